This is an optimization exercise on Yosys and OpenROAD, whose aim is small area and a short achievable clock period, not a production implementation. RTL that was checked went through simulation tests only; none was proved equivalent to the original. Runs are listed by start time; runs that overlapped did not see each other's results, and the first one shown may already differ from the original design. Not every run is shown, and edits may drop behaviour that the tests do not exercise. The RTL of run 2 was laid out without a check of its function. Power figures rest on the tool's default switching activity, not on a simulated workload.

### flow/constraint.sdc
create_clock -name core_clock -period 9.0 [get_ports {clk}]
set_input_delay 1.8000 -clock core_clock [delete_from_list [all_inputs] [get_ports {clk}]]
set_output_delay 1.8000 -clock core_clock [all_outputs]
set_load 0.01 [all_outputs]
### flow/run.sh
#!/bin/bash
# synth_recipe.tcl (not shown) runs the flow's synth.tcl, then flattens the netlist and writes it again
# the make line also repeats each setting of config.mk as NAME=value (left out here)
make -C /OpenROAD-flow-scripts/flow DESIGN_CONFIG=/design/flow/config.mk WORK_HOME=/design/flow/orfs CLKGATE_MAP_FILE= SYNTH_SCRIPT=/design/flow/synth_recipe.tcl finish
### flow/design.v
`timescale 1ns / 1ps
module alu(
  input wire [31:0] a,
  input wire [31:0] b,
  input wire [2:0] funct3,
  input wire [6:0] funct7,
  input wire [6:0] opcode,
  output reg [31:0] result
);
  always @(*) begin
    case (funct3)
      3'b000: result = (opcode == 7'b0110011 && funct7 == 7'b0100000) ? a - b : a + b;   
      3'b111: result = a & b;                                                           
      3'b110: result = a | b;                                                           
      3'b100: result = a ^ b;                                                           
      3'b001: result = a << b[4:0];                                                     
      3'b101: result = (funct7 == 7'b0100000) ? $signed(a) >>> b[4:0] : a >> b[4:0];     
      3'b010: result = ($signed(a) < $signed(b)) ? 32'b1 : 32'b0;                        
      3'b011: result = (a < b) ? 32'b1 : 32'b0;                                           
      default: result = 32'hDEAD_BEEF;
    endcase
  end
endmodule
`timescale 1ns/1ps
module reg_file (input wire clk, input wire [4:0] rs1, rs2, rd, input wire we, input wire [31:0] wd, output wire [31:0] rd1, rd2);
  reg [31:0] regs [0:31];
  assign rd1=(rs1==0)?0:regs[rs1];
  assign rd2=(rs2==0)?0:regs[rs2];
  always @(posedge clk) begin
    if (we && rd!=0)
      regs[rd]<=wd;
  end
endmodule
`timescale 1ns / 1ps
module rv32i_core #(parameter XLEN=32, REG_COUNT=32)(
  input wire clk,
  input wire rst,
  input wire [31:0] instr,
  input wire [31:0] mem_rdata,
  output reg signed [31:0] pc,
  output wire [31:0] mem_addr,
  output wire [31:0] mem_wdata,
  output wire mem_we
);
  reg [31:0] instr_reg;
  reg [31:0] pc_reg;
  wire [6:0] opcode = instr_reg[6:0];
  wire [4:0] rd     = instr_reg[11:7];
  wire [2:0] funct3 = instr_reg[14:12];
  wire [4:0] rs1    = instr_reg[19:15];
  wire [4:0] rs2    = instr_reg[24:20];
  wire [6:0] funct7 = instr_reg[31:25];
  wire signed [31:0] imm_i = $signed({{20{instr_reg[31]}}, instr_reg[31:20]});
  wire signed [31:0] imm_s = $signed({{20{instr_reg[31]}}, instr_reg[31:25], instr_reg[11:7]});
  wire signed [31:0] imm_b = $signed({{19{instr_reg[31]}}, instr_reg[31], instr_reg[7], instr_reg[30:25], instr_reg[11:8], 1'b0});
  wire [31:0]         imm_u = {instr_reg[31:12], 12'b0};
  wire signed [31:0] imm_j = $signed({{11{instr_reg[31]}}, instr_reg[31], instr_reg[19:12], instr_reg[20], instr_reg[30:21], 1'b0});
  wire [31:0] reg_rdata1, reg_rdata2;
  wire [31:0] writeback_data;
  wire writeback_en;
  reg_file regfile (
    .clk(clk),
    .rs1(rs1),
    .rs2(rs2),
    .rd(rd),
    .we(writeback_en),
    .wd(writeback_data),
    .rd1(reg_rdata1),
    .rd2(reg_rdata2)
  );
  wire [31:0] alu_operand_b = (opcode == 7'b0010011 || opcode == 7'b0000011 || opcode == 7'b1100111) ? imm_i :
                              (opcode == 7'b0100011) ? imm_s :
                              reg_rdata2;
  wire [31:0] alu_result;
  alu alu_inst (
    .a(reg_rdata1),
    .b(alu_operand_b),
    .funct3(funct3),
    .funct7(funct7),
    .opcode(opcode),
    .result(alu_result)
  );
  assign writeback_en = (opcode == 7'b0010011 ||   
                         opcode == 7'b0110011 ||   
                         opcode == 7'b0000011 ||   
                         opcode == 7'b1101111 ||   
                         opcode == 7'b1100111 ||   
                         opcode == 7'b0010111 ||   
                         opcode == 7'b0110111);    
  assign writeback_data = (opcode == 7'b0000011) ? mem_rdata :
                          (opcode == 7'b1101111 || opcode == 7'b1100111) ? pc_reg + 4 :
                          (opcode == 7'b0010111 || opcode == 7'b0110111) ? imm_u :
                          alu_result;
  reg [31:0] mem_addr_reg, mem_wdata_reg;
  reg mem_we_reg;
  assign mem_addr  = mem_addr_reg;
  assign mem_wdata = mem_wdata_reg;
  assign mem_we    = mem_we_reg;
  reg branch_taken;
  reg signed [31:0] branch_target;
  always @(*) begin
    branch_taken  = 0;
    branch_target = pc_reg + 4;
    if (opcode == 7'b1100011) begin
      case (funct3)
        3'b000: branch_taken = (reg_rdata1 == reg_rdata2);
        3'b001: branch_taken = (reg_rdata1 != reg_rdata2);
        3'b100: branch_taken = ($signed(reg_rdata1) < $signed(reg_rdata2));
        3'b101: branch_taken = ($signed(reg_rdata1) >= $signed(reg_rdata2));
        3'b110: branch_taken = (reg_rdata1 < reg_rdata2);
        3'b111: branch_taken = (reg_rdata1 >= reg_rdata2);
      endcase
      branch_target = pc_reg + imm_b;
    end
  end
  always @(posedge clk or posedge rst) begin
    if (rst) begin
      pc <= 0;
      pc_reg <= 0;
      instr_reg <= 0;
      mem_addr_reg <= 0;
      mem_wdata_reg <= 0;
      mem_we_reg <= 0;
    end else begin
      pc_reg <= pc;
      instr_reg <= instr;
      case (opcode)
        7'b1100011: pc <= branch_taken ? branch_target : pc_reg + 4;
        7'b1101111: pc <= pc_reg + imm_j;
        7'b1100111: pc <= (reg_rdata1 + imm_i) & ~32'b1;
        default:    pc <= pc_reg + 4;
      endcase
      mem_we_reg <= 0;
      case (opcode)
        7'b0100011: begin
          mem_addr_reg  <= reg_rdata1 + imm_s;
          mem_wdata_reg <= reg_rdata2;
          mem_we_reg    <= 1;
        end
        7'b0000011: begin
          mem_addr_reg <= reg_rdata1 + imm_i;
        end
      endcase
    end
  end
endmodule
### flow/config.mk
export PLATFORM = sky130hd
export DESIGN_NAME = rv32i_core
export DESIGN_NICKNAME = rv32i_core
export VERILOG_FILES = /design/flow/design.v
export SDC_FILE = /design/flow/constraint.sdc
export NUM_CORES = 4
export LEC_CHECK = 0
export CAP_MARGIN = 20
export CORE_MARGIN = 2
export CORE_UTILIZATION = 45
export SLEW_MARGIN = 20
==> impl_metrics.ini, run 1 <==
[outcome]
outcome = finished clean

[final_layout]
final_util_pct = 51.4
final_common_cell = edfxtp_1
drive_gt1_share_pct = 16.8
layout_common_cells = edfxtp_1 (1024), a21oi_1 (434), mux2i_1 (404)
nets = 6164
syn_to_final_growth_pct = 13.8
fill_cells = 13288
largest_reg_flops = 1024

[min_path]
hp-class = reg2reg

[grt]
grt_pass1_vias = 53566
grt_usage_pct = 37.0
grt_pass1_wl_mm = 411
overflow = 0
grt_max_degree = 132
antenna_found_initial = 13

[timing]
worst_pin_slew_ns = 1.23
slew_viol_final = 0
rsz0062_at_grt = no
max_slew_margin_pct = 17.9
fin_crit_sh_pct = 95.5
fin_skew_ns = 0.0554
setup_violations = 0
period_needed_ns = 8.59
fin_setup_tns_ns = 0
hold_viol_final = 0
fmax_mhz = 116

[synthesis]
synth_top_area_share_pct = 44.3
yosys.area.top_type = edfxtp_1
synthDistinctLibCells = 99
synth.avg_cell_area_um2 = 12.1
synth.cell_area_um2 = 69400
netlist_instances = 5720
synthTopCellsByArea = edfxtp_1 (44%), mux4_2 (9.8%), mux2i_1 (5.8%)
async_reset_ff_share_pct = 13.6
ys_ff_latch = 1185
synthFlopType = edfxtp_1
ys_warn_count = 3
ys_seq_area_share_pct = 50.1
synth-edff-count = 1024

[routing]
first_pass_iters = 6
ant_nets = 0
route.detailed.drc = 0
avgRoutedWirePerCell_um = 36.9
wl_mm = 297
via_per_inst = 6.90
vias = 55492
initialDrtViolationCount = 8004

[placed_design]
numPortBuffers = 162
gp_congestion = 1.06
dp_hpwl_mm = 197

[clock_tree]
cts_tree = done
post_cts_resize_count = 0
htreeDepth = 4
cts_root_buf = clkbuf_16
cts_setup_buffers = 0
cts_buffers = 134
ctsHoldBuffers = 0
insertion_delay_ns = 0.80
cts.path.max_buffers = 3
cts_sinks = 1185
clk_pin_slew_ns = 0.06

[floorplan]
die_y_um = 397
num_io_pins = 163
initial_core_util_pct = 45.2
chipWidth_um = 397
rows = 144
dieArea_um2 = 157000
core_um2 = 154000

[critical_path]
cp-start-kind = flip-flop
arrival_ns = 9.09
crit_required_ns = 9.49
worstSetupPathType = reg2reg
endpoint_kind = flip-flop
path_max_fanout = 65

[power]
cellPowerDensity_nw_per_um2 = 212
ir_worst_vdd_mv = 0.186
p_leak_uw = 0.0284

[job]
cap_violations = 0
Yosys cell counts (38+ instances only):
library cell / n
nor2_1: 298
a211oi_1: 62
edfxtp_1: 1024
clkbuf_1: 240
nand2_1: 357
o21a_1: 39
xor2_1: 65
mux2i_1: 404
a31oi_1: 41
mux4_2: 301
buf_1: 48
o22ai_1: 135
xnor2_1: 101
dfrtp_1: 161
nand3_1: 84
o221ai_1: 92
a21o_1: 68
a22oi_1: 54
nand4_1: 42
ha_1: 208
a21oi_1: 438
o211ai_1: 47
o21bai_1: 38
buf_2: 83
nor3_1: 103
inv_1: 147
o21ai_0: 370
mux2_2: 126
cells by family after synthesis:
| family | synth area share (%) |
|---|---|
| compound gates | 15.1 |
| xor+xnor | 2.09 |
| fa+ha+maj | 3.92 |
| buf+inv | 3.37 |
| flops | 50.1 |
| mux | 17.7 |
| other cells | 0.00540 |
| simple gates | 7.74 |
critical path: stages (launching register included):
cell and delay [ns]:
dfrtp_4 0.86, buf_12 0.43, mux2_2 0.40, a221oi_1 0.46, a22oi_1 0.16, o2111ai_1 0.72, inv_1 0.54, ha_1 0.62
inv_1 0.20, nor3_1 0.29, nand3_1 0.25, a211oi_1 0.63, o21ai_0 0.27, a211oi_1 0.42, a211oi_1 0.10, a21oi_1 0.21
xnor2_1 0.14, a211oi_1 0.59, o221ai_2 0.43, buf_4 0.36
stage by stage:
step                      std cells  setup WS (ns)  instance area [um^2]  hold slack (ns)  power [uW]
after global routing           8036          0.281                 79000            0.381       17300
after CTS                      8033          0.656                 78900            0.376       16700
after floorplan                5751           1.35                 69500            0.416        9250
after detailed placement       7789          0.712                 74400            0.358       11100
after global placement         7787          0.611                 74400            0.359       11100
final                          8040          0.407                 79000            0.374       16800
cell type report:
cell class,instances,area (um^2),area share (%)
sequential,1185,34800,44.0
inverter,151,572,0.724
tap,2044,2560,3.24
clock buffer,160,3550,4.50
clock inverter,84,956,1.21
antenna,4,10.0,0.0127
timing repair buffer,402,3680,4.66
multi-input combinational,4010,32900,41.6
report_power, final:
part | total [uW] | internal [uW] | switching, uW
Sequential | 6610 | 6400 | 211
Clock | 5590 | 3210 | 2390
Combinational | 4560 | 1550 | 3010
Total | 16800 | 11200 | 5610
metal layers:
layer	GRT usage, %	wire length (um)
met3	8.20	31400
met4	20.6	19100
met1	48.8	113000
met2	56.8	133000
met5	0	72
worst paths after layout:
check	endpoint	depth (start not counted)	start	slack, ns
setup / recovery	regfile.regs[21][26]$_DFFE_PP_	19	instr_reg[15]$_DFF_PP0_	0.41
hold / removal	pc_reg[20]$_DFF_PP0_	0	pc[20]$_DFF_PP0_	0.37
setup reg to reg	regfile.regs[21][26]$_DFFE_PP_	19	instr_reg[15]$_DFF_PP0_	0.41
hold reg to reg	pc_reg[20]$_DFF_PP0_	0	pc[20]$_DFF_PP0_	0.37
max in group asynchronous	instr_reg[22]$_DFF_PP0_	3	rst	6.42
min in group asynchronous	mem_wdata_reg[27]$_DFFE_PP0P_	2	rst	1.36
==> inputs of run 2 (changes only) <==
==> flow/design.v (replaced) <==
`timescale 1ns / 1ps
module alu(
  input  wire [31:0] a,
  input  wire [31:0] b,
  input  wire [2:0]  funct3,
  input  wire        sub,
  output reg  [31:0] result,
  output wire        eq,
  output wire        lt,
  output wire        ltu
);
  wire [32:0] sum = {1'b0, a} + {1'b0, b ^ {32{sub}}} + {32'b0, sub};
  assign ltu = ~sum[32];
  assign lt  = ltu ^ a[31] ^ b[31];
  assign eq  = (a == b);
  wire [31:0] sll = a << b[4:0];
  wire [31:0] sr  = a >> b[4:0];
  always @(*) begin
    case (funct3)
      3'b000: result = sum[31:0];
      3'b001: result = sll;
      3'b010: result = {31'b0, lt};
      3'b011: result = {31'b0, ltu};
      3'b100: result = a ^ b;
      3'b101: result = sr;
      3'b110: result = a | b;
      default: result = a & b;
    endcase
  end
endmodule
`timescale 1ns/1ps
module reg_file (
  input  wire        clk,
  input  wire [4:0]  rs1,
  input  wire [4:0]  rs2,
  input  wire [4:0]  rd,
  input  wire        we,
  input  wire [31:0] wd,
  output reg  [31:0] rd1,
  output reg  [31:0] rd2
);
  wire [32*32-1:0] q;
  assign q[31:0] = 32'b0;
  genvar g;
  generate
    for (g = 1; g < 32; g = g + 1) begin : r
      reg [31:0] x;
      always @(posedge clk)
        if (we && rd == g)
          x <= wd;
      assign q[32*g +: 32] = x;
    end
  endgenerate
  integer k;
  always @(*) begin
    rd1 = 32'b0;
    rd2 = 32'b0;
    for (k = 1; k < 32; k = k + 1) begin
      rd1 = rd1 | (q[32*k +: 32] & {32{rs1 == k}});
      rd2 = rd2 | (q[32*k +: 32] & {32{rs2 == k}});
    end
  end
endmodule
`timescale 1ns / 1ps
module rv32i_core #(parameter XLEN=32, REG_COUNT=32)(
  input  wire        clk,
  input  wire        rst,
  input  wire [31:0] instr,
  input  wire [31:0] mem_rdata,
  output wire [31:0] pc,
  output wire [31:0] mem_addr,
  output wire [31:0] mem_wdata,
  output wire        mem_we
);
  localparam OP_IMM = 7'b0010011, OP   = 7'b0110011, LOAD  = 7'b0000011,
             STORE  = 7'b0100011, BRANCH = 7'b1100011, JAL = 7'b1101111,
             JALR   = 7'b1100111, AUIPC = 7'b0010111, LUI   = 7'b0110111;
  reg  [31:0] instr_reg;
  reg  [31:1] pc_q;        
  reg  [31:1] pc_reg;
  reg  [31:0] op_a, op_b;  
  reg         sub_q;
  reg  [31:0] mem_addr_reg, mem_wdata_reg;
  reg         mem_we_reg;
  assign pc        = {pc_q, 1'b0};
  assign mem_addr  = mem_addr_reg;
  assign mem_wdata = mem_wdata_reg;
  assign mem_we    = mem_we_reg;
  wire [6:0] opcode = instr_reg[6:0];
  wire [4:0] rd     = instr_reg[11:7];
  wire [2:0] funct3 = instr_reg[14:12];
  wire is_opimm  = opcode == OP_IMM;
  wire is_op     = opcode == OP;
  wire is_load   = opcode == LOAD;
  wire is_store  = opcode == STORE;
  wire is_branch = opcode == BRANCH;
  wire is_jal    = opcode == JAL;
  wire is_jalr   = opcode == JALR;
  wire is_auipc  = opcode == AUIPC;
  wire is_lui    = opcode == LUI;
  wire [31:0] imm_i = {{20{instr_reg[31]}}, instr_reg[31:20]};
  wire [31:0] imm_s = {{20{instr_reg[31]}}, instr_reg[31:25], instr_reg[11:7]};
  wire [31:0] imm_b = {{19{instr_reg[31]}}, instr_reg[31], instr_reg[7], instr_reg[30:25], instr_reg[11:8], 1'b0};
  wire [31:0] imm_u = {instr_reg[31:12], 12'b0};
  wire [31:0] imm_j = {{11{instr_reg[31]}}, instr_reg[31], instr_reg[19:12], instr_reg[20], instr_reg[30:21], 1'b0};
  wire [31:0] alu_result;
  wire        eq, lt, ltu;
  alu alu_inst (
    .a(op_a), .b(op_b), .funct3(funct3), .sub(sub_q),
    .result(alu_result), .eq(eq), .lt(lt), .ltu(ltu)
  );
  wire [31:1] pc_plus4 = {pc_reg[31:2] + 30'd1, pc_reg[1]};
  wire wb_en = is_opimm | is_op | is_load | is_jal | is_jalr | is_auipc | is_lui;
  wire we    = wb_en & (rd != 5'd0);
  wire [31:0] wd = is_load            ? mem_rdata :
                   (is_jal | is_jalr) ? {pc_plus4, 1'b0} :
                   (is_auipc | is_lui) ? imm_u :
                   alu_result;
  wire [4:0] rs1_n = instr[19:15];
  wire [4:0] rs2_n = instr[24:20];
  wire [31:0] rf_rd1, rf_rd2;
  reg_file regfile (
    .clk(clk), .rs1(rs1_n), .rs2(rs2_n), .rd(rd), .we(we), .wd(wd),
    .rd1(rf_rd1), .rd2(rf_rd2)
  );
  wire fwd1 = we & (rd == rs1_n);
  wire fwd2 = we & (rd == rs2_n);
  wire opimm_n = instr[6:0] == OP_IMM;
  always @(posedge clk) begin
    op_a <= fwd1 ? wd : rf_rd1;
    op_b <= opimm_n ? {{20{instr[31]}}, instr[31:20]} : fwd2 ? wd : rf_rd2;
  end
  wire sub_n   = instr[6:0] == BRANCH || instr[14:13] == 2'b01 ||
                 (instr[14:12] == 3'b000 && instr[6:0] == OP && instr[31:25] == 7'b0100000);
  reg cond;
  always @(*) begin
    case (funct3)
      3'b000:  cond = eq;
      3'b001:  cond = ~eq;
      3'b100:  cond = lt;
      3'b101:  cond = ~lt;
      3'b110:  cond = ltu;
      3'b111:  cond = ~ltu;
      default: cond = 1'b0;
    endcase
  end
  wire [31:0] base = (is_jalr | is_load | is_store) ? op_a : {pc_reg, 1'b0};
  wire [31:0] timm = is_jal ? imm_j : is_branch ? imm_b : is_store ? imm_s : imm_i;
  wire [31:0] tgt  = base + timm;
  wire redirect = is_jal | is_jalr | (is_branch & cond);
  wire [31:1] pc_next = redirect ? tgt[31:1] : pc_plus4;
  always @(posedge clk or posedge rst) begin
    if (rst) begin
      pc_q          <= 31'b0;
      pc_reg        <= 31'b0;
      instr_reg     <= 32'b0;
      sub_q         <= 1'b0;
      mem_addr_reg  <= 32'b0;
      mem_wdata_reg <= 32'b0;
      mem_we_reg    <= 1'b0;
    end else begin
      pc_reg    <= pc_q;
      instr_reg <= instr;
      sub_q     <= sub_n;
      pc_q      <= pc_next;
      mem_we_reg <= is_store;
      if (is_load | is_store)
        mem_addr_reg <= tgt;
      if (is_store)
        mem_wdata_reg <= op_b;
    end
  end
endmodule
==> run 2 against run 1 <==
Effect of this change:
- register-to-register slack better by 2.8 ns
- count of clock-buffer cells in the layout is 8 lower
- highest routed layer unchanged
- sequential power is 5.3% higher
- maximum frequency is 49% higher
- critical path depth is 4 lower
- cell count is 17% lower
- non-clock buffer count is 22 lower
- still clean
- clock power is 1% lower
- first-iteration DRC count is 61% higher
- largest cell class unchanged
- core utilization is 1.3 points higher
- worst setup slack better by 2.8 ns
==> impl_metrics.ini, run 2 <==
[power]
ir_worst_vdd_mv = 0.175
p_int_uw = 10900
cellPowerDensity_nw_per_um2 = 234
clock_power_share_pct = 34.5
p_switching_uw = 5130
p_seq_share_pct = 43.5
p_leak_uw = 0.0236
combPwrFrac_pct = 22.0
swShare_pct = 32.1

[critical_path]
crit_required_ns = 9.63
timing.rr.end = pc_q[30]$_DFF_PP0_
crit_chain = nand2b_1 -> or3_1 -> o21a_2 -> nor2_1 -> ha_1 -> fa_1 -> a211oi_1 -> o211ai_1 -> a21oi_1 -> nor3_1 -> o31ai_1 -> a21oi_1 -> mux2i_1 -> o2111ai_1 -> mux2_1
critPathMaxStageDelay_ns = 0.96
crit_slowest_cell = o21a_2
cp-start-kind = flip-flop
worstSetupPathType = reg2reg
crit_top_cell = a21oi_1
r2r_setup_slack_ns = 3.23
arrival_ns = 6.40
rr_startpoint = instr_reg[5]$_DFF_PP0_
reg2reg_depth = 15
path_buf_inv = 0
endpoint_kind = flip-flop
path_max_fanout = 62
path_delay_family = compound AO/OA/AOI/OAI gates

[clock_tree]
cts_sinks = 1216
cts_tree = done
cts_root_buf = clkbuf_16
cts_setup_buffers = 0
insertion_delay_ns = 0.83
cts.path.max_buffers = 3
htreeDepth = 4
ctsHoldBuffers = 0
post_cts_resize_count = 0
cts_buffers = 131
clk_pin_slew_ns = 0.06

[grt]
antenna_found_initial = 17
grt_pass1_wl_mm = 408
grt_pass1_vias = 48912
grt_usage_pct = 44.0
overflow = 0
grt_max_degree = 63

[timing]
hold_viol_final = 0
fin_crit_sh_pct = 64.1
period_needed_ns = 5.77
worst_pin_slew_ns = 1.33
slew_viol_final = 0
rsz0062_at_grt = no
setup_violations = 0
max_slew_margin_pct = 11.1
hold-worst-slack_ns = 0.372
fmax_mhz = 173
fin_skew_ns = 0.0765
fin_setup_tns_ns = 0

[final_layout]
largest_reg_flops = 992
final_common_cell = edfxtp_1
drive_gt1_share_pct = 14.5
nets = 4973
regMostFlops = regfile.r.x
seqCellArea_um2 = 35100
multi_input_area_um2 = 23200
fill_cells = 11018
syn_to_final_growth_pct = 15.9
final_util_pct = 52.7
layout_common_cells = edfxtp_1 (992), a22oi_1 (316), a22o_1 (315)

[outcome]
outcome = finished clean

[synthesis]
yosys.area.top_type = edfxtp_1
ys_seq_area_share_pct = 59.3
synth-edff-count = 992
ys_warn_count = 3
synthTopCellsByArea = edfxtp_1 (50%), dfrtp_1 (6.8%), a22o_1 (4.7%)
async_reset_ff_share_pct = 13.2
synthDistinctLibCells = 100
synthFlopType = edfxtp_1
synth.most_common_cell = edfxtp_1
synth.avg_cell_area_um2 = 12.9
ys_ff_latch = 1216
netlist_instances = 4596
synth_top_area_share_pct = 50.4
synth_commonest_cells = edfxtp_1 (992), a22oi_1 (316), a22o_1 (315), a221oi_1 (312), nor2_1 (267)
synth.cell_area_um2 = 59100

[routing]
wl_mm = 306
vias = 52757
route.detailed.drc = 0
initialDrtViolationCount = 12847
ant_nets = 0
avgRoutedWirePerCell_um = 46.1
first_pass_iters = 20
via_per_inst = 7.95

[floorplan]
dieArea_um2 = 134000
num_io_pins = 163
rows = 132
core_um2 = 130000
die_y_um = 366
initial_core_util_pct = 45.5
chipWidth_um = 366

[placed_design]
gp_congestion = 1.07
dp_hpwl_mm = 180
numPortBuffers = 161

[job]
cap_violations = 0

[min_path]
hp-class = reg2reg
holdPathEnd = pc_reg[19]$_DFF_PP0_
hold_depth = 0
worstHoldStart = pc_q[19]$_DFF_PP0_
## run 2: cell count changes after synthesis, moves of 72 or more
cell / previous run / this run
mux2_2: 126 / 54
nand2_1: 357 / 193
a22oi_1: 54 / 316
a21oi_1: 438 / 161
nand4_1: 42 / 137
mux2i_1: 404 / 52
o22ai_1: 135 / 6
o221ai_1: 92 / 6
mux4_2: 301 / 59
a22o_1: 24 / 315
ha_1: 208 / 128
o21ai_0: 370 / 153
a221oi_1: 35 / 312
## run 2: power by group through the flow
stage | clock (uW) | sequential [uW] | combinational, uW
after floorplan | 0 | 6940 | 1920
after global placement | 0 | 7060 | 3350
after detailed placement | 0 | 7060 | 3360
after CTS | 5520 | 6940 | 3370
after global routing | 5750 | 6970 | 3670
final | 5520 | 6960 | 3520
## run 2: cells by family after synthesis
logic type | after synthesis | synth area share (%)
XOR/XNOR | 113 | 1.69
AO/OA/AOI/OAI | 1576 | 20.5
multiplexers | 187 | 4.93
flip-flops | 1216 | 59.3
other | 1 | 0.00634
AND/OR/NAND/NOR | 943 | 7.84
adder cells (fa/ha/maj) | 130 | 2.78
buffers and inverters | 430 | 2.91
## run 2: worst max-delay path by stage
stage / from / endpoint / slack, ns / cells after the start
6_report: instr_reg[5]$_DFF_PP0_ / pc_q[30]$_DFF_PP0_ / 3.23 / 15
5_1_grt: instr_reg[5]$_DFF_PP0_ / pc_q[30]$_DFF_PP0_ / 2.87 / 15
4_1_cts: instr_reg[5]$_DFF_PP0_ / pc_q[30]$_DFF_PP0_ / 3.34 / 15
3_5_place_dp: instr_reg[5]$_DFF_PP0_ / pc_q[30]$_DFF_PP0_ / 3.42 / 15
3_3_place_gp: instr_reg[5]$_DFF_PP0_ / pc_q[30]$_DFF_PP0_ / 3.46 / 15
2_1_floorplan: rst / instr_reg[0]$_DFF_PP0_ / 2.88 / 1
## run 2: layout make-up
cell class,count,area share [%]
flip-flops and latches,1216,51.2
multi-input cells,2950,33.8
clock buffers,152,4.99
repair buffers,380,4.88
well taps,1742,3.18
clock inverters,86,1.36
inverters,98,0.544
diodes,12,0.0438
## run 2: through the flow
step,cells,instance area (um^2),worst slack [ns],total power [uW]
2_1_floorplan,4596,59100,2.88,8860
3_3_place_gp,6383,64100,3.46,10400
3_5_place_dp,6384,64100,3.42,10400
4_1_cts,6622,68500,3.34,15800
5_1_grt,6624,68500,2.87,16400
6_report,6636,68500,3.23,16000
## run 2: layer usage
layer | part of all wire [%] | GRT usage (%) | wire length [um] | vias up
li1 | - | - | - | 19310
met1 | 33 | 52.2 | 99900 | 25240
met2 | 40 | 61.2 | 122000 | 6153
met3 | 17 | 21.9 | 52500 | 2026
met4 | 10 | 32.5 | 31000 | 28
met5 | 0.12 | 1.10 | 374 | -
==> inputs of run 3 (changes only) <==
==> flow/design.v (replaced) <==
`timescale 1ns / 1ps
module add32 #(parameter KS = 1) (
  input  wire [31:0] a,
  input  wire [31:0] b,
  input  wire        ci,
  output wire [31:0] s,
  output wire        co
);
  wire [32*6-1:0] G, P;
  assign G[31:0] = (a & b) | {31'b0, (a[0] ^ b[0]) & ci};
  assign P[31:0] = a ^ b;
  genvar l, i;
  generate
    for (l = 0; l < 5; l = l + 1) begin : lv
      for (i = 0; i < 32; i = i + 1) begin : bt
        if (KS ? (i >= (1 << l)) : ((i >> l) & 1)) begin : node
          localparam integer J = KS ? i - (1 << l) : ((i >> l) << l) - 1;
          assign G[32*(l+1)+i] = G[32*l+i] | (P[32*l+i] & G[32*l+J]);
          assign P[32*(l+1)+i] = P[32*l+i] & P[32*l+J];
        end else begin : pass
          assign G[32*(l+1)+i] = G[32*l+i];
          assign P[32*(l+1)+i] = P[32*l+i];
        end
      end
    end
  endgenerate
  assign s  = P[31:0] ^ {G[32*5+30 : 32*5], ci};
  assign co = G[32*5+31];
endmodule
module alu(
  input  wire [31:0] a,
  input  wire [31:0] b,
  input  wire [2:0]  funct3,
  input  wire        sub,
  output wire [31:0] result,
  output wire        eq,
  output wire        lt,
  output wire        ltu
);
  wire [31:0] sum;
  wire        co;
  add32 #(.KS(1)) adder (.a(a), .b(b ^ {32{sub}}), .ci(sub), .s(sum), .co(co));
  assign ltu = ~co;
  assign lt  = ltu ^ a[31] ^ b[31];
  assign eq  = (a == b);
  wire [31:0] sll = a << b[4:0];
  wire [31:0] srl = a >> b[4:0];
  wire [7:0] f = 8'b1 << funct3;
  assign result = ({32{f[0]}} & sum)
                | ({32{f[1]}} & sll)
                | ({32{f[2]}} & {31'b0, lt})
                | ({32{f[3]}} & {31'b0, ltu})
                | ({32{f[4]}} & (a ^ b))
                | ({32{f[5]}} & srl)
                | ({32{f[6]}} & (a | b))
                | ({32{f[7]}} & (a & b));
endmodule
`timescale 1ns/1ps
module reg_file (
  input  wire        clk,
  input  wire [4:0]  rs1,
  input  wire [4:0]  rs2,
  input  wire [4:0]  rd,
  input  wire        we,
  input  wire [31:0] wd,
  output reg  [31:0] rd1,
  output reg  [31:0] rd2
);
  wire [32*32-1:0] q;
  assign q[31:0] = 32'b0;
  genvar g;
  generate
    for (g = 1; g < 32; g = g + 1) begin : r
      reg [31:0] x;
      always @(posedge clk)
        if (we && rd == g)
          x <= wd;
      assign q[32*g +: 32] = x;
    end
  endgenerate
  integer k;
  always @(*) begin
    rd1 = 32'b0;
    rd2 = 32'b0;
    for (k = 1; k < 32; k = k + 1) begin
      rd1 = rd1 | (q[32*k +: 32] & {32{rs1 == k}});
      rd2 = rd2 | (q[32*k +: 32] & {32{rs2 == k}});
    end
  end
endmodule
`timescale 1ns / 1ps
module rv32i_core #(parameter XLEN=32, REG_COUNT=32)(
  input  wire        clk,
  input  wire        rst,
  input  wire [31:0] instr,
  input  wire [31:0] mem_rdata,
  output wire [31:0] pc,
  output wire [31:0] mem_addr,
  output wire [31:0] mem_wdata,
  output wire        mem_we
);
  localparam OP_IMM = 7'b0010011, OP   = 7'b0110011, LOAD  = 7'b0000011,
             STORE  = 7'b0100011, BRANCH = 7'b1100011, JAL = 7'b1101111,
             JALR   = 7'b1100111, AUIPC = 7'b0010111, LUI   = 7'b0110111;
  reg  [31:7] instr_reg;   
  reg  [31:1] pc_q;        
  reg  [31:1] pc_reg;
  reg  [31:0] op_a, op_b;  
  reg  [31:0] mem_addr_reg, mem_wdata_reg;
  reg         mem_we_reg;
  reg c_we;       
  reg c_load, c_store, c_ls, c_branch, c_jump;
  reg c_sub, c_base_a, c_ti_j, c_ti_b, c_ti_s, c_u, c_alu;
  assign pc        = {pc_q, 1'b0};
  assign mem_addr  = mem_addr_reg;
  assign mem_wdata = mem_wdata_reg;
  assign mem_we    = mem_we_reg;
  wire [4:0] rd     = instr_reg[11:7];
  wire [2:0] funct3 = instr_reg[14:12];
  wire [31:0] imm_i = {{20{instr_reg[31]}}, instr_reg[31:20]};
  wire [31:0] imm_s = {{20{instr_reg[31]}}, instr_reg[31:25], instr_reg[11:7]};
  wire [31:0] imm_b = {{19{instr_reg[31]}}, instr_reg[31], instr_reg[7], instr_reg[30:25], instr_reg[11:8], 1'b0};
  wire [31:0] imm_u = {instr_reg[31:12], 12'b0};
  wire [31:0] imm_j = {{11{instr_reg[31]}}, instr_reg[31], instr_reg[19:12], instr_reg[20], instr_reg[30:21], 1'b0};
  wire [31:0] alu_result;
  wire        eq, lt, ltu;
  alu alu_inst (
    .a(op_a), .b(op_b), .funct3(funct3), .sub(c_sub),
    .result(alu_result), .eq(eq), .lt(lt), .ltu(ltu)
  );
  wire [31:1] pc_plus4 = {pc_reg[31:2] + 30'd1, pc_reg[1]};
  wire [31:0] wd = ({32{c_load}} & mem_rdata)
                 | ({32{c_jump}} & {pc_plus4, 1'b0})
                 | ({32{c_u}}    & imm_u)
                 | ({32{c_alu}}  & alu_result);
  wire [6:0] op_n  = instr[6:0];
  wire [2:0] f3_n  = instr[14:12];
  wire [4:0] rs1_n = instr[19:15];
  wire [4:0] rs2_n = instr[24:20];
  wire [31:0] rf_rd1, rf_rd2;
  reg_file regfile (
    .clk(clk), .rs1(rs1_n), .rs2(rs2_n), .rd(rd), .we(c_we), .wd(wd),
    .rd1(rf_rd1), .rd2(rf_rd2)
  );
  wire fwd1 = c_we & (rd == rs1_n);
  wire fwd2 = c_we & (rd == rs2_n);
  always @(posedge clk) begin
    op_a <= fwd1 ? wd : rf_rd1;
    op_b <= (op_n == OP_IMM) ? {{20{instr[31]}}, instr[31:20]} : fwd2 ? wd : rf_rd2;
  end
  reg cond;
  always @(*) begin
    case (funct3)
      3'b000:  cond = eq;
      3'b001:  cond = ~eq;
      3'b100:  cond = lt;
      3'b101:  cond = ~lt;
      3'b110:  cond = ltu;
      3'b111:  cond = ~ltu;
      default: cond = 1'b0;
    endcase
  end
  wire [31:0] base = c_base_a ? op_a : {pc_reg, 1'b0};
  wire [31:0] timm = c_ti_j ? imm_j : c_ti_b ? imm_b : c_ti_s ? imm_s : imm_i;
  wire [31:0] tgt;
  add32 #(.KS(1)) tgt_adder (.a(base), .b(timm), .ci(1'b0), .s(tgt), .co());
  wire redirect = c_jump | (c_branch & cond);
  wire [31:1] pc_next = redirect ? tgt[31:1] : pc_plus4;
  always @(posedge clk) begin
    instr_reg <= instr[31:7];
    c_sub     <= op_n == BRANCH || f3_n[2:1] == 2'b01 ||
                 (f3_n == 3'b000 && op_n == OP && instr[31:25] == 7'b0100000);
    c_base_a  <= op_n == JALR || op_n == LOAD || op_n == STORE;
    c_ti_j    <= op_n == JAL;
    c_ti_b    <= op_n == BRANCH;
    c_ti_s    <= op_n == STORE;
    c_u       <= op_n == LUI || op_n == AUIPC;
    c_alu     <= op_n == OP || op_n == OP_IMM;
  end
  always @(posedge clk or posedge rst) begin
    if (rst) begin
      pc_q          <= 31'b0;
      pc_reg        <= 31'b0;
      c_we          <= 1'b0;
      c_load        <= 1'b0;
      c_store       <= 1'b0;
      c_ls          <= 1'b0;
      c_branch      <= 1'b0;
      c_jump        <= 1'b0;
      mem_addr_reg  <= 32'b0;
      mem_wdata_reg <= 32'b0;
      mem_we_reg    <= 1'b0;
    end else begin
      pc_reg   <= pc_q;
      pc_q     <= pc_next;
      c_we     <= (op_n == OP_IMM || op_n == OP || op_n == LOAD || op_n == JAL ||
                   op_n == JALR || op_n == AUIPC || op_n == LUI) && instr[11:7] != 5'd0;
      c_load   <= op_n == LOAD;
      c_store  <= op_n == STORE;
      c_ls     <= op_n == LOAD || op_n == STORE;
      c_branch <= op_n == BRANCH;
      c_jump   <= op_n == JAL || op_n == JALR;
      mem_we_reg <= c_store;
      if (c_ls)
        mem_addr_reg <= tgt;
      if (c_store)
        mem_wdata_reg <= op_b;
    end
  end
endmodule
--- a/flow/config.mk
+++ b/flow/config.mk
@@ -8,4 +8,5 @@
 export CAP_MARGIN = 20
 export CORE_MARGIN = 2
 export CORE_UTILIZATION = 45
+export SETUP_SLACK_MARGIN = 5
 export SLEW_MARGIN = 20
==> run 3 against run 2 <==
Effect of this change:
- first-iteration DRC count is 7.2% higher
- count of clock-buffer cells in the layout decreased by 3
- worst setup slack improved by 1.6 ns
- core utilization grew 0.38 points
- maximum frequency increased by 38%
- total power shrank 6.9%
- die area rose by 0.23%
- flip-flop and latch count is 5 higher
- wire length shrank 2.9%
- critical path depth decreased by 6
- critical endpoint is now op_b[26]$_DFF_P_
- largest power group unchanged
==> impl_metrics.ini, run 3 <==
[timing]
setup_violations = 0
max_slew_margin_pct = 16.9
hold_viol_final = 0
fin_setup_tns_ns = 0
rsz0062_at_grt = yes
fmax_mhz = 239
hold-worst-slack_ns = 0.369
fin_skew_ns = 0.0717
slew_viol_final = 0
period_needed_ns = 4.19
worst_pin_slew_ns = 1.23
fin_crit_sh_pct = 46.5

[synthesis]
synth_top_area_share_pct = 50.3
netlist_instances = 4720
synthFlopType = edfxtp_1
synth.avg_cell_area_um2 = 12.6
async_reset_ff_share_pct = 10.9
ys_ff_latch = 1221
synthDistinctLibCells = 89
synth.most_common_cell = edfxtp_1
ys_seq_area_share_pct = 59.1
synth-edff-count = 992
synth_commonest_cells = edfxtp_1 (992), a22oi_1 (625), nand2_1 (289), clkbuf_1 (265), nor2_1 (264)
synthTopCellsByArea = edfxtp_1 (50%), a22oi_1 (7.9%), dfrtp_1 (5.6%)
ys_warn_count = 2
synth.cell_area_um2 = 59300
yosys.area.top_type = edfxtp_1

[clock_tree]
clk_pin_slew_ns = 0.06
cts_sinks = 1221
htreeDepth = 3
insertion_delay_ns = 0.81
cts_tree = done
cts_buffers = 121
cts_root_buf = clkbuf_16
cts.path.max_buffers = 3
ctsHoldBuffers = 0

[routing]
first_pass_iters = 15
ant_nets = 0
wl_mm = 297
avgRoutedWirePerCell_um = 43.4
initialDrtViolationCount = 13777
vias = 52657
route.detailed.drc = 0
via_per_inst = 7.70

[floorplan]
initial_core_util_pct = 45.2
core_um2 = 131000
dieArea_um2 = 135000
die_y_um = 367
num_io_pins = 163
rows = 133
chipWidth_um = 367

[critical_path]
endpoint_kind = flip-flop
cp-start-kind = input pin
worstSetupPathType = in2reg
arrival_ns = 4.89
crit_required_ns = 9.70
path_max_fanout = 32

[final_layout]
fill_cells = 11120
nets = 5165
regMostFlops = regfile.r.x
layout_common_cells = edfxtp_1 (992), a22oi_1 (625), nand2_1 (282)
final_cells = 6839
largest_reg_flops = 992
final_util_pct = 53.1
syn_to_final_growth_pct = 17.5
drive_gt1_share_pct = 17.4
final_common_cell = edfxtp_1

[job]
cap_violations = 0

[grt]
grt_max_degree = 71
met3_usage_pct = 19.7
grt_util_met1_pct = 50.7
grt_pass1_vias = 49092
busiest_layer = met2
overflow = 0
grt_usage_pct = 42.4
antenna_found_initial = 9
grt_pass1_wl_mm = 396
use_met2_pct = 59.8

[power]
p_leak_uw = 0.0247
ir_worst_vdd_mv = 0.278
finalPower_uw = 14900
cellPowerDensity_nw_per_um2 = 214

[placed_design]
dp.cells = 6500
dp_hpwl_mm = 173
gp_congestion = 1.04
numPortBuffers = 161

[min_path]
hp-class = reg2reg

[outcome]
outcome = finished clean
-- run 3: changes by cell type after synthesis, sizes merged, moves of 23 or more --
| cell | before | now |
|---|---|---|
| a21oi | 161 | 135 |
| nand4 | 138 | 97 |
| o21ai | 176 | 130 |
| nor3 | 70 | 93 |
| a221oi | 313 | 160 |
| inv | 98 | 123 |
| nand2 | 193 | 289 |
| dfxtp | 64 | 96 |
| nand3 | 105 | 139 |
| mux2i | 54 | 77 |
| mux2 | 61 | 100 |
| a22o | 315 | 183 |
| a22oi | 316 | 625 |
| dfrtp | 160 | 133 |
-- run 3: routing by layer --
metal | share of wire [%] | routed length, um | up-vias
met4 | 10 | 29700 | 12
met2 | 40 | 119000 | 5900
met3 | 17 | 50800 | 1937
li1 | - | - | 19588
met1 | 33 | 97300 | 25220
met5 | 0.062 | 184 | -
-- run 3: logic make-up (layout without fill, tap and decap cells) --
kind of cell,after synthesis,in the layout,synth area share (%)
adder cells (fa/ha/maj),130,130,2.77
flip-flops,1221,1221,59.1
multiplexers,247,247,5.90
XOR/XNOR,112,112,1.66
AND/OR/NAND/NOR,1044,1045,8.31
buffers and inverters,463,816,3.10
AO/OA/AOI/OAI,1502,1504,19.1
other,1,9,0.00633
-- run 3: power by group --
part / internal (uW) / leakage [uW] / total (uW) / switching (uW)
registers: 6280 / 0.0117 / 6600 / 325
logic: 1210 / 0.0110 / 3030 / 1820
clock network: 2920 / 0.00198 / 5270 / 2350
total: 10400 / 0.0247 / 14900 / 4490
-- run 3: cell type report --
class	instances	area (um^2)	share of cell area (%)
clock inverter	81	865	1.24
multi-input combinational	3039	23600	33.9
inverter	125	488	0.701
timing repair buffer	457	4120	5.92
sequential	1221	35100	50.4
clock buffer	149	3240	4.65
timing repair inverter	4	30.0	0.0431
antenna	8	20.0	0.0288
tap	1755	2200	3.15
-- run 3: repair_timing --
action                     CTS  global route
pin swaps                   33            10
cloned                       5             2
gates resized for setup    106            62
buffers inserted            80            11
setup endpoints to repair  659           285
-- run 3: final timing paths --
kind                                       startpoint                            end  slack, ns  depth (start not counted)
worst max-delay path                        instr[23]               op_b[26]$_DFF_P_       4.81                          9
max in group asynchronous                         rst  mem_wdata_reg[11]$_DFFE_PP0P_       5.91                          4
min in group asynchronous                         rst   mem_addr_reg[29]$_DFFE_PP0P_       1.68                          3
worst min register to register     pc_q[27]$_DFF_PP0_           pc_reg[27]$_DFF_PP0_       0.37                          0
worst min-delay path               pc_q[27]$_DFF_PP0_           pc_reg[27]$_DFF_PP0_       0.37                          0
worst max register to register  instr_reg[14]$_DFF_P_               op_b[18]$_DFF_P_       4.94                         11
-- run 3: worst max-delay path, cell delays in order --
cell and delay (ns):
clkdlybuf4s15_2 0.32, or3b_2 0.65, nor2_4 0.11, buf_4 0.72, a22oi_1 0.20, nand2_1 0.13
nor4_1 0.06, a31oi_1 0.57, o22a_1 0.26
-- run 3: stage by stage --
stage / setup WS (ns) / cell area, um^2
floorplan: 5.06 / 59300
global placement: 3.27 / 64100
detailed placement: 3.39 / 64100
CTS: 4.96 / 69300
global route: 4.94 / 69600
finish: 4.81 / 69600
==> inputs of run 4 (changes only) <==
==> flow/flow/run.sh (new file) <==
#!/bin/bash
set -euo pipefail
MARGIN=6.5
sed "s/\"\${@:-finish}\"/SETUP_SLACK_MARGIN=$MARGIN 'BUFFER_PORTS_ARGS=-buffer_cell sky130_fd_sc_hd__buf_4' \"\${@:-finish}\"/" standard.sh > standard_tuned.sh
grep -q "SETUP_SLACK_MARGIN=$MARGIN" standard_tuned.sh
bash standard_tuned.sh > flow_make.log 2>&1
==> flow/standard.sh (new file) <==
#!/bin/bash
# synth_recipe.tcl (not shown) runs the flow's synth.tcl, then flattens the netlist and writes it again
# the make line also repeats each setting of config.mk as NAME=value (left out here)
make -C /OpenROAD-flow-scripts/flow DESIGN_CONFIG=/design/flow/config.mk WORK_HOME=/design/flow/orfs CLKGATE_MAP_FILE= SYNTH_SCRIPT=/design/flow/synth_recipe.tcl "${@:-finish}"
--- a/flow/config.mk
+++ b/flow/config.mk
@@ -8,5 +8,7 @@
 export CAP_MARGIN = 20
 export CORE_MARGIN = 2
 export CORE_UTILIZATION = 45
+export CTS_BUF_LIST = sky130_fd_sc_hd__clkbuf_4 sky130_fd_sc_hd__clkbuf_8
 export SETUP_SLACK_MARGIN = 5
 export SLEW_MARGIN = 20
+export TNS_END_PERCENT = 5
removed: flow/run.sh
==> run 4 against run 3 <==
Effect of this change:
- die area stayed put
- sequential power about the same
- register-to-register slack improved by 0.29 ns
- total power increased by 4.7%
- maximum frequency increased by 11%
- flip-flop and latch count is the same
- wire length is 4.7% higher
- final area increased by 5.2%
- first-iteration DRC count grew 5.8%
- worst hold slack better by 0.0019 ns
- synthesized cell count unchanged
- critical path type is now reg2reg
- largest cell class unchanged
- largest power group unchanged
- highest routed layer unchanged
==> impl_metrics.ini, run 4 <==
[routing]
wl_met2_mm = 123
route.detailed.drc = 0
highest_layer = met5
initialDrtViolationCount = 14575
drt-met1-wl_mm = 99.4
ant_nets = 0
vias = 54879
route.met3.wl_mm = 55.6
wl_mm = 311
avgRoutedWirePerCell_um = 43.4
via_per_inst = 7.68
first_pass_iters = 14

[final_layout]
nets = 5401
layout_common_cells = edfxtp_1 (992), a22oi_1 (622), buf_4 (463)
syn_to_final_growth_pct = 23.6
final_common_cell = edfxtp_1
final_util_pct = 55.9
regMostFlops = regfile.r.x
largest_reg_flops = 992
drive_gt1_share_pct = 28.3

[floorplan]
num_io_pins = 163
dieArea_um2 = 135000
die_y_um = 367
initial_core_util_pct = 45.2
chipWidth_um = 367
core_um2 = 131000
rows = 133

[timing]
hold_viol_final = 0
setup_violations = 0
period_needed_ns = 3.77
slew_viol_final = 0
hold-worst-slack_ns = 0.371
rsz0062_at_grt = yes
fin_crit_sh_pct = 41.9
fin_skew_ns = 0.0780
fmax_mhz = 265
worst_pin_slew_ns = 1.29
max_slew_margin_pct = 13.3
fin_setup_tns_ns = 0

[critical_path]
reg2reg_depth = 10
r2r_setup_slack_ns = 5.23
arrival_ns = 4.61
crit_slowest_cell = mux4_2
rr_startpoint = op_a[19]$_DFF_P_
timing.rr.end = op_b[28]$_DFF_P_
critPathMaxStageDelay_ns = 0.56
worstSetupPathType = reg2reg
crit_chain = mux4_2 -> mux4_2 -> nand2_1 -> o211ai_1 -> a222oi_1 -> buf_4 -> o221ai_2 -> buf_6 -> buf_12 -> o22a_1
endpoint_kind = flip-flop
path_max_fanout = 17
crit_required_ns = 9.84
cp-start-kind = flip-flop
crit_top_cell = mux4_2

[synthesis]
async_reset_ff_share_pct = 10.9
synth.most_common_cell = edfxtp_1
yosys.area.top_type = edfxtp_1
synth_top_area_share_pct = 50.3
synth-edff-count = 992
ys_warn_count = 2
netlist_instances = 4720
ys_ff_latch = 1221
synth.avg_cell_area_um2 = 12.6
synth_commonest_cells = edfxtp_1 (992), a22oi_1 (625), nand2_1 (289), clkbuf_1 (265), nor2_1 (264)
synth.cell_area_um2 = 59300
synthTopCellsByArea = edfxtp_1 (50%), a22oi_1 (7.9%), dfrtp_1 (5.6%)
synthFlopType = edfxtp_1
ys_seq_area_share_pct = 59.1
synthDistinctLibCells = 89

[placed_design]
dp_hpwl_mm = 169
numPortBuffers = 161
gp_congestion = 1.02

[grt]
overflow = 0
grt_pass1_wl_mm = 408
grt_usage_pct = 43.7
antenna_found_initial = 13
grt_max_degree = 73
grt_pass1_vias = 50348

[power]
p_leak_uw = 0.0266
ir_worst_vdd_mv = 0.165
cellPowerDensity_nw_per_um2 = 213
finalPower_uw = 15600

[clock_tree]
cts_buffers = 198
insertion_delay_ns = 1.02
cts.path.max_buffers = 3
cts_root_buf = clkbuf_8
htreeDepth = 4
cts_tree = done
cts_sinks = 1221
clk_pin_slew_ns = 0.06

[min_path]
worstHoldStart = pc_q[27]$_DFF_PP0_
hold_depth = 0
holdPathEnd = pc_reg[27]$_DFF_PP0_
hp-class = reg2reg

[outcome]
outcome = finished clean

[job]
cap_violations = 0
[run 4: changes by cell type in the layout (fill, tap and decap cells not counted), sizes merged, moves of 3 or more]
| cell | delta |
|---|---|
| buf | +294 |
| clkbuf | +152 |
| clkdlybuf4s50 | -151 |
| clkinv | +3 |
| diode | +8 |
| nand2 | +3 |
[run 4: area by class of cell]
type / instances / area, um^2
antenna: 16 / 40.0
clock buffer: 295 / 3610
clock inverter: 79 / 845
fill: 10705 / 57900
inverter: 125 / 499
multi-input combinational: 3045 / 25000
sequential: 1221 / 35100
tap: 1755 / 2200
timing repair buffer: 604 / 5910
timing repair inverter: 10 / 75.1
[run 4: stage by stage]
stage	instances	setup WS, ns	cell area [um^2]
after floorplan	4720	5.45	59600
after global placement	6492	3.97	63600
after detailed placement	6492	4.01	63600
after CTS	6986	5.43	70400
after global routing	7140	5.32	73200
final	7150	5.23	73200
[run 4: cell families after synthesis]
logic type | count (synthesis) | share of synthesized area, %
AO/OA/AOI/OAI | 1502 | 19.1
XOR/XNOR | 112 | 1.66
adder cells (fa/ha/maj) | 130 | 2.77
buffers and inverters | 463 | 3.10
flip-flops | 1221 | 59.1
multiplexers | 247 | 5.90
other | 1 | 0.00633
AND/OR/NAND/NOR | 1044 | 8.31
[run 4: per-layer routing]
metal  up-vias  global-route usage [%]
met1     26085                    51.9
met4        19                    31.4
met2      6471                    61.3
li1      20136                       -
met5         -                   0.605
met3      2168                    21.3
[run 4: worst max path at each step]
stage | startpoint | cells past startpoint | slack (ns) | end
2_1_floorplan | instr[23] | 10 | 5.45 | op_b[21]$_DFF_P_
6_report | op_a[19]$_DFF_P_ | 10 | 5.23 | op_b[28]$_DFF_P_
3_3_place_gp | instr[20] | 11 | 3.97 | op_b[17]$_DFF_P_
3_5_place_dp | instr[20] | 10 | 4.01 | op_b[24]$_DFF_P_
5_1_grt | c_sub$_DFF_P_ | 14 | 5.32 | op_a[19]$_DFF_P_
4_1_cts | op_b[1]$_DFF_P_ | 12 | 5.43 | op_b[28]$_DFF_P_
[run 4: timing repair]
item / 4_1_cts / 5_1_grt
pin swaps: 65 / 101
hold buffers: 0 / 0
endpoints found under the setup margin: 1546 / 2192
cloned: 20 / 18
resized for setup: 265 / 323
setup buffers: 100 / 128
[run 4: report_power, final]
group	internal [uW]	leakage [uW]	switching [uW]	total, uW
clock network	2980	0.00236	2460	5440
logic	1480	0.0125	2060	3540
registers	6280	0.0117	340	6620
total	10700	0.0266	4860	15600
[run 4: critical path, delay by kind of cell, from the launching register on]
kind | cells | cell delay (ns)
AO/OA/AOI/OAI | 4 | 1.25
multiplexers | 2 | 1.03
buffers and inverters | 3 | 0.62
flip-flops | 1 | 0.55
AND/OR/NAND/NOR | 1 | 0.09
==> inputs of run 5 (changes only) <==
--- a/flow/config.mk
+++ b/flow/config.mk
@@ -8,7 +8,6 @@
 export CAP_MARGIN = 20
 export CORE_MARGIN = 2
 export CORE_UTILIZATION = 45
-export CTS_BUF_LIST = sky130_fd_sc_hd__clkbuf_4 sky130_fd_sc_hd__clkbuf_8
 export SETUP_SLACK_MARGIN = 5
 export SLEW_MARGIN = 20
 export TNS_END_PERCENT = 5
==> run 5 against run 4 <==
Effect of this change:
- via count shrank 0.58%
- largest power group unchanged
- die area unchanged
- critical path type unchanged
- worst setup slack worse by 0.15 ns
- highest routed layer unchanged
- flip-flop and latch count did not move
- largest cell class unchanged
- first-iteration DRC count decreased by 4.9%
- non-clock buffer count grew 16
==> impl_metrics.ini, run 5 <==
[critical_path]
worstSetupPathType = reg2reg
path_buf_inv = 3
reg2reg_depth = 10
rr_startpoint = op_a[19]$_DFF_P_
critPathMaxStageDelay_ns = 0.71
timing.rr.end = op_b[28]$_DFF_P_
endpoint_kind = flip-flop
crit_top_cell = mux4_2
cp-start-kind = flip-flop
crit_required_ns = 9.63
path_max_fanout = 12
arrival_ns = 4.55
crit_slowest_cell = a222oi_1
path_delay_family = compound AO/OA/AOI/OAI gates
r2r_setup_slack_ns = 5.08
crit_chain = mux4_2 -> mux4_2 -> nand2_1 -> o211ai_1 -> a222oi_1 -> buf_4 -> o221ai_2 -> buf_6 -> buf_12 -> o22a_1

[job]
cap_violations = 0

[synthesis]
synth.avg_cell_area_um2 = 12.6
yosys.area.top_type = edfxtp_1
ys_warn_count = 2
synth.cell_area_um2 = 59300
synthXorXnorAreaFrac_pct = 1.66
synth_top_family_by_area = compound AO/OA/AOI/OAI gates
synth_compound_gate_area_share_pct = 19.1
synth_commonest_cells = edfxtp_1 (992), a22oi_1 (625), nand2_1 (289), clkbuf_1 (265), nor2_1 (264)
synth_top_area_share_pct = 50.3
synthDistinctLibCells = 89
synth.most_common_cell = edfxtp_1
synth-edff-count = 992
synthFlopType = edfxtp_1
synth_fa_ha_area_share_pct = 2.77
netlist_instances = 4720
ys_ff_latch = 1221
synthTopCellsByArea = edfxtp_1 (50%), a22oi_1 (7.9%), dfrtp_1 (5.6%)
ys_seq_area_share_pct = 59.1
synth_mux_area_share_pct = 5.90
synthSimpleGateAreaFrac_pct = 8.31
async_reset_ff_share_pct = 10.9

[floorplan]
num_io_pins = 163
rows = 133
die_y_um = 367
chipWidth_um = 367
dieArea_um2 = 135000
initial_core_util_pct = 45.2
core_um2 = 131000

[placed_design]
gp_congestion = 1.02
numPortBuffers = 161
dp_hpwl_mm = 169

[clock_tree]
cts_root_buf = clkbuf_16
cts_tree = done
htreeDepth = 4
cts_sinks = 1221
ctsHoldBuffers = 0
cts.path.max_buffers = 3
cts_buffers = 133
insertion_delay_ns = 0.82
clk_pin_slew_ns = 0.06

[grt]
antenna_found_initial = 15
grt_pass1_vias = 49819
grt_pass1_wl_mm = 407
grt_max_degree = 73
grt_usage_pct = 43.7
overflow = 0

[power]
cellPowerDensity_nw_per_um2 = 215
p_leak_uw = 0.0265
ir_worst_vdd_mv = 0.202

[final_layout]
largest_reg_flops = 992
layout_common_cells = edfxtp_1 (992), a22oi_1 (619), buf_4 (458)
syn_to_final_growth_pct = 23.6
drive_gt1_share_pct = 25.9
regMostFlops = regfile.r.x
final_util_pct = 55.9
nets = 5347
fill_cells = 10662
final_common_cell = edfxtp_1

[timing]
fin_crit_sh_pct = 43.5
fin_skew_ns = 0.0601
slew_viol_final = 0
fmax_mhz = 255
period_needed_ns = 3.92
hold_viol_final = 0
rsz0062_at_grt = yes
fin_setup_tns_ns = 0
worst_pin_slew_ns = 1.26
max_slew_margin_pct = 15.1
setup_violations = 0

[routing]
vias = 54561
first_pass_iters = 17
route.detailed.drc = 0
avgRoutedWirePerCell_um = 44.5
wl_mm = 313
initialDrtViolationCount = 13859
via_per_inst = 7.77
ant_nets = 0

[outcome]
outcome = finished clean

[min_path]
hp-class = reg2reg
holdPathEnd = pc_reg[27]$_DFF_PP0_
hold_depth = 0
worstHoldStart = pc_q[27]$_DFF_PP0_
==> run 5: cell counts after synthesis <==
Identical to the previous run, type by type.
==> run 5: layout make-up <==
cell class	instances	area (um^2)	area share, %
sequential	1221	35100	47.9
multi-input combinational	3041	24600	33.6
timing repair buffer	620	6190	8.45
clock buffer	176	3670	5.00
tap	1755	2200	3.00
clock inverter	69	910	1.24
inverter	125	497	0.678
timing repair inverter	9	67.6	0.0922
antenna	9	22.5	0.0307
==> run 5: worst max path at each step <==
stage | slack [ns] | cells after the start | startpoint | to
after global routing | 5.18 | 12 | op_b[1]$_DFF_P_ | op_b[28]$_DFF_P_
after CTS | 5.43 | 12 | op_b[1]$_DFF_P_ | op_b[28]$_DFF_P_
after detailed placement | 4.01 | 10 | instr[20] | op_b[24]$_DFF_P_
final | 5.08 | 10 | op_a[19]$_DFF_P_ | op_b[28]$_DFF_P_
after floorplan | 5.45 | 10 | instr[23] | op_b[21]$_DFF_P_
after global placement | 3.97 | 11 | instr[20] | op_b[17]$_DFF_P_
==> run 5: cells by family (layout without fill, tap and decap cells) <==
kind of cell,Yosys count,in the layout
XOR/XNOR,112,112
multiplexers,247,247
buffers and inverters,463,999
adder cells (fa/ha/maj),130,130
other,1,10
AO/OA/AOI/OAI,1502,1503
flip-flops,1221,1221
AND/OR/NAND/NOR,1044,1048
==> run 5: routing by layer <==
layer	wire length [um]	track usage, %	share of wire [%]
met1	98400	51.7	31
met5	444	0.605	0.14
met4	33700	30.7	11
met3	56400	21.9	18
met2	124000	61.4	40
==> run 5: stage by stage <==
step	setup slack, ns	total power, uW	hold WS (ns)	instances	instance area [um^2]
detailed placement	4.01	9470	0.362	6492	63600
CTS	5.43	15400	0.373	6853	70400
floorplan	5.45	8320	0.352	4720	59600
global placement	3.97	9460	0.359	6492	63600
global route	5.18	16100	0.392	7018	73300
finish	5.08	15800	0.372	7025	73300
==> run 5: repair_timing <==
item / CTS / global route
gates cloned: 18 / 21
endpoints found under the hold margin: 0 / 0
gates resized for setup: 269 / 287
setup endpoints to repair: 1537 / 2201
setup buffers: 98 / 139
pin swaps: 58 / 71
==> run 5: report_power, final <==
part           internal [uW]  switching, uW
Sequential              6280            334
Clock                   3340           2430
Combinational           1410           2000
==> inputs of run 6 (changes only) <==
--- a/flow/config.mk
+++ b/flow/config.mk
@@ -5,6 +5,7 @@
 export SDC_FILE = /design/flow/constraint.sdc
 export NUM_CORES = 4
 export LEC_CHECK = 0
+export ABC_AREA = 1
 export CAP_MARGIN = 20
 export CORE_MARGIN = 2
 export CORE_UTILIZATION = 45
==> run 6 against run 5 <==
Effect of this change:
- still clean
- core utilization fell by 0.82 points
- clock skew decreased by 0.0012 ns
- maximum frequency grew 12%
- die area up 7.1%
- critical endpoint is now op_b[31]$_DFF_P_
==> impl_metrics.ini, run 6 <==
[outcome]
outcome = finished clean

[floorplan]
initial_core_util_pct = 45.4
chipWidth_um = 380
die_y_um = 380
dieArea_um2 = 144000
rows = 137
num_io_pins = 163
core_um2 = 140000

[timing]
rsz0062_at_grt = yes
fin_skew_ns = 0.0589
fin_crit_sh_pct = 38.9
slew_viol_final = 0
fmax_mhz = 285
fin_setup_tns_ns = 0
period_needed_ns = 3.50
max_slew_margin_pct = 9.18
worst_pin_slew_ns = 1.36
setup_violations = 0
hold_viol_final = 0

[clock_tree]
ctsHoldBuffers = 0
cts_root_buf = clkbuf_16
cts_sinks = 1221
cts.path.max_buffers = 3
insertion_delay_ns = 0.83
cts_tree = done
htreeDepth = 4
cts_buffers = 136
clk_pin_slew_ns = 0.06

[synthesis]
synth_top_area_share_pct = 46.9
synth_mux_area_share_pct = 0.0315
synth.cell_area_um2 = 63500
synth.most_common_cell = nand2_1
yosys.area.top_type = edfxtp_1
synthDistinctLibCells = 58
synth-edff-count = 992
synthXorXnorAreaFrac_pct = 1.05
synth_compound_gate_area_share_pct = 11.8
synth.avg_cell_area_um2 = 8.84
synth_top_family_by_area = simple AND/OR/NAND/NOR gates
synth_commonest_cells = nand2_1 (1961), edfxtp_1 (992), inv_1 (896), nor2_1 (613), nand3_1 (531)
ys_warn_count = 2
synthFlopType = edfxtp_1
synth_fa_ha_area_share_pct = 2.58
ys_ff_latch = 1221
async_reset_ff_share_pct = 10.9
netlist_instances = 7188
ys_seq_area_share_pct = 55.1
synthSimpleGateAreaFrac_pct = 21.8
synthTopCellsByArea = edfxtp_1 (47%), nand2_1 (12%), inv_1 (5.3%)

[routing]
ant_nets = 0
via_per_inst = 6.70
first_pass_iters = 10
vias = 64202
route.detailed.drc = 0
wl_mm = 372
initialDrtViolationCount = 11507
avgRoutedWirePerCell_um = 38.8

[grt]
grt_max_degree = 71
grt_usage_pct = 48.9
overflow = 0
grt_pass1_wl_mm = 480
grt_util_met1_pct = 57.9
grt_pass1_vias = 57546
met3_usage_pct = 20.5
busiest_layer = met2
antenna_found_initial = 32
use_met2_pct = 68.6

[placed_design]
dpl-instance-area_um2 = 67400
dp_hpwl_mm = 221
numPortBuffers = 161
dp.cells = 9101
gp_congestion = 1.05

[final_layout]
syn_to_final_growth_pct = 21.2
nets = 7734
final_common_cell = nand2_1
final_cells = 9581
final_util_pct = 55.1
largest_reg_flops = 992
regMostFlops = regfile.r.x
finalInstanceArea_um2 = 77000
layout_common_cells = nand2_1 (1854), edfxtp_1 (992), inv_1 (860)
drive_gt1_share_pct = 14.6

[critical_path]
reg2reg_depth = 14
crit_required_ns = 9.66
r2r_setup_slack_ns = 5.67
crit_chain = buf_4 -> inv_2 -> nor2_1 -> nand3_4 -> buf_6 -> buf_12 -> o22ai_1 -> nor2_1 -> nand2_1 -> nor2_1 -> nand3_2 -> nand2_1 -> inv_1 -> nand2_1 -> nand2_1
path_max_fanout = 11
arrival_ns = 4.17
cp-start-kind = input pin
endpoint_kind = flip-flop
timing.rr.end = regfile.r[12].x[16]$_DFFE_PP_
worstSetupPathType = in2reg
rr_startpoint = op_b[13]$_DFF_P_
crit_top_cell = nand2_1
crit_slowest_cell = buf_6
critPathMaxStageDelay_ns = 0.30

[power]
p_leak_uw = 0.0323
finalPower_uw = 15500
ir_worst_vdd_mv = 0.173
cellPowerDensity_nw_per_um2 = 202

[min_path]
holdPathEnd = pc_reg[16]$_DFF_PP0_
hold_depth = 0
worstHoldStart = pc_q[16]$_DFF_PP0_
hp-class = reg2reg

[job]
cap_violations = 0
run 6: cell types whose count changed after synthesis, sizes merged, moves of 309 or more:
cell | previous run | this run
inv | 123 | 926
nand2 | 289 | 1969
nand3 | 139 | 534
nor2 | 264 | 617
o22ai | 6 | 315
a22oi | 625 | 35
run 6: cell families (layout without fill, tap and decap cells):
logic type                 count (synthesis)  in the layout
and+or+nand+nor                         3349           3363
DFF                                     1221           1221
buffers and inverters                   1235           1681
adders and majority gates                130            130
muxes                                      2              2
AOI/OAI and AO/OA                       1174           1174
xor gates and xnor gates                  76             76
other                                      1             58
run 6: cell type report:
class	count	area [um^2]
Antenna cell	57	143
Clock buffer	180	3740
Clock inverter	68	821
Fill cell	12898	62900
Inverter	949	3820
Multi-Input combinational cell	4746	25700
Sequential cell	1221	35100
Tap cell	1876	2350
Timing Repair Buffer	481	5280
Timing Repair inverter	3	25.0
run 6: metrics by stage:
step,setup slack [ns],hold WS [ns]
floorplan,5.55,0.352
global placement,3.76,0.364
detailed placement,3.70,0.369
CTS,5.76,0.377
global route,5.63,0.394
finish,5.50,0.376
run 6: layer usage:
| layer | vias to the layer above | wire [um] |
|---|---|---|
| met1 | 30335 | 123000 |
| met4 | 22 | 39800 |
| met3 | 2005 | 59300 |
| li1 | 25421 | - |
| met5 | - | 526 |
| met2 | 6419 | 149000 |
run 6: what timing repair did:
action,in CTS,in global routing
setup buffers,56,74
cloned,19,26
endpoints found under the setup margin,2084,1954
gates resized for setup,414,316
pin swaps,18,35
run 6: how the worst max path moves through the flow:
stage	slack, ns	cells after the start	from	to
after floorplan	5.55	1	rst	c_branch$_DFF_PP0_
after CTS	5.76	14	instr[22]	op_b[28]$_DFF_P_
after global routing	5.63	15	instr[23]	op_b[31]$_DFF_P_
after detailed placement	3.70	14	instr[24]	op_b[24]$_DFF_P_
after global placement	3.76	16	op_b[0]$_DFF_P_	regfile.r[10].x[12]$_DFFE_PP_
final	5.50	15	instr[23]	op_b[31]$_DFF_P_
run 6: worst max-delay path, delay by kind of cell:
family | cells | cell delay (ns)
AND/OR/NAND/NOR | 9 | 1.14
buffers and inverters | 5 | 1.00
AO/OA/AOI/OAI | 1 | 0.15
run 6: power breakdown:
group	internal, uW	leakage (uW)	switching, uW
clock network	3280	0.00223	2530
logic	1020	0.0189	2080
registers	6280	0.0112	346
==> inputs of run 7 (changes only) <==
--- a/flow/config.mk
+++ b/flow/config.mk
@@ -9,6 +9,7 @@
 export CAP_MARGIN = 20
 export CORE_MARGIN = 2
 export CORE_UTILIZATION = 45
+export CTS_BUF_LIST = sky130_fd_sc_hd__clkbuf_4 sky130_fd_sc_hd__clkbuf_8
 export SETUP_SLACK_MARGIN = 5
 export SLEW_MARGIN = 20
 export TNS_END_PERCENT = 5
==> run 7 against run 6 <==
Effect of this change:
- final area down 0.70%
- sequential share of layout area grew 0.33 points
- critical path depth did not move
- worst hold slack improved by 0.0014 ns
- flip-flop and latch count is the same
- register-to-register slack worse by 0.10 ns
- combinational power increased by 1%
- total power is 3.1% lower
- synthesized cell count stayed put
- critical endpoint is now regfile.r[20].x[16]$_DFFE_PP_
==> impl_metrics.ini, run 7 <==
[final_layout]
nets = 7810
layout_common_cells = nand2_1 (1844), edfxtp_1 (992), inv_1 (857)
drive_gt1_share_pct = 16.6
fill_cells = 12977
final_common_cell = nand2_1
syn_to_final_growth_pct = 20.3
regMostFlops = regfile.r.x
largest_reg_flops = 992

[clock_tree]
clk_pin_slew_ns = 0.06
cts_sinks = 1221
cts_buffers = 201
htreeDepth = 4
insertion_delay_ns = 0.99
ctsHoldBuffers = 0
cts.path.max_buffers = 3
cts_tree = done
cts_root_buf = clkbuf_8

[synthesis]
synth.most_common_cell = nand2_1
synthFlopType = edfxtp_1
synth_top_area_share_pct = 46.9
synth.avg_cell_area_um2 = 8.84
ys_warn_count = 2
synthTopCellsByArea = edfxtp_1 (47%), nand2_1 (12%), inv_1 (5.3%)
yosys.area.top_type = edfxtp_1
async_reset_ff_share_pct = 10.9
synth-edff-count = 992
netlist_instances = 7188
synthDistinctLibCells = 58
ys_seq_area_share_pct = 55.1
ys_ff_latch = 1221
synth.cell_area_um2 = 63500
synth_commonest_cells = nand2_1 (1961), edfxtp_1 (992), inv_1 (896), nor2_1 (613), nand3_1 (531)

[min_path]
hp-class = reg2reg
worstHoldStart = pc_q[17]$_DFF_PP0_

[routing]
first_pass_iters = 9
via_per_inst = 6.61
ant_nets = 0
avgRoutedWirePerCell_um = 38.1
initialDrtViolationCount = 12085
vias = 63976
route.detailed.drc = 0
wl_mm = 369

[timing]
rsz0062_at_grt = yes
fin_setup_tns_ns = 0
period_needed_ns = 3.43
setup_violations = 0
fin_skew_ns = 0.0853
fin_crit_sh_pct = 38.2
max_slew_margin_pct = 6.75
hold_viol_final = 0
fmax_mhz = 291
setup_ws_ns = 5.57
worst_pin_slew_ns = 1.40
slew_viol_final = 0

[floorplan]
chipWidth_um = 380
rows = 137
core_um2 = 140000
num_io_pins = 163
die_y_um = 380
initial_core_util_pct = 45.4
dieArea_um2 = 144000

[placed_design]
place_ws_ns = 3.70
gp_congestion = 1.05
dp_hpwl_mm = 221
numPortBuffers = 161

[power]
p_leak_uw = 0.0323
ir_worst_vdd_mv = 0.144
cellPowerDensity_nw_per_um2 = 197

[critical_path]
path_max_fanout = 32
timing.critical_path.from = c_sub$_DFF_P_
worstSetupPathType = reg2reg
endpoint_kind = flip-flop
crit_required_ns = 9.68
cp-start-kind = flip-flop
arrival_ns = 4.12
rr_startpoint = c_sub$_DFF_P_

[grt]
grt_pass1_wl_mm = 480
antenna_found_initial = 24
grt_pass1_vias = 58187
grt_max_degree = 71
overflow = 0
grt_usage_pct = 48.8

[job]
cap_violations = 0

[outcome]
outcome = finished clean
==> run 7: cell count changes in the layout (fill, tap and decap cells not counted), moves of 15 or more <==
cell | before | now
buf_12 | 71 | 56
buf_4 | 343 | 367
clkbuf_1 | 29 | 0
clkbuf_16 | 156 | 10
clkbuf_4 | 0 | 89
clkbuf_8 | 16 | 227
diode_2 | 57 | 28
==> run 7: power breakdown <==
| group | internal (uW) | total (uW) | switching (uW) | leakage [uW] |
|---|---|---|---|---|
| logic | 1050 | 3140 | 2100 | 0.0189 |
| clock network | 2820 | 5290 | 2470 | 0.00227 |
| registers | 6280 | 6630 | 344 | 0.0112 |
==> run 7: final cells by class <==
type / count / area (um^2) / share of cell area (%)
flip-flops and latches: 1221 / 35100 / 45.9
multi-input cells: 4747 / 25700 / 33.7
repair buffers: 491 / 5090 / 6.66
inverters: 949 / 3790 / 4.96
clock buffers: 314 / 3760 / 4.92
well taps: 1876 / 2350 / 3.07
clock inverters: 55 / 504 / 0.659
diodes: 28 / 70.1 / 0.0916
repair inverters: 3 / 25.0 / 0.0327
==> run 7: logic make-up after synthesis <==
kind of cell / share of synthesized area (%)
XOR/XNOR: 1.05
AO/OA/AOI/OAI: 11.8
multiplexers: 0.0315
adder cells (fa/ha/maj): 2.58
other: 0.00590
flip-flops: 55.1
AND/OR/NAND/NOR: 21.8
buffers and inverters: 7.60
==> run 7: final timing paths <==
kind,end,cells past startpoint,slack [ns]
max in group asynchronous,c_store$_DFF_PP0_,4,6.28
min in group asynchronous,pc_q[27]$_DFF_PP0_,3,1.14
setup reg to reg,regfile.r[20].x[16]$_DFFE_PP_,15,5.57
hold reg to reg,pc_reg[17]$_DFF_PP0_,0,0.38
hold / removal,pc_reg[17]$_DFF_PP0_,0,0.38
setup / recovery,regfile.r[20].x[16]$_DFFE_PP_,15,5.57
==> run 7: stage by stage <==
step	std cells	total power (uW)	area [um^2]	hold WS (ns)	utilization (%)
after floorplan	7188	8150	63500	0.352	-
after global placement	9101	9390	67400	0.364	48.2
after detailed placement	9101	9380	67400	0.369	48.2
after CTS	9548	14800	73900	0.375	52.8
after global routing	9661	15500	76400	0.394	54.6
final	9684	15100	76500	0.378	54.7
==> run 7: what timing repair did <==
| item | in CTS | in global routing |
|---|---|---|
| cloned | 20 | 18 |
| endpoints found under the setup margin | 2084 | 1896 |
| setup buffers | 58 | 90 |
| resized for setup | 375 | 356 |
| pin swaps | 40 | 38 |
==> run 7: routing by layer <==
metal / up-vias / GRT usage (%) / part of all wire [%]
met5: - / 0 / 0.069
met4: 22 / 41.0 / 11
met3: 1945 / 20.3 / 16
met2: 6331 / 68.5 / 40
met1: 30135 / 58.0 / 33
li1: 25543 / - / -
==> run 7: worst max-delay path: stages, from the launching register on <==
cell,delay (ns)
dfxtp_4,0.47
buf_6,0.15
xor2_4,0.38
ha_4,0.29
nand2_1,0.07
nand2_1,0.11
inv_1,0.08
nand2_1,0.08
a21oi_2,0.16
nand2_2,0.12
buf_4,0.15
o21ai_2,0.17
nand4_1,0.34
nand2_2,0.24
nand2_1,0.13
buf_12,0.18
==> inputs of run 8 (changes only) <==
--- a/flow/config.mk
+++ b/flow/config.mk
@@ -12,4 +12,4 @@
 export CTS_BUF_LIST = sky130_fd_sc_hd__clkbuf_4 sky130_fd_sc_hd__clkbuf_8
 export SETUP_SLACK_MARGIN = 5
 export SLEW_MARGIN = 20
-export TNS_END_PERCENT = 5
+export TNS_END_PERCENT = 0
==> run 8 against run 7 <==
Effect of this change:
- synthesized cell count is the same
- final area shrank 3.8%
- register-to-register slack is essentially flat
- core utilization shrank 2.1 points
- total power shrank 1.6%
- maximum frequency shrank 3.8%
- wire length shrank 2.4%
- count of clock-buffer cells in the layout is the same
- clock power is essentially flat
- critical path type is now in2reg
- area after synthesis is the same
- global-route usage shrank 0.59 points
==> impl_metrics.ini, run 8 <==
[grt]
grt_max_degree = 71
overflow = 0
grt_usage_pct = 48.2
grt_pass1_vias = 57381
grt_pass1_wl_mm = 475
antenna_found_initial = 34

[timing]
fin_crit_sh_pct = 39.7
hold_viol_final = 0
setup_ws_ns = 5.43
max_slew_margin_pct = 14.8
worst_pin_slew_ns = 1.28
period_needed_ns = 3.57
rsz0062_at_grt = yes
fin_setup_tns_ns = 0
fin_skew_ns = 0.0832
slew_viol_final = 0
setup_violations = 0
fmax_mhz = 280

[power]
finalPower_uw = 14800
ir_worst_vdd_mv = 0.144
p_leak_uw = 0.0312
cellPowerDensity_nw_per_um2 = 201

[clock_tree]
cts_tree = done
ctsHoldBuffers = 0
cts.path.max_buffers = 3
clk_pin_slew_ns = 0.07
insertion_delay_ns = 0.99
htreeDepth = 4
cts_sinks = 1221
cts_buffers = 201
cts_root_buf = clkbuf_8

[routing]
first_pass_iters = 8
via_per_inst = 6.57
avgRoutedWirePerCell_um = 37.7
route.detailed.drc = 0
vias = 62784
wl_mm = 360
ant_nets = 0
initialDrtViolationCount = 11859

[critical_path]
crit_slowest_cell = buf_8
path_buf_inv = 5
endpoint_kind = flip-flop
crit_required_ns = 9.81
crit_chain = buf_4 -> inv_2 -> nand2_1 -> nor2_1 -> nand2_1 -> buf_8 -> inv_4 -> a211oi_1 -> nand2_1 -> nor2_1 -> nand3_1 -> nand2_1 -> inv_1 -> nand2_1 -> nand2_1
path_max_fanout = 23
critPathMaxStageDelay_ns = 0.40
worstSetupPathType = in2reg
crit_top_cell = nand2_1
arrival_ns = 4.38
path_delay_family = simple AND/OR/NAND/NOR gates
cp-start-kind = input pin

[synthesis]
async_reset_ff_share_pct = 10.9
synth.most_common_cell = nand2_1
ys_seq_area_share_pct = 55.1
synthFlopType = edfxtp_1
synth_commonest_cells = nand2_1 (1961), edfxtp_1 (992), inv_1 (896), nor2_1 (613), nand3_1 (531)
synth.avg_cell_area_um2 = 8.84
synthDistinctLibCells = 58
synthTopCellsByArea = edfxtp_1 (47%), nand2_1 (12%), inv_1 (5.3%)
synth.cell_area_um2 = 63500
netlist_instances = 7188
synth-edff-count = 992
yosys.area.top_type = edfxtp_1
synth_top_area_share_pct = 46.9
ys_warn_count = 2
ys_ff_latch = 1221

[placed_design]
place_ws_ns = 3.70
gp_congestion = 1.05
numPortBuffers = 161
dp_hpwl_mm = 221

[floorplan]
rows = 137
dieArea_um2 = 144000
die_y_um = 380
initial_core_util_pct = 45.4
num_io_pins = 163
core_um2 = 140000
chipWidth_um = 380

[min_path]
hp-class = reg2reg

[final_layout]
regMostFlops = regfile.r.x
final_util_pct = 52.6
nets = 7680
drive_gt1_share_pct = 13.2
syn_to_final_growth_pct = 15.8
layout_common_cells = nand2_1 (1893), edfxtp_1 (992), inv_1 (871)
largest_reg_flops = 992
final_common_cell = nand2_1

[job]
cap_violations = 0

[outcome]
outcome = finished clean
==> run 8: cell counts after synthesis <==
No cell type changed its count.
==> run 8: final timing paths <==
kind | cells after the start | to | start | slack, ns
max | 15 | op_b[31]$_DFF_P_ | instr[23] | 5.43
min | 0 | pc_reg[17]$_DFF_PP0_ | pc_q[17]$_DFF_PP0_ | 0.37
max reg2reg | 17 | pc_q[25]$_DFF_PP0_ | op_a[26]$_DFF_P_ | 5.56
min reg2reg | 0 | pc_reg[17]$_DFF_PP0_ | pc_q[17]$_DFF_PP0_ | 0.37
max in group asynchronous | 4 | c_store$_DFF_PP0_ | rst | 6.30
min in group asynchronous | 3 | mem_addr_reg[12]$_DFFE_PP0P_ | rst | 1.15
==> run 8: logic make-up after synthesis <==
group                    synth area share (%)
AND/OR/NAND/NOR                          21.8
buffers and inverters                    7.60
flip-flops                               55.1
AO/OA/AOI/OAI                            11.8
adder cells (fa/ha/maj)                  2.58
XOR/XNOR                                 1.05
multiplexers                           0.0315
other                                 0.00590
==> run 8: routing by layer <==
layer	part of all wire [%]	global-route usage (%)	vias up
met3	16	19.4	1820
met2	41	68.0	6182
met4	10	39.9	32
li1	-	-	25260
met5	0.092	0	-
met1	34	57.6	29490
==> run 8: per-stage QoR <==
step                      hold slack [ns]  area [um^2]  std cells
after floorplan                     0.352        63500       7188
after global placement              0.364        67400       9101
after detailed placement            0.369        67400       9101
after CTS                           0.375        72600       9497
after global routing                0.394        73500       9531
final                               0.375        73600       9557
==> run 8: cell type report <==
class | count | area (um^2)
fill | 13287 | 66300
sequential | 1221 | 35100
multi-input combinational | 4739 | 24700
clock buffer | 314 | 3760
inverter | 949 | 3690
timing repair buffer | 369 | 3320
tap | 1876 | 2350
clock inverter | 55 | 504
antenna | 31 | 77.6
timing repair inverter | 3 | 25.0
==> run 8: power breakdown <==
group / total [uW] / internal (uW) / switching, uW
registers: 6620 / 6280 / 339
clock network: 5280 / 2820 / 2460
logic: 2920 / 929 / 1990
==> run 8: what timing repair did <==
action                     4_1_cts  5_1_grt
gates cloned                     7       10
resized for setup              198      152
setup endpoints to repair     2084     2083
setup buffers                   20       19
pin swaps                        6       10
==> inputs of run 9 (changes only) <==
--- a/flow/config.mk
+++ b/flow/config.mk
@@ -8,7 +8,7 @@
 export ABC_AREA = 1
 export CAP_MARGIN = 20
 export CORE_MARGIN = 2
-export CORE_UTILIZATION = 45
+export CORE_UTILIZATION = 55
 export CTS_BUF_LIST = sky130_fd_sc_hd__clkbuf_4 sky130_fd_sc_hd__clkbuf_8
 export SETUP_SLACK_MARGIN = 5
 export SLEW_MARGIN = 20
==> run 9 against run 8 <==
Effect of this change:
- cell count shrank 3.5%
- wire length shrank 5.9%
- via count grew 3.2%
- critical endpoint is now op_a[27]$_DFF_P_
- sequential share of layout area is essentially flat
- largest power group unchanged
- critical path type unchanged
- count of clock-buffer cells in the layout shrank 30
- synthesized cell count is the same
- clock skew grew 0.011 ns
==> impl_metrics.ini, run 9 <==
[synthesis]
yosys.area.top_type = edfxtp_1
synth-edff-count = 992
ys_seq_area_share_pct = 55.1
synthDistinctLibCells = 58
synthFlopType = edfxtp_1
async_reset_ff_share_pct = 10.9
ys_ff_latch = 1221
synth_top_area_share_pct = 46.9
synth.most_common_cell = nand2_1
netlist_instances = 7188
synth_commonest_cells = nand2_1 (1961), edfxtp_1 (992), inv_1 (896), nor2_1 (613), nand3_1 (531)
ys_warn_count = 2
synthTopCellsByArea = edfxtp_1 (47%), nand2_1 (12%), inv_1 (5.3%)
synth.avg_cell_area_um2 = 8.84
synth.cell_area_um2 = 63500

[final_layout]
drive_gt1_share_pct = 13.4
final_common_cell = nand2_1
nets = 7688
layout_common_cells = nand2_1 (1891), edfxtp_1 (992), inv_1 (870)
final_cells = 9225
syn_to_final_growth_pct = 15.7
regMostFlops = regfile.r.x
largest_reg_flops = 992
final_util_pct = 64.2

[critical_path]
endpoint = op_a[27]$_DFF_P_
timing.critical_path.from = instr[17]
rr_startpoint = op_b[0]$_DFF_P_
arrival_ns = 4.43
timing.rr.end = op_b[12]$_DFF_P_
endpoint_kind = flip-flop
crit_required_ns = 9.87
reg2reg_depth = 19
worstSetupPathType = in2reg
cp-start-kind = input pin
r2r_setup_slack_ns = 5.54
path_max_fanout = 17

[timing]
fin_skew_ns = 0.0945
max_slew_margin_pct = 19.3
setup_ws_ns = 5.44
period_needed_ns = 3.56
fmax_mhz = 281
slew_viol_final = 0
rsz0062_at_grt = yes
hold_viol_final = 0
fin_crit_sh_pct = 39.5
worst_pin_slew_ns = 1.21
setup_violations = 0
fin_setup_tns_ns = 0

[routing]
wl_mm = 339
avgRoutedWirePerCell_um = 36.8
initialDrtViolationCount = 14102
first_pass_iters = 17
vias = 64788
route.detailed.drc = 0
via_per_inst = 7.02
ant_nets = 0

[job]
cap_violations = 0

[placed_design]
dp_hpwl_mm = 206
place_ws_ns = 3.73
numPortBuffers = 161
gp_congestion = 1.07
dp.cells = 8739

[clock_tree]
insertion_delay_ns = 1.00
cts_tree = done
htreeDepth = 4
cts_root_buf = clkbuf_8
cts_buffers = 197
cts_sinks = 1221
clk_pin_slew_ns = 0.06
cts.path.max_buffers = 3

[outcome]
outcome = finished clean

[power]
ir_worst_vdd_mv = 0.190
p_leak_uw = 0.0312
cellPowerDensity_nw_per_um2 = 202

[min_path]
hp-class = reg2reg

[floorplan]
initial_core_util_pct = 55.5
chipWidth_um = 344
rows = 124
core_um2 = 115000
num_io_pins = 163
die_y_um = 344
dieArea_um2 = 118000

[grt]
overflow = 0
grt_pass1_vias = 57630
grt_max_degree = 79
grt_pass1_wl_mm = 449
grt_usage_pct = 55.8
antenna_found_initial = 30
==> run 9: changes by cell type in the layout (fill, tap and decap cells not counted), sizes merged <==
cell and delta:
inv -8, bufbuf +2, diode +19, nand2 -4
buf +13, clkinvlp +10, clkinv +21, clkbuf -28
nand3 +1, bufinv +6
==> run 9: worst min path at each step <==
stage          slack [ns]               start              endpoint  cells past startpoint
2_1_floorplan        0.35   c_store$_DFF_PP0_  mem_we_reg$_DFF_PP0_                      0
6_report             0.36  pc_q[20]$_DFF_PP0_  pc_reg[20]$_DFF_PP0_                      0
3_3_place_gp         0.36   pc_q[5]$_DFF_PP0_   pc_reg[5]$_DFF_PP0_                      0
3_5_place_dp         0.36  pc_q[28]$_DFF_PP0_  pc_reg[28]$_DFF_PP0_                      0
4_1_cts              0.37  pc_q[20]$_DFF_PP0_  pc_reg[20]$_DFF_PP0_                      0
5_1_grt              0.36  pc_q[20]$_DFF_PP0_  pc_reg[20]$_DFF_PP0_                      0
==> run 9: what timing repair did <==
action                     4_1_cts  5_1_grt
buffers inserted                39       15
hold buffers                     0        0
resized for setup              203      180
pin swaps                        5        7
setup endpoints to repair     1379     1578
gates cloned                     9        3
==> run 9: kinds of logic (layout without fill, tap and decap cells) <==
group	after synthesis	in the layout	synth area share [%]
AOI/OAI and AO/OA	1174	1174	11.8
DFF	1221	1221	55.1
muxes	2	2	0.0315
and+or+nand+nor	3349	3353	21.8
other	1	51	0.00590
adders and majority gates	130	130	2.58
xor gates and xnor gates	76	76	1.05
buffers and inverters	1235	1706	7.60
==> run 9: worst max-delay path: stages <==
cell	delay (ns)
buf_4	0.18
nor2_2	0.12
nand3_1	0.10
buf_4	0.54
inv_1	0.42
buf_6	0.35
nand2_1	0.10
o21ai_0	0.08
nor2_1	0.13
nand3_1	0.13
nor4_1	0.23
nand2_1	0.10
nand2_1	0.07
nand2_1	0.04
==> run 9: per-stage QoR <==
stage / cell area [um^2] / power [uW] / hold WS [ns]
5_1_grt: 73400 / 15200 / 0.358
3_5_place_dp: 66900 / 9340 / 0.361
4_1_cts: 72500 / 14600 / 0.372
3_3_place_gp: 66900 / 9330 / 0.362
2_1_floorplan: 63500 / 8150 / 0.352
6_report: 73500 / 14900 / 0.363
==> run 9: layout make-up <==
type | count | area (um^2)
fill | 9723 | 41000
sequential | 1221 | 35100
multi-input combinational | 4736 | 24900
inverter | 949 | 3750
clock buffer | 284 | 3460
timing repair buffer | 386 | 3440
tap | 1512 | 1890
clock inverter | 86 | 843
antenna | 50 | 125
timing repair inverter | 1 | 7.51
==> run 9: where the power goes <==
part / switching [uW] / leakage, uW / internal [uW]
Clock: 2490 / 0.00226 / 2840
Sequential: 315 / 0.0112 / 6280
Combinational: 2000 / 0.0178 / 944
Total: 4810 / 0.0312 / 10100
==> run 9: per-layer routing <==
metal	part of all wire, %	GRT usage (%)
met1	31	64.0
met4	11	46.9
met3	19	32.6
met5	0.61	7.29
met2	38	73.4

[afterwards: timing with drivers on the ports]
Ports are ideal in the flow. The routed layouts listed here were re-timed in OpenROAD.
Step 1 sets driving cells, clkbuf_16 on the clock port and buf_2 on the other inputs (assumed; they add their load-dependent delay and slew).
Step 2 also shifts input and output timing later by t, the mid clock arrival at the registers, as if the neighbouring blocks saw the same clock.
Slacks: ideal ports / drivers / drivers and shift; pairs: ideal ports / drivers.
run | t (ns) | setup WS [ns] | hold WS [ns] | worst setup path at the end | worst data-port slew with drivers (ns)
run 1 | 0.859 | 0.407 / 0.407 / 0.407 | 0.374 / 0.374 / 0.374 | register to register | 0.08
run 2 | 0.875 | 3.233 / 3.233 / 3.029 | 0.372 / 0.372 / 0.372 | input to register | 0.07
run 3 | 0.855 | 4.814 / 4.870 / 4.015 | 0.369 / 0.369 / 0.369 | input to register | 0.05
run 4 | 1.060 | 5.231 / 5.231 / 4.361 | 0.371 / 0.371 / 0.371 | input to register | 0.11
run 5 | 0.873 | 5.083 / 5.083 / 4.412 | 0.372 / 0.372 / 0.372 | input to register | 0.11
run 6 | 0.885 | 5.497 / 5.471 / 4.586 | 0.376 / 0.376 / 0.376 | input to register | 0.19
run 7 | 1.030 | 5.566 / 5.500 / 4.469 | 0.378 / 0.378 / 0.378 | input to register | 0.20
run 8 | 1.024 | 5.429 / 5.378 / 4.354 | 0.375 / 0.375 / 0.375 | input to register | 0.19
run 9 | 1.031 | 5.442 / 5.411 / 4.379 | 0.363 / 0.363 / 0.363 | input to register | 0.16
After both steps every run listed still meets setup and hold. The setup slack of run 7, which loses most, moves by -0.066 ns with the drivers and by -1.097 ns with both steps.
